Background: an optimization exercise with open tools, aiming at small area. Do not read the settings as production practice. At most, simulation tests tie the RTL to the original design; equivalence was not proved. The runs stand in the order in which they began. Some may have run side by side, so a run need not build on the results above it, and the first need not be the original design. Not every run is shown, and edits may drop behaviour that the tests do not exercise. The RTL of run 3 was laid out without a check of its function. The flow treats the clock pin as an ideal source, which a real chip does not have. Power and IR drop assume default switching activity.

`config.mk`:
```
export PLATFORM = sky130hd
export DESIGN_NAME = seg_clock
export DESIGN_NICKNAME = seg_clock
export VERILOG_FILES = /design/flow/design.v
export SDC_FILE = /design/flow/constraint.sdc
export NUM_CORES = 4
export LEC_CHECK = 0
export CAP_MARGIN = 20
export CORE_MARGIN = 2
export CORE_UTILIZATION = 40
export SLEW_MARGIN = 20
```
`constraint.sdc`:
```
create_clock -name core_clock -period 150.0 [get_ports {clock}]
set_input_delay 30.0000 -clock core_clock [delete_from_list [all_inputs] [get_ports {clock}]]
set_output_delay 30.0000 -clock core_clock [all_outputs]
set_load 0.01 [all_outputs]
```
`design.v`:
```
module seg_clock(clock, rst, seg_d, seg_w,w_key,val); 
input  clock;      
input  rst;
input [3:0] val;
input [4:0] w_key;
output [7:0] seg_d;  
output [3:0] seg_w;  
wire   scan_en;    
wire [11:0] num_reg1;
wire [11:0] num_reg2;
wire [3:0] opcode;
wire [11:0] num_out;
wire [7:0] result;
wire [23:0] my_code;
wire [3:0] key_byte;
wire [11:0] p2;
wire state;
wire a;
reg cnt;
	always @(posedge clock or negedge rst) begin
		if (!rst) 
			cnt <= 1'b0;
		else 
			cnt <= cnt + 1'b1;
	end
	wire div_en;
	assign div_en = ~cnt;
clock_div   clock_div(
                       .clk(clock),
                       .rst(rst),
                       .en(div_en),
		               .tick(scan_en)
		     );
the_key    the_key(
                  .clk(clock),
	                .rst(rst),
	                .val(val),
	                .w_key(w_key),
	                .key_byte(key_byte),
	                .state(state),
	                .a(a)
                  );
bcd  bcd2 (
             .b(result),
             .p(p2)
);
in_ctrl control(
                  .CLK_1K(clock),
                  .RST(rst),
                  .key_value(key_byte),
                  .num_result(p2),
                  .reg1(num_reg1),
                  .reg2(num_reg2),
                  .opcodedd(opcode),
                  .num_out(num_out),
                  .flag(state)
                );
calculate calculate(
                     .num_reg1(num_reg1),
                     .num_reg2(num_reg2),
                     .rst(rst),
                     .sym(opcode),
                     .clk(clock),
                     .eval_flag(a),
                     .result(result)
);
num_to_code  to_code(  
                      .my_code(my_code),
                      .my_data(num_out)
		    );
display   Display(
                   .clk(clock),
                   .en(scan_en),
                   .rst(rst),
		               .seg(my_code),		      
		               .seg_d(seg_d),
                   .seg_w(seg_w)
		 );		
endmodule
module clock_div(clk,rst,en,tick);
input  clk;
input  rst;
input  en;
output tick;
reg    clk_out2;
reg [27:0] DIV_cnt2;
parameter  period2=2;
assign tick = en && (DIV_cnt2 == (period2>>1)-1);
always @ (posedge clk or negedge rst)  
 begin
  if (!rst)
    begin
      DIV_cnt2 <= 28'd0;
      clk_out2 <= 1'b0;
    end
  else if (en)
    begin
      DIV_cnt2 <= DIV_cnt2 + 1;
      if(DIV_cnt2 == (period2>>1)-1) 
        clk_out2 <= 1'b1;
      else if(DIV_cnt2 == period2-1) 
        begin
          clk_out2  <= 1'b0;
          DIV_cnt2  <= 28'd0;
        end
    end
 end
endmodule
module the_key(
  input clk,
  input rst,
  input [3:0] val,
  input [4:0] w_key,
  output [3:0] key_byte,
  output state,
  output a
);
reg [3:0]ss;
assign a = w_key[0];
assign key_byte = ss; 
assign state = w_key[4]|w_key[3]|w_key[2]|w_key[1]|w_key[0];
always@(posedge clk or negedge rst)
begin
  if (!rst)
      ss <= 0;
  else if(w_key[4] == 1)
    ss <= 4'ha;
  else if(w_key[3] == 1)
    ss <= 4'hb;
  else if(w_key[2] == 1)
    ss <= 4'hc;
  else if(w_key[1] == 1)
    ss <= val;
  else if(w_key[0] == 1)
    ss <= 4'he;
end
endmodule
module bcd (
  input wire [7:0] b,
  output wire [11:0] p
);
reg [17:0] z;
reg [11:0] pp;
assign p = pp;
integer i;
always @ ( * )
begin
  for (i = 0; i <=17; i = i + 1)
    z[i] = 0;
    z[10:3] = b;  
  repeat (5)  
  begin
    if (z[11:8] > 4)  
      z[11:8] = z[11:8] +3;  
    if (z[15:12] > 4)  
      z[15:12] = z[15:12] +3;  
    z[17:1] = z[16:0];  
  end
  pp = {2'b00,z[17:8]}; 
end
endmodule
module in_ctrl(
input CLK_1K,
input RST,
input [3:0] key_value,
input flag,
input [11:0] num_result,
output [11:0] reg1,
output [11:0] reg2,
output [3:0] opcodedd,
output [11:0] num_out
);
localparam IDLE = 4'b0000;
localparam S0 = 4'b0001;
localparam S1 = 4'b0010;
localparam S2 = 4'b0100;
reg [11:0]num_reg1;
reg [11:0]num_reg2;
assign reg1 = num_reg1;
assign reg2 = num_reg2;
reg [3:0] state_now, next;
reg [3:0] opcode_reg;
reg [3:0] opcode;
reg done;
reg [1:0] flag_in_r;
wire flag_in_pos;
reg flag_1;
assign num_out = reg2 ? reg2 : reg1;
assign opcodedd = opcode;
always@(posedge CLK_1K or negedge RST)
begin
if(~RST)
  state_now <= S0;
else
  state_now <= next;
end
always@(posedge CLK_1K or negedge RST)
begin
  if(~RST)
    begin
      num_reg1 <= 0;
      num_reg2 <= 0;
      opcode_reg <= 0;
      opcode <= 0;
      next <= 4'b0001;
      done<= 0;
    end
  else if(flag_1&!done)
    begin
    case(state_now)
    S0:if((key_value >= 4'h0)&&(key_value <= 4'h9))
          num_reg1 <= {num_reg1[7:0],key_value};
      else if(key_value>=4'ha && key_value <= 4'hd)
        begin
          next<=S1;
          opcode_reg <= key_value;
        end
    S1:if(key_value >= 4'ha && key_value<= 4'hd)
         opcode_reg <= key_value;
       else if(key_value >= 4'h0 && key_value <= 4'h9)
         begin
          num_reg2 <= {num_reg2[7:0],key_value[3:0]};
          opcode<=opcode_reg;
         end
       else if(key_value == 4'he)
         begin
           next <= S2;       
         end
     S2:if(key_value>=4'h0 && key_value<=4'h9)
        begin 
          num_reg2 <= 0;
          opcode_reg <=0;
          num_reg1 <= key_value;
          next <= S0;
        end
        else if((key_value >= 4'ha) && (key_value <= 4'hd))
          begin
            num_reg1 <= num_result;
            num_reg2 <= 0;
            opcode_reg <= key_value;
            next <= S1;
          end
     endcase
     done <= 1;
   end
   else if(flag_in_pos)
     done <= 0;
end
always@(posedge CLK_1K or negedge RST)
begin
  if(!RST)
    flag_in_r <= 2'b0;
  else
    flag_in_r <= {flag_in_r[0], flag};
end
assign flag_in_pos = ~flag_in_r[1] & flag_in_r[0];
always@(posedge CLK_1K or negedge RST)
begin
  if(!RST)
    flag_1 <= 0;
  else if (flag_in_pos)
  begin
    flag_1 <= 1'b1;
  end
  else if(done)
    flag_1 <= 0;
  else 
    flag_1 <= flag_1;
end
endmodule
module calculate(
  input [11:0]num_reg1,
  input [11:0]num_reg2,
  input[3:0]sym,
  input eval_flag,
  input rst,
  input clk,
  output [7:0 ]result
);
reg flag;
reg [7:0] sum1;
reg [7:0] sum2;
reg [7:0] binary;
reg [1:0]b;
assign result = binary;
always @(posedge clk or negedge rst )
begin
  if(!rst)
    b <= 2'b00;
  else 
b <= {b[0],eval_flag};
end
always @(posedge clk or negedge rst )
begin
  if(!rst)
    binary <= 8'd0;
  else if(eval_flag == 1)
    case (sym) 
           4'ha: binary <= (num_reg1[11:8]*100+num_reg1[7:4]*10+num_reg1[3:0]) + (num_reg2[11:8]*100+num_reg2[7:4]*10+num_reg2[3:0]);
           4'hb: binary <= (num_reg1[11:8]*100+num_reg1[7:4]*10+num_reg1[3:0]) - (num_reg2[11:8]*100+num_reg2[7:4]*10+num_reg2[3:0]);
           4'hc: binary <= (num_reg1[11:8]*100+num_reg1[7:4]*10+num_reg1[3:0]) * (num_reg2[11:8]*100+num_reg2[7:4]*10+num_reg2[3:0]);
           4'hd: if (num_reg2 == 12'd0)
                   binary <= 8'hff;
                 else
                   binary <= (num_reg1[11:8]*100+num_reg1[7:4]*10+num_reg1[3:0]) / (num_reg2[11:8]*100+num_reg2[7:4]*10+num_reg2[3:0]);
     default: binary <= binary;
endcase
end
endmodule
module num_to_code(my_code,my_data);
input [11:0] my_data;       
output [23:0]my_code;     
reg [23:0] code;
wire [11:0] data; 
assign my_code = code;
assign data = my_data;
always @ (*)
      begin
	    case(data[11:8])
	      4'h0 : code[23:16] = 8'hfc;  
	      4'h1 : code[23:16] = 8'h60;  
	      4'h2 : code[23:16] = 8'hda;  
	      4'h3 : code[23:16] = 8'hf2;  
	      4'h4 : code[23:16] = 8'h66;  
	      4'h5 : code[23:16] = 8'hb6;  
	      4'h6 : code[23:16] = 8'hbe;  
	      4'h7 : code[23:16] = 8'he0;  
	      4'h8 : code[23:16] = 8'hfe;  
	      4'h9 : code[23:16] = 8'hf6;  
	      default : code[23:16] = 8'h00;  
        endcase 
        case(data[7:4])
          4'h0 : code[15:8] = 8'hfc;  
          4'h1 : code[15:8] = 8'h60;  
          4'h2 : code[15:8] = 8'hda;  
          4'h3 : code[15:8] = 8'hf2;  
          4'h4 : code[15:8] = 8'h66;  
          4'h5 : code[15:8] = 8'hb6;  
          4'h6 : code[15:8] = 8'hbe;  
          4'h7 : code[15:8] = 8'he0;  
          4'h8 : code[15:8] = 8'hfe;  
          4'h9 : code[15:8] = 8'hf6;  
          default : code[15:8] = 8'h00; 
         endcase 
        case(data[3:0])
           4'h0 : code[7:0] = 8'hfc;  
           4'h1 : code[7:0] = 8'h60;  
           4'h2 : code[7:0] = 8'hda;  
           4'h3 : code[7:0] = 8'hf2;  
           4'h4 : code[7:0] = 8'h66;  
           4'h5 : code[7:0] = 8'hb6;  
           4'h6 : code[7:0] = 8'hbe;  
           4'h7 : code[7:0] = 8'he0;  
          4'h8 : code[7:0] = 8'hfe;  
          4'h9 : code[7:0] = 8'hf6;  
          default : code[7:0] = 8'h00; 
        endcase 
 end
endmodule 
module display(clk, en, seg, seg_d, seg_w,rst);
input [23:0] seg;                   
input clk;                      
input en;                       
input rst;                      
output [7:0]seg_d;               
output [3:0]seg_w;              
reg[7:0] seg_d0;
reg[3:0] seg_w0;
reg[3:0] scan_cnt;  
wire[7:0] seg1,seg2,seg3; 
assign seg_d = seg_d0;
assign seg_w = seg_w0;
assign seg3 = seg[23:16];
assign seg2 = seg[15:8];
assign seg1 = seg[7:0];
always @ (posedge clk or negedge rst)   
 begin
  if(!rst)
    scan_cnt <= 0;
  else if (en)
    begin
      scan_cnt <= scan_cnt+1;
      if (scan_cnt == 3'd3)
        scan_cnt <=  0;
    end
 end
always @ (*)    
 begin
   case (scan_cnt)
	3'd0 : seg_w0 = 4'b0100;
	3'd1 : seg_w0 = 4'b0010;
	3'd2 : seg_w0 = 4'b0001;
	default :seg_w0 = 4'b0000;
   endcase
 end 
always @ (*)   
 begin
   case (scan_cnt)
	3'd0 : seg_d0 = seg3; 
	3'd1 : seg_d0 = seg2;
	3'd2 : seg_d0 = seg1;
	default :seg_d0 = 8'h00;
   endcase  
 end
endmodule 
```
`run.sh`:
```
#!/bin/bash
# synth_recipe.tcl (not shown) runs the flow's synth.tcl, then flattens the netlist and writes it again
# the make line also repeats each setting of config.mk as NAME=value (left out here)
make -C /OpenROAD-flow-scripts/flow DESIGN_CONFIG=/design/flow/config.mk WORK_HOME=/design/flow/orfs CLKGATE_MAP_FILE= SYNTH_SCRIPT=/design/flow/synth_recipe.tcl finish
```
==> results.json, run 1 <==
{
  "setup_tns_ps": 0,
  "grt_pass1_vias": 27464,
  "die_x_um": 274,
  "dpl.cell_count": 4919,
  "slowest_delay_ps": 850,
  "hold_start": "control.next[0]",
  "synth_area_mm2": 0.0292,
  "clock_path_buffers": 2,
  "drive_gt1_share_pct": 7.09,
  "final_cells": 4936,
  "post_drt_wl_per_cell_um": 17.0,
  "max_freq_mhz": 9.43,
  "rsz0062_at_grt": "no",
  "cap_violations": 0,
  "grt.overflow.total": 0,
  "ys_ff_latch": 89,
  "met3_usage_pct": 1.39,
  "r2r_slack_ps": 43990,
  "synth_compound_area_share_pct": 29.6,
  "wirelength_um": 83700,
  "path_class": "reg2reg",
  "grt_max_degree": 68,
  "drtPass1Iterations": 5,
  "ant_nets": 0,
  "synthMuxAreaShare_pct": 4.76,
  "drt_iter0_drc": 1507,
  "htree_num_levels": 3,
  "r2r_start": "control.num_reg2[7]",
  "antenna_found_initial": 0,
  "async_reset_ff_share_pct": 100,
  "met1_usage_pct": 29.6,
  "crit_path_start_kind": "register",
  "synth_top_family_by_area": "compound AO/OA/AOI/OAI gates",
  "cts_buffers": 9,
  "routed_via_density": 5.98,
  "core_region_area_mm2": 0.0726,
  "fin_area_mm2": 0.0309,
  "finalCriticalPeriod_ps": 106010,
  "r2r_cells": 440,
  "fillerInstances": 7666,
  "path_clk_slew_ps": 70,
  "cts-root-buf": "clkbuf_16",
  "rows": 99,
  "syn_avg_cell_area_um2": 7.34,
  "drv_slew": 0,
  "final_nets": 4440,
  "hold_slack_ps": 371,
  "cts_hold_buffers": 0,
  "cp_slowest_cell": "a211oi_1",
  "synth_edf_count": 0,
  "vias": 29493,
  "ys.flop_type": "dfrtp_1",
  "cp.arrival_ps": 106270,
  "ys_types": 124,
  "grt_use_met2_pct": 38.0,
  "grt_pass1_wl_um": 138000,
  "placed_cell_area_mm2": 0.0306,
  "yosys_warnings": 8,
  "syn_to_final_growth_pct": 5.86,
  "crit_fanout": 28,
  "largest_reg_flops": 28,
  "worst_setup_path_end_kind": "register",
  "clk_latency_ps": 360,
  "r2r-end": "calculate.binary[0]",
  "largest-register": "clock_div.DIV_cnt2",
  "reg.largest.list": "clock_div.DIV_cnt2 x28, control.num_reg1 x12, control.num_reg2 x12",
  "cts_setup_buffers": 0,
  "drc": 0,
  "fin_skew_ps": 15.3,
  "clkSinkCount": 89,
  "hold_end": "control.state_now[0]",
  "place.port_buffers": 20,
  "hpwl_um": 66700,
  "setup-violations-final": 0,
  "gp_congestion": 0.908,
  "busiest_layer": "met2",
  "syn_inst": 3979,
  "finalCritPeriodShare_pct": 70.7,
  "relSlewSlack_pct": 33.0,
  "die_h_um": 274,
  "synthSimpleGateAreaFrac_pct": 27.6,
  "cp.required_ps": 150250,
  "cp_common_cell": "o21a_1",
  "whs_path_depth": 0,
  "synth_adder_area_share_pct": 20.3,
  "cts_resized": 0,
  "die_area_mm2": 0.0752,
  "worst_pin_slew_ps": 1000,
  "status": "complete, no violations",
  "yosysSeqAreaShare_pct": 7.64,
  "cts_tree": "yes",
  "pin_count": 23,
  "layout_common_cells": "435 x ha_1, 379 x nor2_1, 348 x nand2_1",
  "hp-class": "reg2reg",
  "finalHoldViolCount": 0,
  "final_common_cell": "ha_1",
  "synth-xor-area-share_pct": 6.78,
  "startpoint": "control.num_reg2[7]",
  "grtUsageTotal_pct": 21.8,
  "start_util_pct": 40.2
}
==> per-stage QoR <==
step	setup slack [ps]	utilization, %
after floorplan	54760	-
after global placement	46640	42.2
after detailed placement	44840	42.2
after CTS	44480	42.6
after global routing	34360	42.6
final	43990	42.6
==> kinds of logic (layout without fill, tap and decap cells) <==
| kind of cell | Yosys count | count (layout) |
|---|---|---|
| simple gates | 1580 | 1580 |
| compound gates | 1251 | 1251 |
| fa+ha+maj | 460 | 460 |
| buf+inv | 243 | 220 |
| xor+xnor | 226 | 226 |
| mux | 129 | 129 |
| flops | 89 | 89 |
| other cells | 1 | 22 |
==> critical path, delay by kind of cell (launching register included) <==
kind	cells	cell delay [ps]
and+or+nand+nor	129	33220
AOI/OAI and AO/OA	242	52880
muxes	11	4560
xor gates and xnor gates	1	180
DFF	1	600
adders and majority gates	36	10800
buffers and inverters	21	3450
==> how the worst max path moves through the flow <==
stage,end,cells past startpoint
final,calculate.binary[0],440
after global routing,calculate.binary[0],442
after CTS,calculate.binary[0],439
after detailed placement,calculate.binary[0],439
after global placement,calculate.binary[0],442
after floorplan,calculate.binary[0],475
==> synthesized netlist by cell type (all sizes together), types with 34 or more instances <==
master,n,area [µm²]
o21a,211,1580
nor2,381,1430
mux2i,51,510
dfrtp,87,2180
o211ai,38,285
mux2,78,878
nor2b,36,225
o31ai,111,862
nor3,240,1260
xor2,90,788
nand3,107,561
a21oi,280,1410
nand2b,59,369
nand2,349,1310
ha,435,5440
inv,138,518
or3,42,268
and2,63,394
clkbuf,65,245
nand4,63,400
a211oi,39,338
and3,45,282
a31oi,34,213
buf,36,180
a21o,69,518
xnor2,136,1190
or2,69,432
o21ai,196,981
==> area by class of cell <==
class                      instances  area [µm²]  area share, %
sequential                        89        2230           7.21
clock buffer                      11         233          0.753
inverter                         142         533           1.72
clock inverter                     5        62.6          0.202
antenna                            1        2.50        0.00810
tap                              959        1200           3.88
timing repair buffer              62         513           1.66
multi-input combinational       3667       26100           84.6
==> per-layer routing <==
metal	vias up	part of all wire (%)
met5	-	0
met4	0	1.8
met3	102	3.2
met2	506	47
met1	13818	48
li1	15067	-
Power of run 1 is left out: the tool's default activity adds up to more than one toggle a clock period on the data nets, which glitch-free logic cannot reach.
==> run 2: changes to the inputs <==
==> design.v (replaced) <==
module seg_clock(clock, rst, seg_d, seg_w, w_key, val);
input        clock;
input        rst;
input  [3:0] val;
input  [4:0] w_key;
output [7:0] seg_d;
output [3:0] seg_w;
reg [3:0] scan;
always @(posedge clock or negedge rst)
  if (!rst) scan <= 4'd3;
  else      scan <= scan + 4'd1;
wire anykey = |w_key;
reg  [1:0] pst;
wire idle = (pst == 2'd0);
wire proc = (pst == 2'd2);         
always @(posedge clock or negedge rst)
  if (!rst) pst <= 2'd0;
  else case (pst)
    2'd0: pst <= anykey ? 2'd1 : 2'd0;
    2'd1: pst <= 2'd2;
    default: pst <= anykey ? 2'd3 : 2'd0;
  endcase
reg [3:0] key;
always @(posedge clock)
  if (idle)
    key <= w_key[1] ? val : {1'b1, w_key[2] | w_key[0], ~w_key[2], w_key[3]};
wire is_dig = ~key[3] | ~(key[2] | key[1]);
wire is_op  = key[3] & (key[2] ^ key[1]);
wire is_eq  = key[3] & key[2] & key[1] & ~key[0];
reg  [1:0]  st;
reg  [1:0]  opreg;    
reg  [1:0]  opc;      
reg  [11:0] reg1;
reg  [11:0] reg2;
reg  [9:0]  res;      
wire s0 = (st == 2'd0);
wire s1 = (st == 2'd1);
wire s2 = st[1];
always @(posedge clock)
  if (proc & is_op) opreg <= key[1:0];
always @(posedge clock or negedge rst)
  if (!rst) begin
    st   <= 2'd0;
    opc  <= 2'd0;
    reg1 <= 12'd0;
    reg2 <= 12'd0;
  end else if (proc) begin
    if (s0) begin
      if (is_dig) reg1 <= {reg1[7:0], key};
      else if (is_op) st <= 2'd1;
    end else if (s1) begin
      if (is_dig) begin
        reg2 <= {reg2[7:0], key};
        opc  <= opreg;
      end else if (is_eq) st <= 2'd2;
    end else begin
      if (is_dig) begin
        reg1 <= {8'd0, key};
        reg2 <= 12'd0;
        st   <= 2'd0;
      end else if (is_op) begin
        reg1 <= {2'd0, res};
        reg2 <= 12'd0;
        st   <= 2'd1;
      end
    end
  end
wire [9:0] abin = reg1[11:8] * 7'd100 + reg1[7:4] * 4'd10 + reg1[3:0];
wire [9:0] bbin = reg2[11:8] * 7'd100 + reg2[7:4] * 4'd10 + reg2[3:0];
reg  [4:0]  cnt;
reg  [10:0] r;
wire go    = w_key[0];
wire ph1   = cnt[4];
wire ph2   = ~cnt[4] & cnt[3];
wire last  = (cnt == 5'd16);
wire isdiv = (opc == 2'd1);
wire ismul = (opc == 2'd0);
wire issub = (opc == 2'd3);
wire abit  = abin[cnt[3:0]];
wire sin   = ph1 & abit & ~ismul;
wire en    = ph1 & (isdiv | (ismul ? abit : last));
wire neg   = isdiv ? ~r[10] : issub;
wire [10:0] x = {1'b0, bbin ^ {10{neg}}} | {neg, 10'd0};
wire [10:0] t = {r[9:0], sin} + (en ? x : 11'd0) + {10'd0, en & neg};
always @(posedge clock or negedge rst)
  if (!rst) cnt <= 5'd0;
  else if (go) cnt <= 5'd25;
  else if (cnt[4] | cnt[3]) cnt <= cnt - 5'd1;
always @(posedge clock)
  r <= go ? 11'd0 : t;
wire       dsh = isdiv ? (ph1 & ~cnt[3]) : ph2;
wire       din = isdiv ? ~t[10] : r[7];
wire [3:0] u3  = (res[3:0] > 4'd4) ? res[3:0] + 4'd3 : res[3:0];
wire [3:0] t3  = (res[7:4] > 4'd4) ? res[7:4] + 4'd3 : res[7:4];
always @(posedge clock or negedge rst)
  if (!rst) res <= 10'd0;
  else if (go) res <= 10'd0;
  else if (dsh) res <= {res[8], t3, u3, din};
wire [11:0] num = (reg2 != 12'd0) ? reg2 : reg1;
reg  [3:0]  dig;
reg  [3:0]  sw;
always @(*)
  case (scan[3:2])
    2'd0: begin dig = num[11:8]; sw = 4'b0100; end
    2'd1: begin dig = num[7:4];  sw = 4'b0010; end
    2'd2: begin dig = num[3:0];  sw = 4'b0001; end
    default: begin dig = 4'hf;   sw = 4'b0000; end
  endcase
reg [7:0] sd;
always @(*)
  case (dig)
    4'h0: sd = 8'hfc;
    4'h1: sd = 8'h60;
    4'h2: sd = 8'hda;
    4'h3: sd = 8'hf2;
    4'h4: sd = 8'h66;
    4'h5: sd = 8'hb6;
    4'h6: sd = 8'hbe;
    4'h7: sd = 8'he0;
    4'h8: sd = 8'hfe;
    4'h9: sd = 8'hf6;
    default: sd = 8'h00;
  endcase
assign seg_d = sd;
assign seg_w = sw;
endmodule
==> run 2 against run 1 <==
Still clean. Via count fell by 85%. Final area fell by 80%. Routed wire length fell by 86%. Clock-buffer cell count fell by 2. Utilization rose by 3.4 points. Critical endpoint is now seg_d[7]. Highest routed layer unchanged.
==> results.json, run 2 <==
{
  "synth.most_common_cell": "ha_1",
  "synth-xor-area-share_pct": 5.93,
  "worst_pin_slew_ps": 979,
  "cts_resized": 0,
  "vias": 4316,
  "post_drt_wl_per_cell_um": 14.8,
  "yosys.area.top_type_share_pct": 21.8,
  "hold_start": "scan[0]",
  "finalCritPeriodShare_pct": 22.5,
  "r2r-end": "res[0]",
  "crit_end": "seg_d[7]",
  "finalCriticalPeriod_ps": 33690,
  "setup_tns_ps": 0,
  "setup-violations-final": 0,
  "fillerInstances": 1304,
  "grtUsageTotal_pct": 17.9,
  "clk_latency_ps": 340,
  "htree_num_levels": 3,
  "max_freq_mhz": 29.7,
  "clkSinkCount": 66,
  "synth_area_mm2": 0.00540,
  "synth_compound_area_share_pct": 19.2,
  "die_h_um": 120,
  "cp.required_ps": 120000,
  "crit_fanout": 6,
  "syn_to_final_growth_pct": 12.6,
  "die_x_um": 120,
  "final_nets": 721,
  "path_clk_slew_ps": 60,
  "drc": 0,
  "cts_setup_buffers": 0,
  "wirelength_um": 12000,
  "hp-class": "reg2reg",
  "core_region_area_mm2": 0.0132,
  "antenna_found_initial": 0,
  "yosys-top-cells-area": "dfrtp_1 22%, ha_1 16%, fa_1 4.4%",
  "relSlewSlack_pct": 34.4,
  "ant_nets": 0,
  "synth_adder_area_share_pct": 20.2,
  "path_class": "reg2out",
  "ys_types": 65,
  "async_reset_ff_share_pct": 74.2,
  "synth_edf_count": 6,
  "rows": 42,
  "yosys.area.top_type": "dfrtp_1",
  "rsz0062_at_grt": "no",
  "yosys_warnings": 1,
  "ys_ff_latch": 66,
  "grt_pass1_vias": 4255,
  "fin_skew_ps": 6.11,
  "yosysSeqAreaShare_pct": 30.2,
  "status": "complete, no violations",
  "syn_avg_cell_area_um2": 8.77,
  "drv_slew": 0,
  "r2r_start": "reg1[5]",
  "cts_hold_buffers": 0,
  "hpwl_um": 9010,
  "grt_pass1_wl_um": 20700,
  "start_util_pct": 40.8,
  "synthSimpleGateAreaFrac_pct": 15.7,
  "routed_via_density": 5.32,
  "synth_common_cells": "68 x ha_1, 59 x nor2_1, 53 x inv_1",
  "pwr_density_cell_mw_per_mm2": 15.1,
  "crit_path_start_kind": "register",
  "drtPass1Iterations": 4,
  "layout_common_cells": "68 x ha_1, 59 x nor2_1, 53 x inv_1",
  "grt.overflow.total": 0,
  "gp_congestion": 0.827,
  "synthMuxAreaShare_pct": 3.43,
  "cp.arrival_ps": 3690,
  "clock_path_buffers": 2,
  "ys.flop_type": "dfrtp_1",
  "pin_count": 23,
  "cts-root-buf": "clkbuf_16",
  "cap_violations": 0,
  "worst_setup_path_end_kind": "output pin",
  "post-route-util_pct": 45.9,
  "p_leak_nw": 2.83,
  "r2r_slack_ps": 144420,
  "reg.largest.list": "reg1 x12, reg2 x12, r x11",
  "cts_tree": "yes",
  "grt_max_degree": 50,
  "syn_inst": 616,
  "n_antenna_cell": 0,
  "startpoint": "reg2[9]",
  "place.port_buffers": 20,
  "final_common_cell": "ha_1",
  "synth_top_family_by_area": "adder cells",
  "drt_iter0_drc": 311,
  "cts_buffers": 9,
  "peakVddDrop_uv": 8.10,
  "finalHoldViolCount": 0,
  "r2r_cells": 22,
  "die_area_mm2": 0.0145,
  "drive_gt1_share_pct": 6.30
}
run 2: changes by cell type in the layout (fill, tap and decap cells not counted), sizes merged, moves of 207 or more:
cell   delta
a21oi   -237
nand2   -299
o21a    -207
ha      -367
nor2    -322
nor3    -231
run 2: report_power, final:
part / switching [W] / leakage (nW) / internal, W
Clock: 0.00000833 / 0.153 / 0.0000145
Combinational: 0.0000257 / 1.91 / 0.0000211
Sequential: 0.00000254 / 0.767 / 0.0000199
run 2: kinds of logic after synthesis:
kind of cell / Yosys count
flip-flops: 66
other: 1
adder cells (fa/ha/maj): 80
multiplexers: 16
AND/OR/NAND/NOR: 180
buffers and inverters: 75
XOR/XNOR: 35
AO/OA/AOI/OAI: 163
run 2: metal layers:
metal | global-route usage, % | part of all wire (%) | routed length (µm)
met4 | 7.78 | 2.1 | 251
met2 | 28.6 | 46 | 5530
met1 | 24.3 | 49 | 5910
met5 | 0 | 0 | 0
met3 | 2.50 | 2.6 | 307
run 2: per-stage QoR:
step                total power (W)  hold slack, ps  setup slack [ps]  instance area (µm²)  instances
floorplan                 0.0000571             425            117290                 5410        617
global placement          0.0000676             435            116770                 5770        795
detailed placement        0.0000691             446            116670                 5770        795
CTS                       0.0000925             460            116300                 6080        811
global route               0.000100             477            116080                 6080        811
finish                    0.0000921             455            116310                 6080        811
run 2: how the worst min path moves through the flow:
stage / slack, ps / to / cells past startpoint
2_1_floorplan: 430 / scan[0] / 1
6_report: 460 / scan[0] / 1
5_1_grt: 480 / scan[0] / 1
4_1_cts: 460 / scan[0] / 1
3_5_place_dp: 450 / scan[0] / 1
3_3_place_gp: 430 / scan[0] / 1
run 2: critical path: stages (launching register included):
cell	delay [ps]
dfrtp_1	430
inv_1	120
ha_1	140
or4bb_1	530
or3_1	420
o211ai_1	390
inv_1	210
ha_1	220
nor2b_1	120
o21ai_0	100
o21ai_0	110
clkdlybuf4s50_1	570
run 2: cell type report:
| class | instances | area (µm²) | share of cell area (%) |
|---|---|---|---|
| Inverter | 53 | 199 | 3.27 |
| Timing Repair Buffer | 24 | 225 | 3.70 |
| Sequential cell | 66 | 1630 | 26.8 |
| Clock inverter | 7 | 93.8 | 1.54 |
| Tap cell | 176 | 220 | 3.62 |
| Clock buffer | 9 | 225 | 3.70 |
| Multi-Input combinational cell | 476 | 3490 | 57.4 |
==> run 3: changes to the inputs <==
--- a/design.v
+++ b/design.v
@@ -1,2 +1,40 @@
 module seg_clock(clock, rst, seg_d, seg_w, w_key, val);
+function [3:0] dab;
+  input [3:0] d;
+  case (d)
+    4'd0: dab = 4'd0;   4'd1: dab = 4'd1;   4'd2: dab = 4'd2;
+    4'd3: dab = 4'd3;   4'd4: dab = 4'd4;   4'd5: dab = 4'd8;
+    4'd6: dab = 4'd9;   4'd7: dab = 4'd10;  4'd8: dab = 4'd11;
+    4'd9: dab = 4'd12;  4'd10: dab = 4'd13; 4'd11: dab = 4'd14;
+    4'd12: dab = 4'd15; 4'd13: dab = 4'd0;  4'd14: dab = 4'd1;
+    default: dab = 4'd2;
+  endcase
+endfunction
+function [11:0] radd;
+  input [10:0] a;
+  input [10:0] b;
+  input        ci;
+  integer k;
+  reg c;
+  begin
+    c = ci;
+    for (k = 0; k < 11; k = k + 1) begin
+      radd[k] = a[k] ^ b[k] ^ c;
+      c = (a[k] & b[k]) | (c & (a[k] ^ b[k]));
+    end
+    radd[11] = c;
+  end
+endfunction
+function [9:0] bcd2bin;
+  input [11:0] d;
+  reg [11:0] y;
+  reg [11:0] z;
+  begin
+    y = radd({6'd0, d[11:8], 1'b0}, {4'd0, d[11:8], 3'b0}, 1'b0);
+    y = radd(y[10:0], {7'd0, d[7:4]}, 1'b0);
+    z = radd({3'd0, y[6:0], 1'b0}, {1'b0, y[6:0], 3'b0}, 1'b0);
+    z = radd(z[10:0], {7'd0, d[3:0]}, 1'b0);
+    bcd2bin = z[9:0];
+  end
+endfunction
 input        clock;
@@ -10,3 +48,3 @@
   if (!rst) scan <= 4'd3;
-  else      scan <= scan + 4'd1;
+  else      scan <= scan ^ {&scan[2:0], &scan[1:0], scan[0], 1'b1};
 wire anykey = |w_key;
@@ -67,4 +105,4 @@
   end
-wire [9:0] abin = reg1[11:8] * 7'd100 + reg1[7:4] * 4'd10 + reg1[3:0];
-wire [9:0] bbin = reg2[11:8] * 7'd100 + reg2[7:4] * 4'd10 + reg2[3:0];
+wire [9:0] abin = bcd2bin(reg1);
+wire [9:0] bbin = bcd2bin(reg2);
 reg  [4:0]  cnt;
@@ -83,3 +121,4 @@
 wire [10:0] x = {1'b0, bbin ^ {10{neg}}} | {neg, 10'd0};
-wire [10:0] t = {r[9:0], sin} + (en ? x : 11'd0) + {10'd0, en & neg};
+wire [11:0] sum = radd({r[9:0], sin}, x & {11{en}}, en & neg);
+wire [10:0] t = sum[10:0];
 always @(posedge clock or negedge rst)
@@ -87,3 +126,4 @@
   else if (go) cnt <= 5'd25;
-  else if (cnt[4] | cnt[3]) cnt <= cnt - 5'd1;
+  else if (cnt[4] | cnt[3])
+    cnt <= cnt ^ {~|cnt[3:0], ~|cnt[2:0], ~|cnt[1:0], ~cnt[0], 1'b1};
 always @(posedge clock)
@@ -92,4 +132,4 @@
 wire       din = isdiv ? ~t[10] : r[7];
-wire [3:0] u3  = (res[3:0] > 4'd4) ? res[3:0] + 4'd3 : res[3:0];
-wire [3:0] t3  = (res[7:4] > 4'd4) ? res[7:4] + 4'd3 : res[7:4];
+wire [3:0] u3  = dab(res[3:0]);
+wire [3:0] t3  = dab(res[7:4]);
 always @(posedge clock or negedge rst)
--- a/config.mk
+++ b/config.mk
@@ -10,2 +10,5 @@
 export CORE_UTILIZATION = 40
+export CTS_BUF_LIST = sky130_fd_sc_hd__clkbuf_4
+export CTS_CLUSTER_DIAMETER = 100
+export CTS_CLUSTER_SIZE = 30
 export SLEW_MARGIN = 20
==> run 3 against run 2 <==
Still clean on timing, DRC and antenna. Sequential power decreased by 5%. Combinational power decreased by 51%. Die area decreased by 12%. Via count decreased by 24%. Utilization decreased by 0.36 points. Synthesized cell count decreased by 23%. Non-clock buffer count unchanged. Sequential share of layout area increased by 4.3 points. Critical path type unchanged. Highest routed layer unchanged.
==> results.json, run 3 <==
{
  "path_buf_inv": 2,
  "die_h_um": 113,
  "drv_slew": 0,
  "cp_slowest_cell": "dfrtp_1",
  "die_x_um": 113,
  "max_freq_mhz": 30.2,
  "finalCriticalPeriod_ps": 33120,
  "pin_count": 23,
  "syn_avg_cell_area_um2": 10.0,
  "ys_ff_latch": 66,
  "layout_common_cells": "64 x inv_1, 47 x dfrtp_1, 44 x ha_1",
  "cts_hold_buffers": 0,
  "pwr_density_cell_mw_per_mm2": 11.7,
  "antenna_found_initial": 1,
  "peakVddDrop_uv": 6.20,
  "cap_violations": 0,
  "drive_gt1_share_pct": 7.33,
  "grt_pass1_vias": 3254,
  "htree_num_levels": 3,
  "grt_max_degree": 50,
  "grt_pass1_wl_um": 16000,
  "routed_via_density": 5.18,
  "yosys.area.top_type": "dfrtp_1",
  "worst_setup_path_end_kind": "output pin",
  "setup_tns_ps": 0,
  "clk_latency_ps": 430,
  "drt_iter0_drc": 135,
  "vias": 3287,
  "placed_cell_area_mm2": 0.00504,
  "synth_common_cells": "64 x inv_1, 47 x dfrtp_1, 44 x ha_1",
  "synth_edf_count": 6,
  "final_common_cell": "inv_1",
  "p_leak_nw": 2.45,
  "place.port_buffers": 20,
  "status": "complete, no violations",
  "fillerInstances": 1093,
  "setup-violations-final": 0,
  "netSwitchingFraction_pct": 34.0,
  "worst_pin_slew_ps": 923,
  "intPower_w": 0.0000406,
  "yosys.area.top_type_share_pct": 24.8,
  "rsz0062_at_grt": "no",
  "fin_skew_ps": 11.4,
  "grtUsageTotal_pct": 15.7,
  "hp-class": "reg2reg",
  "critPathTopFamily": "buffers and inverters",
  "cp.required_ps": 120000,
  "post_drt_wl_per_cell_um": 14.4,
  "slowest_delay_ps": 650,
  "crit_path_start_kind": "register",
  "ys_types": 54,
  "yosys-top-cells-area": "dfrtp_1 25%, fa_1 12%, ha_1 12%",
  "clock_path_buffers": 2,
  "cp_cell_sequence": "mux2_2 > o22ai_1 > o21a_1 > inv_1 > ha_1 > o22ai_1 > clkdlybuf4s50_1",
  "p_switching_w": 0.0000209,
  "drtPass1Iterations": 18,
  "seqPwrFrac_pct": 34.8,
  "finalHoldViolCount": 0,
  "gp_congestion": 0.809,
  "combinationalPowerShare_pct": 37.6,
  "syn_inst": 474,
  "cp_common_cell": "o22ai_1",
  "p_clk_share_pct": 27.6,
  "relSlewSlack_pct": 36.7,
  "yosys_warnings": 1,
  "fin_area_mm2": 0.00525,
  "finalCritPeriodShare_pct": 22.1,
  "synth.most_common_cell": "inv_1",
  "crit_fanout": 13,
  "yosysSeqAreaShare_pct": 34.4,
  "cp.arrival_ps": 3120,
  "wirelength_um": 9170,
  "path_clk_slew_ps": 120,
  "cts_setup_buffers": 0,
  "final_nets": 569,
  "r2r_start": "reg1[5]",
  "start_util_pct": 41.2,
  "startpoint": "scan[2]",
  "ys.flop_type": "dfrtp_1",
  "die_area_mm2": 0.0127,
  "ant_nets": 0,
  "post-route-util_pct": 45.6,
  "cts_tree": "yes",
  "grt.overflow.total": 0,
  "async_reset_ff_share_pct": 74.2,
  "core_region_area_mm2": 0.0115,
  "cts_buffers": 9,
  "cts-root-buf": "clkbuf_4",
  "hpwl_um": 6900,
  "clkSinkCount": 66,
  "reg.largest.list": "reg1 x12, reg2 x12, r x11",
  "hold_start": "scan[0]",
  "drc": 0,
  "rows": 39,
  "synth_area_mm2": 0.00474,
  "cts_resized": 0,
  "path_class": "reg2out",
  "syn_to_final_growth_pct": 10.7
}
==> run 3: cell count changes after synthesis, sizes merged, moves of 6 or more <==
cell and change:
xnor2 -10, inv +11, o21ai -19, a22o +9, fa +16, a21o -7
ha -24, nor2 -30, a21oi -29, nand2 -25, nand3 -6, o31ai -8
==> run 3: path summary, 6_finish.rpt <==
check	endpoint	slack, ps	depth (start not counted)
min in group asynchronous	cnt[0]	29660	2
min	scan[0]	460	1
max reg2reg	res[0]	140760	35
max in group asynchronous	reg2[10]	119870	2
min reg2reg	scan[0]	460	1
max	seg_d[6]	116880	7
==> run 3: worst reg2reg max path: cells and delay by family (launching register included) <==
family                   cells  cell delay [ps]
AND/OR/NAND/NOR              4              670
buffers and inverters        6              400
AO/OA/AOI/OAI                3              840
XOR/XNOR                     3              620
adder cells (fa/ha/maj)     19             6180
flip-flops                   1              450
==> run 3: kinds of logic (layout without fill, tap and decap cells) <==
kind of cell / Yosys count / in the layout / share of synthesized area, %
and+or+nand+nor: 106 / 106 / 11.2
AOI/OAI and AO/OA: 94 / 94 / 13.5
buffers and inverters: 88 / 104 / 7.23
adders and majority gates: 72 / 72 / 23.4
DFF: 66 / 66 / 34.4
xor gates and xnor gates: 25 / 25 / 5.07
muxes: 22 / 22 / 5.12
other: 1 / 3 / 0.0791
==> run 3: per-stage QoR <==
| stage | hold WS, ps | power (W) | instances | worst slack (ps) |
|---|---|---|---|---|
| global route | 473 | 0.0000665 | 635 | 116580 |
| finish | 456 | 0.0000615 | 635 | 116880 |
| detailed placement | 430 | 0.0000448 | 617 | 117200 |
| global placement | 424 | 0.0000442 | 617 | 117330 |
| floorplan | 418 | 0.0000376 | 475 | 118040 |
| CTS | 459 | 0.0000621 | 633 | 116720 |
==> run 3: layout make-up <==
| class | count | area [µm²] | share of cell area [%] |
|---|---|---|---|
| multi-input cells | 321 | 2770 | 52.8 |
| diodes | 1 | 2.50 | 0.0477 |
| clock buffers | 10 | 75.1 | 1.43 |
| repair buffers | 24 | 223 | 4.24 |
| flip-flops and latches | 66 | 1630 | 31.0 |
| well taps | 143 | 179 | 3.41 |
| inverters | 64 | 240 | 4.58 |
| clock inverters | 6 | 129 | 2.45 |
==> run 3: power by group through the flow <==
stage | clock, W | sequential, W | combinational (W)
after floorplan | 0 | 0.0000211 | 0.0000165
after global placement | 0 | 0.0000218 | 0.0000224
after detailed placement | 0 | 0.0000218 | 0.0000231
after CTS | 0.0000172 | 0.0000214 | 0.0000235
after global routing | 0.0000181 | 0.0000217 | 0.0000267
final | 0.0000170 | 0.0000214 | 0.0000231
==> run 3: metal layers <==
layer / up-vias / part of all wire, % / GRT usage [%]
met3: 13 / 2.8 / 2.30
met5: - / 0 / 0
li1: 1633 / - / -
met4: 0 / 1.9 / 6.83
met2: 52 / 46 / 24.6
met1: 1589 / 49 / 21.9
==> run 4: changes to the inputs <==
--- a/design.v
+++ b/design.v
@@ -3,10 +3,8 @@
   input [3:0] d;
-  case (d)
-    4'd0: dab = 4'd0;   4'd1: dab = 4'd1;   4'd2: dab = 4'd2;
-    4'd3: dab = 4'd3;   4'd4: dab = 4'd4;   4'd5: dab = 4'd8;
-    4'd6: dab = 4'd9;   4'd7: dab = 4'd10;  4'd8: dab = 4'd11;
-    4'd9: dab = 4'd12;  4'd10: dab = 4'd13; 4'd11: dab = 4'd14;
-    4'd12: dab = 4'd15; 4'd13: dab = 4'd0;  4'd14: dab = 4'd1;
-    default: dab = 4'd2;
-  endcase
+  begin
+    dab[3] = d[3] | (d[2] & (d[1] | d[0]));
+    dab[2] = (d[2] & ~d[1] & ~d[0]) | (d[3] & d[0]);
+    dab[1] = (d[1] & (~d[2] | d[0])) | (d[3] & ~d[0]);
+    dab[0] = (~d[3] & ~d[2] & d[0]) | (d[2] & d[1] & ~d[0]) | (d[3] & ~d[0]);
+  end
 endfunction
@@ -72,3 +70,2 @@
 reg  [11:0] reg2;
-reg  [9:0]  res;      
 wire s0 = (st == 2'd0);
@@ -99,3 +96,3 @@
       end else if (is_op) begin
-        reg1 <= {2'd0, res};
+        reg1 <= {2'd0, q};
         reg2 <= 12'd0;
@@ -105,7 +102,7 @@
   end
-wire [9:0] abin = bcd2bin(reg1);
-wire [9:0] bbin = bcd2bin(reg2);
+wire        go   = w_key[0];
+wire [9:0]  bin  = bcd2bin(go ? reg1 : reg2);
 reg  [4:0]  cnt;
 reg  [10:0] r;
-wire go    = w_key[0];
+reg  [9:0]  q;        
 wire ph1   = cnt[4];
@@ -116,3 +113,3 @@
 wire issub = (opc == 2'd3);
-wire abit  = abin[cnt[3:0]];
+wire abit  = q[9];
 wire sin   = ph1 & abit & ~ismul;
@@ -120,3 +117,3 @@
 wire neg   = isdiv ? ~r[10] : issub;
-wire [10:0] x = {1'b0, bbin ^ {10{neg}}} | {neg, 10'd0};
+wire [10:0] x = {1'b0, bin ^ {10{neg}}} | {neg, 10'd0};
 wire [11:0] sum = radd({r[9:0], sin}, x & {11{en}}, en & neg);
@@ -124,3 +121,3 @@
 always @(posedge clock or negedge rst)
-  if (!rst) cnt <= 5'd0;
+  if (!rst) cnt <= 5'd25;
   else if (go) cnt <= 5'd25;
@@ -130,37 +127,29 @@
   r <= go ? 11'd0 : t;
-wire       dsh = isdiv ? (ph1 & ~cnt[3]) : ph2;
-wire       din = isdiv ? ~t[10] : r[7];
-wire [3:0] u3  = dab(res[3:0]);
-wire [3:0] t3  = dab(res[7:4]);
-always @(posedge clock or negedge rst)
-  if (!rst) res <= 10'd0;
-  else if (go) res <= 10'd0;
-  else if (dsh) res <= {res[8], t3, u3, din};
+wire       ue  = ph2 | (isdiv & ph1 & ~cnt[3] & ~(cnt[2] & cnt[1]));
+wire       te  = ph2 | (isdiv & ph1 & ~cnt[3] & ~cnt[2] & ~cnt[1]);
+wire       din = ph1 ? (isdiv & ~cnt[3] & ~t[10]) : r[7];
+wire       dsh = ph1 | (ph2 & ~isdiv);
+wire [3:0] u3  = ue ? dab(q[3:0]) : q[3:0];
+wire [3:0] t3  = te ? dab(q[7:4]) : q[7:4];
+always @(posedge clock)
+  if (go) q <= bin;
+  else if (dsh) q <= {q[8], t3, u3, din};
 wire [11:0] num = (reg2 != 12'd0) ? reg2 : reg1;
-reg  [3:0]  dig;
-reg  [3:0]  sw;
+reg  [3:0]  d;
 always @(*)
   case (scan[3:2])
-    2'd0: begin dig = num[11:8]; sw = 4'b0100; end
-    2'd1: begin dig = num[7:4];  sw = 4'b0010; end
-    2'd2: begin dig = num[3:0];  sw = 4'b0001; end
-    default: begin dig = 4'hf;   sw = 4'b0000; end
+    2'd0: d = num[11:8];
+    2'd1: d = num[7:4];
+    default: d = num[3:0];
   endcase
-reg [7:0] sd;
-always @(*)
-  case (dig)
-    4'h0: sd = 8'hfc;
-    4'h1: sd = 8'h60;
-    4'h2: sd = 8'hda;
-    4'h3: sd = 8'hf2;
-    4'h4: sd = 8'h66;
-    4'h5: sd = 8'hb6;
-    4'h6: sd = 8'hbe;
-    4'h7: sd = 8'he0;
-    4'h8: sd = 8'hfe;
-    4'h9: sd = 8'hf6;
-    default: sd = 8'h00;
-  endcase
-assign seg_d = sd;
-assign seg_w = sw;
+wire bl = scan[3] & scan[2];
+wire sa = d[3] | d[1] | ~(d[2] ^ d[0]);
+wire sb = ~d[2] | ~(d[1] ^ d[0]);
+wire sc = d[2] | ~d[1] | d[0];
+wire sdd = d[3] | (~d[2] & ~d[0]) | (~d[2] & d[1]) | (d[1] & ~d[0]) | (d[2] & ~d[1] & d[0]);
+wire se = ~d[0] & (~d[2] | d[1]);
+wire sf = d[3] | (~d[1] & ~d[0]) | (d[2] & ~d[1]) | (d[2] & ~d[0]);
+wire sg = d[3] | (d[2] ^ d[1]) | (d[1] & ~d[0]);
+assign seg_d = {sa, sb, sc, sdd, se, sf, sg, 1'b0} & {8{~bl}};
+assign seg_w = {1'b0, ~scan[3] & ~scan[2], ~scan[3] & scan[2], scan[3] & ~scan[2]};
 endmodule
==> flow/run.sh (new file) <==
#!/bin/bash
# Standard ORFS layout (standard.sh, standard synthesis unchanged) with
# two changes: the port buffers are buf_1 cells, and clock tree synthesis
# uses clkbuf_4 buffers without dummy loads.
set -euo pipefail
cd "$(dirname "$0")/.."
bash standard.sh finish \
  BUFFER_PORTS_ARGS="-buffer_cell sky130_fd_sc_hd__buf_1" \
  CTS_ARGS="-sink_clustering_enable -repair_clock_nets -buf_list sky130_fd_sc_hd__clkbuf_4 -sink_clustering_size 30 -sink_clustering_max_diameter 100 -dont_use_dummy_load" \
  > standard_make.log 2>&1
==> standard.sh (new file) <==
#!/bin/bash
# synth_recipe.tcl (not shown) runs the flow's synth.tcl, then flattens the netlist and writes it again
# the make line also repeats each setting of config.mk as NAME=value (left out here)
make -C /OpenROAD-flow-scripts/flow DESIGN_CONFIG=/design/flow/config.mk WORK_HOME=/design/flow/orfs CLKGATE_MAP_FILE= SYNTH_SCRIPT=/design/flow/synth_recipe.tcl "${@:-finish}"
removed: run.sh
==> run 4 against run 3 <==
Global-route usage grew 0.81 points. Combinational power is 39% higher. Clock-buffer cell count is 1 lower. Utilization decreased by 1.6 points. Largest cell class unchanged. Highest routed layer unchanged.
==> results.json, run 4 <==
{
  "reg.largest.list": "reg1 x12, reg2 x12, r x11",
  "cp.required_ps": 150160,
  "ys_types": 62,
  "r2r_cells": 21,
  "cts_buffers": 9,
  "async_reset_ff_share_pct": 59.1,
  "crit_fanout": 58,
  "ant_nets": 0,
  "grt_use_met2_pct": 26.4,
  "grt_max_degree": 59,
  "finalHoldViolCount": 0,
  "rows": 37,
  "worst_setup_path_end_kind": "register",
  "cp_cell_sequence": "clkbuf_2 > buf_4 > nand2_1 > o21ai_0 > ha_1 > inv_1 > fa_1 > inv_1 > ha_1 > fa_1 > xnor2_1 > nand2_1 > fa_1 > fa_1 > fa_1 > fa_1 > fa_1 > fa_1 > fa_1 > xor2_1 > xnor2_1 > a22oi_1 > o21ai_1",
  "grt_pass1_vias": 3144,
  "finalCriticalPeriod_ps": 35860,
  "drv_slew": 0,
  "ys.flop_type": "dfrtp_1",
  "gp_congestion": 0.833,
  "hpwl_um": 6690,
  "cap_violations": 0,
  "synth_area_mm2": 0.00432,
  "syn_to_final_growth_pct": 6.20,
  "finalCritPeriodShare_pct": 23.9,
  "grt_pass1_wl_um": 15100,
  "clk_latency_ps": 420,
  "synth_common_cells": "59 x inv_1, 50 x nor2_1, 34 x dfrtp_1",
  "cts_tree": "yes",
  "hold_start": "scan[0]",
  "drtPass1Iterations": 4,
  "drt_iter0_drc": 230,
  "cts-root-buf": "clkbuf_4",
  "cp.arrival_ps": 36010,
  "htree_num_levels": 3,
  "fin_skew_ps": 42.0,
  "path_class": "in2reg",
  "max_freq_mhz": 27.9,
  "routed_via_density": 5.20,
  "rsz0062_at_grt": "no",
  "critPathTopFamily": "adder cells",
  "hold_end": "scan[0]",
  "fillerInstances": 1016,
  "final_nets": 536,
  "post_drt_wl_per_cell_um": 14.3,
  "start_util_pct": 41.4,
  "r2r_slack_ps": 143840,
  "pin_count": 23,
  "r2r_start": "reg2[8]",
  "cts_resized": 0,
  "cts_setup_buffers": 0,
  "layout_common_cells": "59 x inv_1, 50 x nor2_1, 34 x dfrtp_1",
  "syn_avg_cell_area_um2": 9.26,
  "hp-class": "reg2reg",
  "relSlewSlack_pct": 26.9,
  "yosysSeqAreaShare_pct": 39.0,
  "drive_gt1_share_pct": 7.31,
  "setup-violations-final": 0,
  "worst_pin_slew_ps": 1090,
  "path_clk_slew_ps": 120,
  "slowest_delay_ps": 580,
  "die_h_um": 108,
  "clkSinkCount": 66,
  "yosys-top-cells-area": "dfrtp_1 20%, edfxtp_1 11%, fa_1 8.8%",
  "met1_usage_pct": 23.4,
  "path_buf_inv": 4,
  "r2r-end": "q[0]",
  "cts_hold_buffers": 0,
  "yosys.area.top_type": "dfrtp_1",
  "pwr_density_cell_mw_per_mm2": 14.4,
  "synth_edf_count": 16,
  "synth.most_common_cell": "inv_1",
  "grt.overflow.total": 0,
  "met3_usage_pct": 1.82,
  "place.port_buffers": 20,
  "antenna_found_initial": 0,
  "status": "complete, no violations",
  "n_antenna_cell": 0,
  "whs_path_depth": 1,
  "yosys.area.top_type_share_pct": 19.7,
  "die_area_mm2": 0.0116,
  "core_region_area_mm2": 0.0104,
  "cp_slowest_cell": "fa_1",
  "syn_inst": 466,
  "ys_ff_latch": 66,
  "vias": 3197,
  "p_leak_nw": 1.95,
  "cp_common_cell": "fa_1",
  "clock_path_buffers": 2,
  "drc": 0,
  "grtUsageTotal_pct": 16.6,
  "crit_path_start_kind": "primary input",
  "wirelength_um": 8820,
  "placed_cell_area_mm2": 0.00450,
  "peakVddDrop_uv": 5.65,
  "yosys_warnings": 1,
  "die_x_um": 108,
  "fin_area_mm2": 0.00458,
  "final_common_cell": "inv_1",
  "setup_tns_ps": 0,
  "busiest_layer": "met2"
}
-- run 4: how the worst max path moves through the flow --
| stage | slack, ps | cells after the start | to | from |
|---|---|---|---|---|
| final | 114150 | 23 | q[0] | w_key[0] |
| after global routing | 113860 | 23 | q[0] | w_key[0] |
| after CTS | 114160 | 23 | q[0] | w_key[0] |
| after detailed placement | 113660 | 23 | q[0] | w_key[0] |
| after global placement | 113780 | 23 | q[0] | w_key[0] |
| after floorplan | 113970 | 23 | q[0] | w_key[0] |
-- run 4: cells by family (layout without fill, tap and decap cells) --
| group | count (synthesis) | count (layout) | synth area share, % |
|---|---|---|---|
| multiplexers | 16 | 16 | 4.18 |
| AND/OR/NAND/NOR | 136 | 136 | 14.9 |
| AO/OA/AOI/OAI | 101 | 101 | 14.5 |
| flip-flops | 66 | 66 | 39.0 |
| adder cells (fa/ha/maj) | 44 | 44 | 16.1 |
| buffers and inverters | 85 | 97 | 7.83 |
| other | 1 | 2 | 0.0869 |
| XOR/XNOR | 17 | 17 | 3.45 |
-- run 4: per-layer routing --
metal	part of all wire, %	vias up
li1	-	1610
met1	47	1524
met2	48	54
met3	3.6	9
met4	1.2	0
met5	0	-
-- run 4: area by class of cell --
type,instances,area [µm²],share of cell area (%)
Sequential cell,66,1680,36.7
Tap cell,136,170,3.71
Multi-Input combinational cell,316,2300,50.2
Clock buffer,9,67.6,1.47
Inverter,63,236,5.16
Timing Repair Buffer,25,128,2.78
-- run 4: stage by stage --
stage / total power (W) / instances / utilization, % / hold slack, ps / worst slack, ps
after floorplan: 0.0000501 / 467 / - / 418 / 113970
after global placement: 0.0000576 / 605 / 43.2 / 424 / 113780
after detailed placement: 0.0000582 / 605 / 43.2 / 428 / 113660
after CTS: 0.0000669 / 614 / 43.8 / 459 / 114160
after global routing: 0.0000727 / 615 / 44.0 / 473 / 113860
final: 0.0000661 / 615 / 44.0 / 455 / 114150
-- run 4: report_power, final --
| group | internal (W) | switching [W] | leakage [nW] | total (W) |
|---|---|---|---|---|
| Clock | 0.00000279 | 0.00000557 | 0.0414 | 0.00000835 |
| Combinational | 0.0000142 | 0.0000178 | 1.16 | 0.0000320 |
| Sequential | 0.0000224 | 0.00000337 | 0.743 | 0.0000258 |
-- run 4: worst register-to-register path: cells and delay by family, from the launching register on --
family	cells	cell delay, ps
simple gates	1	90
compound gates	3	460
fa+ha+maj	11	4360
flops	1	420
xor+xnor	3	420
buf+inv	3	190
==> run 5: changes to the inputs <==
==> run.sh (new file) <==
#!/bin/bash
# synth_recipe.tcl (not shown) runs the flow's synth.tcl, then flattens the netlist and writes it again
# the make line also repeats each setting of config.mk as NAME=value (left out here)
make -C /OpenROAD-flow-scripts/flow DESIGN_CONFIG=/design/flow/config.mk WORK_HOME=/design/flow/orfs CLKGATE_MAP_FILE= SYNTH_SCRIPT=/design/flow/synth_recipe.tcl finish
--- a/config.mk
+++ b/config.mk
@@ -9,6 +9,6 @@
 export CORE_MARGIN = 2
-export CORE_UTILIZATION = 40
+export CORE_UTILIZATION = 70
 export CTS_BUF_LIST = sky130_fd_sc_hd__clkbuf_4
-export CTS_CLUSTER_DIAMETER = 100
-export CTS_CLUSTER_SIZE = 30
+export CTS_CLUSTER_DIAMETER = 200
+export CTS_CLUSTER_SIZE = 40
 export SLEW_MARGIN = 20
removed: flow/run.sh
removed: standard.sh
==> run 5 against run 4 <==
Still clean on timing, DRC and antenna. Clock-buffer cell count rose by 3. Routed wire length rose by 1.5%. Clock skew fell by 30 ps. Combinational power rose by 7.8%. Synthesized area did not move. Sequential power barely moved. Critical path depth did not move. First-iteration DRC count fell by 5.7%. Sequential share of layout area fell by 0.46 points. Flip-flop and latch count did not move. Critical path type unchanged. Largest cell class unchanged.
==> results.json, run 5 <==
{
  "cts_setup_buffers": 0,
  "grt_max_degree": 59,
  "synth-xor-area-share_pct": 3.45,
  "startpoint": "w_key[0]",
  "cts_hold_buffers": 0,
  "vias": 3268,
  "setup_tns_ps": 0,
  "synth.most_common_cell": "inv_1",
  "relSlewSlack_pct": 25.7,
  "crit_end": "q[0]",
  "synthMuxAreaShare_pct": 4.18,
  "pwr_density_cell_mw_per_mm2": 15.2,
  "syn_inst": 466,
  "clkSinkCount": 66,
  "synth_compound_area_share_pct": 14.5,
  "synth_top_family_by_area": "adder cells",
  "syn_avg_cell_area_um2": 9.26,
  "peakVddDrop_uv": 15.1,
  "ant_nets": 0,
  "drv_slew": 0,
  "hpwl_um": 6740,
  "grtUsageTotal_pct": 29.1,
  "yosys_warnings": 1,
  "syn_to_final_growth_pct": 7.54,
  "cts_tree": "yes",
  "cts-root-buf": "clkbuf_4",
  "grt.overflow.total": 0,
  "rows": 28,
  "core_region_area_mm2": 0.00596,
  "cts_resized": 0,
  "die_area_mm2": 0.00681,
  "p_clk_share_pct": 14.1,
  "routed_via_density": 5.84,
  "drive_gt1_share_pct": 8.25,
  "synth_area_mm2": 0.00432,
  "combinationalPowerShare_pct": 49.1,
  "drt_iter0_drc": 217,
  "status": "complete, no violations",
  "synth_adder_area_share_pct": 16.1,
  "max_freq_mhz": 27.8,
  "place.port_buffers": 20,
  "seqPwrFrac_pct": 36.8,
  "intPower_w": 0.0000419,
  "cp.arrival_ps": 36120,
  "worst_pin_slew_ps": 1110,
  "path_clk_slew_ps": 100,
  "netSwitchingFraction_pct": 40.5,
  "drc": 0,
  "grt_pass1_vias": 3093,
  "die_h_um": 82.5,
  "r2r_slack_ps": 143730,
  "pin_count": 23,
  "ys_ff_latch": 66,
  "final_cells": 560,
  "synth_common_cells": "59 x inv_1, 50 x nor2_1, 34 x dfrtp_1",
  "layout_common_cells": "59 x inv_1, 50 x nor2_1, 34 x dfrtp_1",
  "gp_congestion": 0.946,
  "post-route-util_pct": 77.9,
  "crit_path_start_kind": "primary input",
  "synthSimpleGateAreaFrac_pct": 14.9,
  "finalCriticalPeriod_ps": 35980,
  "r2r_start": "reg2[8]",
  "dpl.cell_count": 544,
  "r2r_cells": 21,
  "cap_violations": 0,
  "antenna_found_initial": 0,
  "finalHoldViolCount": 0,
  "clock_path_buffers": 2,
  "p_leak_nw": 2.01,
  "wirelength_um": 8950,
  "worst_setup_path_end_kind": "register",
  "htree_num_levels": 3,
  "drtPass1Iterations": 4,
  "rsz0062_at_grt": "no",
  "r2r-end": "q[0]",
  "fin_skew_ps": 12.1,
  "yosys-top-cells-area": "dfrtp_1 20%, edfxtp_1 11%, fa_1 8.8%",
  "hp-class": "reg2reg",
  "crit_fanout": 58,
  "n_antenna_cell": 0,
  "path_class": "in2reg",
  "start_util_pct": 72.5,
  "reg.largest.list": "reg1 x12, reg2 x12, r x11",
  "clk_latency_ps": 400,
  "final_common_cell": "inv_1",
  "setup-violations-final": 0,
  "cp.required_ps": 150140,
  "ys_types": 62,
  "ys.flop_type": "dfrtp_1",
  "async_reset_ff_share_pct": 59.1,
  "synth_edf_count": 16,
  "yosys.area.top_type": "dfrtp_1",
  "grt_pass1_wl_um": 14600,
  "post_drt_wl_per_cell_um": 16.0,
  "die_x_um": 82.5,
  "yosys.area.top_type_share_pct": 19.7,
  "p_switching_w": 0.0000285,
  "final_nets": 535,
  "yosysSeqAreaShare_pct": 39.0,
  "finalCritPeriodShare_pct": 24.0,
  "cts_buffers": 9
}
[run 5: per-stage QoR]
stage / area [µm²] / total power (W) / worst slack, ps / hold slack (ps)
3_3_place_gp: 4530 / 0.0000587 / 113850 / 424
4_1_cts: 4640 / 0.0000706 / 114050 / 456
2_1_floorplan: 4320 / 0.0000501 / 113970 / 418
6_report: 4640 / 0.0000704 / 114020 / 450
5_1_grt: 4640 / 0.0000766 / 113740 / 469
3_5_place_dp: 4530 / 0.0000606 / 113600 / 430
[run 5: power by group through the flow]
stage                      logic, W  clock network, W  registers (W)
after global routing      0.0000395         0.0000108      0.0000262
final                     0.0000345        0.00000996      0.0000259
after CTS                 0.0000347         0.0000102      0.0000257
after detailed placement  0.0000344                 0      0.0000261
after global placement    0.0000327                 0      0.0000260
after floorplan           0.0000253                 0      0.0000248
[run 5: worst min path at each step]
| stage | slack, ps | to | cells after the start | from |
|---|---|---|---|---|
| floorplan | 420 | scan[0] | 1 | scan[0] |
| global placement | 420 | scan[0] | 1 | scan[0] |
| global route | 470 | scan[0] | 1 | scan[0] |
| finish | 450 | scan[0] | 1 | scan[0] |
| detailed placement | 430 | scan[0] | 1 | scan[0] |
| CTS | 460 | scan[0] | 1 | scan[0] |
[run 5: cell families after synthesis]
| kind of cell | count (synthesis) |
|---|---|
| compound gates | 101 |
| flops | 66 |
| other cells | 1 |
| buf+inv | 85 |
| simple gates | 136 |
| xor+xnor | 17 |
| mux | 16 |
| fa+ha+maj | 44 |
[run 5: worst max-delay path: stages]
cell and delay [ps]:
buf_2 80, buf_4 470, nand2_1 100, o21ai_0 140, ha_1 180, inv_1 50, fa_1 530, inv_1 70
ha_1 320, fa_1 600, xnor2_1 140, nand2_1 90, fa_1 420, fa_1 390, fa_1 380, fa_1 400
fa_1 390, fa_1 380, fa_1 380, xor2_1 160, xnor2_1 150, a22oi_1 180, o21ai_1 80
[run 5: final cells by class]
type,count,area (µm²)
fillers,418,1320
inverters,63,236
repair buffers,24,220
multi-input cells,316,2300
well taps,75,93.8
flip-flops and latches,66,1680
clock buffers,12,90.1
clock inverters,4,18.8
[run 5: metal layers]
layer / global-route usage [%] / routed length (µm) / part of all wire, %
met1: 40.8 / 4220 / 47
met2: 46.1 / 4170 / 47
met3: 4.89 / 407 / 4.5
met4: 10.0 / 153 / 1.7
met5: 0 / 0 / 0
==> run 6: changes to the inputs <==
==> flow/run.sh (new file) <==
#!/bin/bash
# Standard ORFS layout (standard.sh, standard synthesis unchanged) with
# three changes: the combinational logic of the synthesized netlist is
# re-mapped for area by Yosys/ABC (registers untouched), the port buffers are
# buf_1 cells, and clock tree synthesis uses clkbuf_4 buffers, no dummy loads.
# Each tool's output goes to its own log in this folder.
set -euo pipefail
W="$(cd "$(dirname "$0")/.." && pwd)"
cd "$W"
R="$W/orfs/results/sky130hd/seg_clock/base"
LIB="$FLOW_HOME/platforms/sky130hd/lib/sky130_fd_sc_hd__tt_025C_1v80.lib"
YOSYS="$FLOW_HOME/../tools/install/yosys/bin/yosys"
[[ -x "$YOSYS" ]] || YOSYS=yosys

bash standard.sh synth > make_synth.log 2>&1
cp "$R/1_2_yosys.v" "$W/standard_synth.v"
sed -e "s#LIBFILE#$LIB#g" -e "s#STDNETLIST#$W/standard_synth.v#" \
    -e "s#TOP#$FLOW_TOP#" -e "s#ABCSCRIPT#$W/flow/resynth.abc#" \
    -e "s#OUTNETLIST#$W/resynth.v#" flow/resynth.ys > resynth_run.ys
if "$YOSYS" -l resynth.log -q resynth_run.ys > /dev/null 2>&1 &&
   "$YOSYS" -l resynth_check.log -q -p "read_liberty -lib $LIB; read_verilog $W/resynth.v; hierarchy -top $FLOW_TOP; check -assert -mapped" > /dev/null 2>&1; then
  cp "$W/resynth.v" "$R/1_2_yosys.v"
  rm -f "$R/1_synth.odb" "$R/1_synth.sdc"
  bash standard.sh synth > make_synth2.log 2>&1
fi
bash standard.sh finish \
  BUFFER_PORTS_ARGS="-buffer_cell sky130_fd_sc_hd__buf_1" \
  CTS_ARGS="-sink_clustering_enable -repair_clock_nets -buf_list sky130_fd_sc_hd__clkbuf_4 -sink_clustering_size 30 -sink_clustering_max_diameter 100 -dont_use_dummy_load" \
  > make_finish.log 2>&1
==> flow/resynth.abc (new file) <==
&get -n
&st
&deepsyn -T 60
&put
dch -f
amap -m -Q 0.1 -F 20 -A 20 -C 5000
strash
dch -f
amap -m -Q 0.1 -F 20 -A 20 -C 5000
==> flow/resynth.ys (new file) <==
# Re-map the combinational logic of the standard synthesis netlist for area.
# Registers (and tie cells) are kept as black boxes, so their instances and
# names stay exactly as the standard synthesis made them.
read_liberty -wb -ignore_miss_func LIBFILE
delete =sky130_fd_sc_hd__df* =sky130_fd_sc_hd__edf* =sky130_fd_sc_hd__conb_1 =sky130_fd_sc_hd__sdf* =sky130_fd_sc_hd__dl*
read_liberty -lib -nooverwrite LIBFILE
read_verilog STDNETLIST
hierarchy -top TOP
flatten -wb
opt
abc -liberty LIBFILE -dont_use sky130_fd_sc_hd__lpflow_* -dont_use sky130_fd_sc_hd__probe* -script ABCSCRIPT
splitnets
opt_clean -purge
hilomap -singleton -hicell sky130_fd_sc_hd__conb_1 HI -locell sky130_fd_sc_hd__conb_1 LO
insbuf -buf sky130_fd_sc_hd__buf_1 A X
opt_clean -purge
stat -liberty LIBFILE
write_verilog -noattr -nohex -nodec OUTNETLIST
==> standard.sh (new file) <==
#!/bin/bash
# synth_recipe.tcl (not shown) runs the flow's synth.tcl, then flattens the netlist and writes it again
# the make line also repeats each setting of config.mk as NAME=value (left out here)
make -C /OpenROAD-flow-scripts/flow DESIGN_CONFIG=/design/flow/config.mk WORK_HOME=/design/flow/orfs CLKGATE_MAP_FILE= SYNTH_SCRIPT=/design/flow/synth_recipe.tcl "${@:-finish}"
==> config.mk (replaced) <==
export PLATFORM = sky130hd
export DESIGN_NAME = seg_clock
export DESIGN_NICKNAME = seg_clock
export VERILOG_FILES = /design/flow/design.v
export SDC_FILE = /design/flow/constraint.sdc
export NUM_CORES = 4
export LEC_CHECK = 0
export CAP_MARGIN = 0
export CORE_MARGIN = 2
export CORE_UTILIZATION = 70
export SLEW_MARGIN = 0
removed: run.sh
==> run 6 against run 5 <==
Still clean on timing, DRC and antenna. Register-to-register slack better by 250 ps. Maximum frequency decreased by 0.79%. Utilization shrank 0.38 points. Sequential share of layout area up 6.2 points. Synthesized area down 14%. Via count increased by 8.0%. Global-route usage grew 2.5 points. Clock skew up 24 ps. Critical endpoint unchanged. Largest cell class unchanged. Highest routed layer unchanged.
==> results.json, run 6 <==
{
  "drtPass1Iterations": 5,
  "gp_congestion": 0.912,
  "post-route-util_pct": 77.5,
  "drv_slew": 0,
  "pin_count": 23,
  "slowest_delay_ps": 820,
  "cts_resized": 0,
  "crit_path_start_kind": "primary input",
  "routed_via_density": 6.41,
  "finalCriticalPeriod_ps": 36260,
  "cp.arrival_ps": 36410,
  "rsz0062_at_grt": "no",
  "finalHoldViolCount": 0,
  "r2r_slack_ps": 143980,
  "status": "complete, no violations",
  "final_nets": 493,
  "worst_setup_path_end_kind": "register",
  "grt_pass1_wl_um": 14700,
  "drive_gt1_share_pct": 3.33,
  "cts_tree": "yes",
  "crit_fanout": 40,
  "cp.required_ps": 150150,
  "htree_num_levels": 3,
  "r2r_start": "reg2[8]",
  "startpoint": "w_key[0]",
  "grt_pass1_vias": 3115,
  "die_h_um": 76.9,
  "die_x_um": 76.9,
  "place.port_buffers": 20,
  "worst_pin_slew_ps": 1150,
  "final_common_cell": "clkinv_1",
  "cts_buffers": 9,
  "r2r-end": "q[0]",
  "ant_nets": 0,
  "p_leak_nw": 1.48,
  "max_freq_mhz": 27.6,
  "cap_violations": 0,
  "grt.overflow.total": 0,
  "vias": 3528,
  "antenna_found_initial": 0,
  "syn_to_final_growth_pct": 6.32,
  "cts_hold_buffers": 0,
  "path_class": "in2reg",
  "post_drt_wl_per_cell_um": 16.1,
  "seqPwrFrac_pct": 40.3,
  "n_antenna_cell": 0,
  "r2r_cells": 30,
  "rows": 26,
  "crit_end": "q[0]",
  "grtUsageTotal_pct": 31.5,
  "clkSinkCount": 66,
  "combinationalPowerShare_pct": 46.6,
  "layout_common_cells": "74 x clkinv_1, 64 x nor2_1, 38 x o21ai_0, 38 x o22ai_1, 34 x dfrtp_1",
  "hpwl_um": 6390,
  "p_clk_share_pct": 13.1,
  "setup_tns_ps": 0,
  "finalPower_w": 0.0000630,
  "start_util_pct": 72.9,
  "die_area_mm2": 0.00592,
  "core_region_area_mm2": 0.00511,
  "fin_skew_ps": 36.4,
  "grt_max_degree": 41,
  "hold_slack_ps": 473,
  "synth_area_mm2": 0.00372,
  "cp_slowest_cell": "clkinv_1",
  "finalCritPeriodShare_pct": 24.2,
  "netSwitchingFraction_pct": 42.3,
  "setup-violations-final": 0,
  "cts_setup_buffers": 0,
  "syn_inst": 451,
  "wirelength_um": 8860,
  "syn_avg_cell_area_um2": 8.26,
  "clock_path_buffers": 2,
  "p_switching_w": 0.0000266,
  "peakVddDrop_uv": 8.86,
  "relSlewSlack_pct": 23.1,
  "cts-root-buf": "clkbuf_4",
  "reg.largest.list": "reg1 x12, reg2 x12, r x11",
  "path_clk_slew_ps": 100,
  "hp-class": "reg2reg",
  "intPower_w": 0.0000363,
  "pwr_density_cell_mw_per_mm2": 15.9,
  "drt_iter0_drc": 422,
  "cp_common_cell": "nor2_1",
  "clk_latency_ps": 410,
  "yosys_warnings": 1,
  "drc": 0
}
==> run 6: worst min path at each step <==
stage | from | endpoint | slack [ps] | depth (start not counted)
floorplan | scan[0] | scan[0] | 430 | 1
global placement | scan[0] | scan[0] | 430 | 1
detailed placement | scan[0] | scan[0] | 450 | 1
CTS | scan[0] | scan[0] | 480 | 1
global route | scan[0] | scan[0] | 490 | 1
finish | scan[0] | scan[0] | 470 | 1
==> run 6: worst max-delay path, delay by kind of cell <==
| kind | cells | cell delay, ps |
|---|---|---|
| XOR/XNOR | 1 | 140 |
| AND/OR/NAND/NOR | 7 | 960 |
| AO/OA/AOI/OAI | 17 | 3920 |
| buffers and inverters | 5 | 1380 |
==> run 6: final cells by class <==
cell class | count | area, µm²
well taps | 70 | 87.6
repair buffers | 21 | 83.8
clock buffers | 9 | 67.6
fillers | 370 | 1150
flip-flops and latches | 66 | 1680
multi-input cells | 310 | 1760
inverters | 74 | 278
==> run 6: per-stage QoR <==
stage          std cells  cell area, µm²  setup WS, ps
6_report             550            3960        113740
4_1_cts              550            3960        113940
5_1_grt              550            3960        113050
3_3_place_gp         541            3890        113860
3_5_place_dp         541            3890        113540
2_1_floorplan        452            3730        114870
==> run 6: routing by layer <==
| layer | vias to the layer above | part of all wire (%) | wire [µm] | track usage (%) |
|---|---|---|---|---|
| li1 | 1726 | - | - | - |
| met1 | 1601 | 47 | 4120 | 44.6 |
| met2 | 166 | 43 | 3800 | 46.9 |
| met3 | 35 | 7.2 | 641 | 7.18 |
| met4 | 0 | 3.3 | 293 | 13.3 |
| met5 | - | 0 | 0 | 0 |
==> run 6: power groups by stage <==
stage / Clock, W / Combinational [W] / Sequential, W
detailed placement: 0 / 0.0000284 / 0.0000256
CTS: 0.00000838 / 0.0000286 / 0.0000252
finish: 0.00000824 / 0.0000293 / 0.0000254
global placement: 0 / 0.0000275 / 0.0000255
floorplan: 0 / 0.0000224 / 0.0000248
global route: 0.00000893 / 0.0000328 / 0.0000257
==> run 7: changes to the inputs <==
--- a/design.v
+++ b/design.v
@@ -75,2 +75,5 @@
   if (proc & is_op) opreg <= key[1:0];
+always @(posedge clock)
+  if (proc & is_op & ~s1) reg2 <= 12'd0;
+  else if (proc & is_dig & s1) reg2 <= {reg2[7:0], key};
 always @(posedge clock or negedge rst)
@@ -80,3 +83,2 @@
     reg1 <= 12'd0;
-    reg2 <= 12'd0;
   end else if (proc) begin
@@ -86,6 +88,4 @@
     end else if (s1) begin
-      if (is_dig) begin
-        reg2 <= {reg2[7:0], key};
-        opc  <= opreg;
-      end else if (is_eq) st <= 2'd2;
+      if (is_dig) opc <= opreg;
+      else if (is_eq) st <= 2'd2;
     end else begin
@@ -93,3 +93,2 @@
         reg1 <= {8'd0, key};
-        reg2 <= 12'd0;
         st   <= 2'd0;
@@ -97,3 +96,2 @@
         reg1 <= {2'd0, q};
-        reg2 <= 12'd0;
         st   <= 2'd1;
@@ -115,3 +113,3 @@
 wire sin   = ph1 & abit & ~ismul;
-wire en    = ph1 & (isdiv | (ismul ? abit : last));
+wire en    = ph1 & ~s0 & (isdiv | (ismul ? abit : last));
 wire neg   = isdiv ? ~r[10] : issub;
@@ -136,3 +134,3 @@
   else if (dsh) q <= {q[8], t3, u3, din};
-wire [11:0] num = (reg2 != 12'd0) ? reg2 : reg1;
+wire [11:0] num = (~s0 & (reg2 != 12'd0)) ? reg2 : reg1;
 reg  [3:0]  d;
==> run 7 against run 6 <==
Critical endpoint unchanged. Worst hold slack lost 27 ps. Largest cell class unchanged. Utilization shrank 0.56 points. Synthesized cell count decreased by 3.5%. Sequential share of layout area down 0.95 points.
==> results.json, run 7 <==
{
  "finalHoldViolCount": 0,
  "cts_setup_buffers": 0,
  "gp_congestion": 0.916,
  "peakVddDrop_uv": 17.8,
  "fillerInstances": 392,
  "worst_setup_path_end_kind": "register",
  "layout_common_cells": "70 x clkinv_1, 68 x nor2_1, 34 x o22ai_1",
  "seqCellArea_mm2": 0.00162,
  "critPathTopFamily": "compound AO/OA/AOI/OAI gates",
  "vias": 3508,
  "cp.arrival_ps": 36240,
  "place.port_buffers": 20,
  "core_region_area_mm2": 0.00507,
  "clk_latency_ps": 420,
  "hpwl_um": 6540,
  "htree_num_levels": 3,
  "finalPower_w": 0.0000793,
  "clock_path_buffers": 2,
  "setup_tns_ps": 0,
  "syn_avg_cell_area_um2": 8.41,
  "p_leak_nw": 1.41,
  "reg.largest.list": "reg1 x12, reg2 x12, r x11",
  "path_clk_slew_ps": 110,
  "drt_iter0_drc": 358,
  "grtUsageTotal_pct": 32.1,
  "start_util_pct": 72.1,
  "status": "complete, no violations",
  "drtPass1Iterations": 6,
  "slowest_delay_ps": 710,
  "worst_pin_slew_ps": 853,
  "multi_input_area_mm2": 0.00177,
  "rsz0062_at_grt": "no",
  "fin_skew_ps": 50.6,
  "wirelength_um": 8680,
  "die_h_um": 76.3,
  "post_drt_wl_per_cell_um": 16.2,
  "cts-root-buf": "clkbuf_4",
  "hp-class": "reg2reg",
  "path_class": "in2reg",
  "syn_inst": 435,
  "drv_slew": 0,
  "synth_area_mm2": 0.00366,
  "setup-violations-final": 0,
  "finalCriticalPeriod_ps": 36110,
  "clkSinkCount": 66,
  "pwr_density_cell_mw_per_mm2": 20.3,
  "rows": 26,
  "final_nets": 479,
  "max_freq_mhz": 27.7,
  "routed_via_density": 6.54,
  "cp_slowest_cell": "clkinv_1",
  "grt.overflow.total": 0,
  "cts_tree": "yes",
  "die_area_mm2": 0.00582,
  "grt_max_degree": 32,
  "crit_path_start_kind": "primary input",
  "pin_count": 23,
  "die_x_um": 76.3,
  "final_common_cell": "clkinv_1",
  "crit_fanout": 31,
  "finalCritPeriodShare_pct": 24.1,
  "cts_hold_buffers": 0,
  "drc": 0,
  "cap_violations": 0,
  "ant_nets": 0,
  "path_buf_inv": 4,
  "antenna_found_initial": 0,
  "yosys_warnings": 1,
  "cp_common_cell": "nor2_1",
  "grt_pass1_vias": 3251,
  "n_antenna_cell": 0,
  "syn_to_final_growth_pct": 6.81,
  "relSlewSlack_pct": 42.4,
  "grt_pass1_wl_um": 14900,
  "drive_gt1_share_pct": 3.65,
  "cp.required_ps": 150130,
  "cts_resized": 0,
  "cts_buffers": 9
}
## run 7: path summary, 6_finish.rpt
| check | from | end | slack (ps) | depth (start not counted) |
|---|---|---|---|---|
| max in group asynchronous | rst | cnt[0] | 120120 | 2 |
| worst min-delay path | opreg[0] | opc[0] | 450 | 1 |
| min in group asynchronous | rst | scan[3] | 29560 | 2 |
| worst max register to register | reg2[9] | q[0] | 144200 | 31 |
| worst max-delay path | w_key[0] | q[0] | 113890 | 34 |
| worst min register to register | opreg[0] | opc[0] | 450 | 1 |
## run 7: routing by layer
| layer | track usage [%] | vias to the layer above | wire length, µm |
|---|---|---|---|
| met5 | 0 | - | 0 |
| met4 | 12.0 | 0 | 194 |
| met3 | 5.81 | 21 | 606 |
| met2 | 53.3 | 155 | 4130 |
| met1 | 42.1 | 1627 | 3750 |
| li1 | - | 1705 | - |
## run 7: layout make-up
cell class / instances / share of cell area (%)
well taps: 70 / 2.24
repair buffers: 23 / 2.50
flip-flops and latches: 66 / 41.5
multi-input cells: 298 / 45.3
clock buffers: 9 / 1.73
inverters: 70 / 6.73
## run 7: metrics by stage
| step | utilization, % | setup slack, ps | instances | hold WS [ps] | instance area [µm²] |
|---|---|---|---|---|---|
| 2_1_floorplan | - | 114960 | 436 | 425 | 3660 |
| 4_1_cts | 77.0 | 114020 | 536 | 454 | 3910 |
| 3_5_place_dp | 75.6 | 113620 | 527 | 434 | 3840 |
| 5_1_grt | 77.0 | 113170 | 536 | 475 | 3910 |
| 6_report | 77.0 | 113890 | 536 | 446 | 3910 |
| 3_3_place_gp | 75.6 | 113950 | 527 | 432 | 3840 |
## run 7: power by group
group	switching, W	total (W)	internal, W
registers	0.00000440	0.0000282	0.0000238
clock network	0.00000557	0.00000836	0.00000279
logic	0.0000258	0.0000428	0.0000170
==> run 8: changes to the inputs <==
--- a/config.mk
+++ b/config.mk
@@ -9,3 +9,3 @@
 export CORE_MARGIN = 2
-export CORE_UTILIZATION = 70
+export CORE_UTILIZATION = 88
 export SLEW_MARGIN = 0
==> run 8 against run 7 <==
The run now fails in global placement without I/O. Synthesized cell count stayed put. Synthesized area stayed put.
==> results.json, run 8 <==
{
  "syn_avg_cell_area_um2": 8.41,
  "start_util_pct": 91.4,
  "die_x_um": 68.5,
  "synth_area_mm2": 0.00366,
  "die_h_um": 68.5,
  "yosys_warnings": 1,
  "syn_inst": 435,
  "stop_error": "[ERROR GPL-0301] Utilization 105.646 % exceeds 100%.",
  "rows": 23,
  "status": "aborted with a tool error",
  "haltStage": "global placement without I/O"
}
==> run 9: changes to the inputs <==
--- a/flow/run.sh
+++ b/flow/run.sh
@@ -4,3 +4,4 @@
 # re-mapped for area by Yosys/ABC (registers untouched), the port buffers are
-# buf_1 cells, and clock tree synthesis uses clkbuf_4 buffers, no dummy loads.
+# buf_1 cells, and clock tree synthesis uses clkbuf_4 buffers, no dummy loads,
+# with the clock buffers that give a high clock-pin slew upsized to clkbuf_8.
 # Each tool's output goes to its own log in this folder.
@@ -25,3 +26,5 @@
 fi
+export CLK_SLEW_TARGET=0.100
 bash standard.sh finish \
+  POST_CTS_TCL="$W/flow/upsize_clk.tcl" \
   BUFFER_PORTS_ARGS="-buffer_cell sky130_fd_sc_hd__buf_1" \
==> flow/upsize_clk.tcl (new file) <==
estimate_parasitics -placement
set target $::env(CLK_SLEW_TARGET)
set swapped 0
foreach inst [get_cells *] {
  set m [get_property $inst ref_name]
  if {![string match sky130_fd_sc_hd__clkbuf_* $m] || $m eq "sky130_fd_sc_hd__clkbuf_8"} { continue }
  set out [get_pins -of_objects $inst -filter "direction == output"]
  set worst 0
  foreach p [get_pins -of_objects [get_nets -of_objects $out] -filter "direction == input"] {
    set s [get_property $p slew_max]
    if {$s > $worst} { set worst $s }
  }
  if {$worst > $target} {
    replace_cell $inst sky130_fd_sc_hd__clkbuf_8
    incr swapped
  }
}
puts "clock buffers upsized: $swapped"
detailed_placement
estimate_parasitics -placement
--- a/config.mk
+++ b/config.mk
@@ -9,3 +9,3 @@
 export CORE_MARGIN = 2
-export CORE_UTILIZATION = 88
+export CORE_UTILIZATION = 70
 export SLEW_MARGIN = 0
==> run 9 against run 8 <==
Now clean on timing, DRC and antenna. Synthesized cell count unchanged. Synthesized area unchanged.
==> results.json, run 9 <==
{
  "intPower_w": 0.0000445,
  "hp-class": "reg2reg",
  "peakVddDrop_uv": 17.8,
  "layout_common_cells": "70 x clkinv_1, 68 x nor2_1, 34 x o22ai_1",
  "fin_skew_ps": 27.9,
  "routed-wl-met2_um": 4140,
  "worst_setup_path_end_kind": "register",
  "met1_length_um": 3740,
  "final_common_cell": "clkinv_1",
  "finalCriticalPeriod_ps": 36130,
  "status": "complete, no violations",
  "p_leak_nw": 1.42,
  "post_drt_wl_per_cell_um": 16.3,
  "path_clk_slew_ps": 90,
  "netSwitchingFraction_pct": 44.8,
  "drc": 0,
  "clkSinkCount": 66,
  "finalPower_w": 0.0000805,
  "yosys_warnings": 1,
  "cp_common_cell": "nor2_1",
  "grt_pass1_wl_um": 15000,
  "n_antenna_cell": 0,
  "rsz0062_at_grt": "no",
  "cap_violations": 0,
  "cts_tree": "yes",
  "crit_path_start_kind": "primary input",
  "grt_pass1_vias": 3255,
  "grtUsageTotal_pct": 32.3,
  "met3_length_um": 649,
  "place.port_buffers": 20,
  "crit_fanout": 31,
  "path_class": "in2reg",
  "gp_congestion": 0.916,
  "die_h_um": 76.3,
  "clk_latency_ps": 350,
  "finalCritPeriodShare_pct": 24.1,
  "max_freq_mhz": 27.7,
  "pin_count": 23,
  "post-route-util_pct": 77.3,
  "hpwl_um": 6540,
  "finalHoldViolCount": 0,
  "syn_inst": 435,
  "synth_area_mm2": 0.00366,
  "cp_slowest_cell": "clkinv_1",
  "p_switching_w": 0.0000360,
  "vias": 3487,
  "pwr_density_cell_mw_per_mm2": 20.5,
  "final_nets": 479,
  "setup_tns_ps": 0,
  "slowest_delay_ps": 690,
  "drt_iter0_drc": 356,
  "rows": 26,
  "routed_via_density": 6.51,
  "die_area_mm2": 0.00582,
  "placed_cell_area_mm2": 0.00384,
  "seqPwrFrac_pct": 35.2,
  "start_util_pct": 72.1,
  "syn_avg_cell_area_um2": 8.41,
  "cp.required_ps": 150080,
  "die_x_um": 76.3,
  "top_layer_used": "met4",
  "setup-violations-final": 0,
  "combinationalPowerShare_pct": 53.1,
  "drive_gt1_share_pct": 3.65,
  "relSlewSlack_pct": 44.1,
  "syn_to_final_growth_pct": 7.32,
  "core_region_area_mm2": 0.00507,
  "cp.arrival_ps": 36210,
  "reg.largest.list": "reg1 x12, reg2 x12, r x11",
  "p_clk_share_pct": 11.7,
  "grt_max_degree": 32,
  "grt.overflow.total": 0,
  "drtPass1Iterations": 8,
  "ant_nets": 0,
  "worst_pin_slew_ps": 828,
  "wirelength_um": 8730,
  "drv_slew": 0,
  "fin_area_mm2": 0.00393,
  "antenna_found_initial": 0
}
==> run 9: routing by layer <==
metal  up-vias  track usage (%)
met4         0             12.0
met3        19             6.16
met2       168             53.6
met1      1597             42.2
met5         -                0
li1       1703                -
==> run 9: layout make-up <==
cell class,count,area (µm²)
Tap cell,70,87.6
Clock buffer,9,86.3
Inverter,70,263
Timing Repair Buffer,23,97.6
Sequential cell,66,1620
Fill cell,387,1150
Multi-Input combinational cell,298,1770
==> run 9: critical path, delay by kind of cell <==
kind / cells / cell delay (ps)
AOI/OAI and AO/OA: 17 / 3290
buffers and inverters: 4 / 1250
and+or+nand+nor: 13 / 1640
==> run 9: per-stage QoR <==
step | setup slack, ps | std cells | hold WS [ps]
after global placement | 113950 | 527 | 432
after detailed placement | 113620 | 527 | 434
final | 113870 | 536 | 454
after global routing | 113110 | 536 | 475
after floorplan | 114960 | 436 | 425
==> run 9: power by group through the flow <==
stage / logic [W] / registers [W] / clock network, W
finish: 0.0000427 / 0.0000283 / 0.00000942
floorplan: 0.0000337 / 0.0000270 / 0
global placement: 0.0000404 / 0.0000283 / 0
detailed placement: 0.0000418 / 0.0000284 / 0
global route: 0.0000478 / 0.0000288 / 0.0000100
==> run 9: worst paths after layout <==
| check | from | end | slack, ps | depth (start not counted) |
|---|---|---|---|---|
| worst min register to register | scan[0] | scan[0] | 450 | 1 |
| worst max register to register | reg2[9] | q[0] | 144260 | 31 |
| worst min-delay path | scan[0] | scan[0] | 450 | 1 |
| worst max-delay path | w_key[0] | q[0] | 113870 | 34 |
| max in group asynchronous | rst | cnt[0] | 120010 | 2 |
| min in group asynchronous | rst | reg1[11] | 29650 | 2 |

## separate check: timing with driven ports
The results above use ideal ports. As a check the final layouts listed here were re-extracted and re-timed, cells and wires unchanged.
Step 1 sets driving cells, clkbuf_16 on the clock port and buf_2 on the other inputs (assumed; they add their load-dependent delay and slew).
Step 2 adds t to the input delays and takes it off the output delays; t is the mean of the earliest and latest rising clock arrival at the registers after step 1. Input paths then give back, and output paths get back, about the clock's delay inside the block.
a / b / c = ideal / step 1 / step 2; a / b = the first two.
run	t, ns	setup slack, ns	worst hold slack (ns)	worst register clock-pin slew, ns	worst data-port slew with drivers (ns)
run 1	0.396	43.987 / 43.987 / 43.987	0.371 / 0.371 / 0.371	0.07 / 0.07	0.03
run 2	0.369	116.311 / 116.276 / 116.645	0.455 / 0.455 / 0.455	0.06 / 0.06	0.03
run 3	0.453	116.879 / 116.849 / 117.302	0.456 / 0.456 / 0.456	0.12 / 0.12	0.03
run 4	0.425	114.145 / 114.152 / 113.727	0.455 / 0.455 / 0.455	0.12 / 0.12	0.03
run 5	0.425	114.022 / 114.024 / 113.599	0.450 / 0.450 / 0.450	0.11 / 0.11	0.03
run 6	0.421	113.737 / 113.743 / 113.321	0.473 / 0.473 / 0.473	0.11 / 0.11	0.03
run 7	0.426	113.894 / 113.901 / 113.475	0.446 / 0.446 / 0.446	0.13 / 0.13	0.03
run 9	0.364	113.868 / 113.877 / 113.513	0.454 / 0.454 / 0.454	0.10 / 0.10	0.03
After both steps every run listed still meets setup and hold. The setup slack of run 5, which loses most, moves by +0.002 ns with the drivers and by -0.423 ns with both steps.
